From an optimization exercise on the open Yosys and OpenROAD flow, aimed at small area and a short achievable clock period; shortcuts taken in it are not production practice.
Function was checked by simulation only, so behaviour that the tests miss may differ from the original.
Runs are listed by start time; runs that overlapped did not see each other's results, and the first one shown may already differ from the original design.
The series may have gaps, and a smaller design here may also do less where the tests do not look.
Power is estimated from default activity; no workload was simulated.

===== design/flow/config.mk =====
export PLATFORM = sky130hd
export DESIGN_NAME = data_path
export DESIGN_NICKNAME = data_path
export VERILOG_FILES = /design/flow/design.v
export SDC_FILE = /design/flow/constraint.sdc
export NUM_CORES = 4
export LEC_CHECK = 0
export CAP_MARGIN = 20
export CORE_MARGIN = 2
export CORE_UTILIZATION = 35
export SETUP_SLACK_MARGIN = 0.5
export SLEW_MARGIN = 20

===== design/flow/constraint.sdc =====
create_clock -name core_clock -period 8.5 [get_ports {clk}]
set_input_delay 1.7000 -clock core_clock [delete_from_list [all_inputs] [get_ports {clk}]]
set_output_delay 1.7000 -clock core_clock [all_outputs]
set_load 0.01 [all_outputs]

===== design/flow/design.v =====
`timescale 1ns/1ps
module write_back #(
    parameter DATA_WIDTH = 32
) (
    input [DATA_WIDTH-1:0] alu_result,
    output reg [DATA_WIDTH-1:0] wr_data_reg
);
always @(*) wr_data_reg = alu_result;
endmodule
`timescale 1ns/1ps
module alu #(
    parameter DATA_WIDTH = 32,
    parameter SHIFT = 2  
) (
    input [DATA_WIDTH-1:0] x,
    input [DATA_WIDTH-1:0] y,
    input [3:0] ALUctrl,
    output reg [DATA_WIDTH-1:0] out_result,
    output reg n_flag,
    output reg z_flag,
    output reg c_flag,
    output reg v_flag
);
    reg [DATA_WIDTH-1:0] logic_out;      
    reg [DATA_WIDTH-1:0] shift_out;      
    reg [DATA_WIDTH-1:0] slt_out;        
    reg [DATA_WIDTH-1:0] mux3_out;       
    wire [DATA_WIDTH-1:0] y_mod;         
    wire adder_cin;
    wire [DATA_WIDTH-1:0] adder_result;
    wire carry_out;
    assign y_mod = y ^ {DATA_WIDTH{ALUctrl[2]}};   
    assign adder_cin = ALUctrl[2];
    assign {carry_out, adder_result} = x + y_mod + adder_cin;
always@(*)
begin
        c_flag = 0;
        v_flag = 0;
        logic_out = (ALUctrl[1:0] == 2'b00) ? (x & y) :
                    (ALUctrl[1:0] == 2'b01) ? (x | y) :
                    (ALUctrl[1:0] == 2'b10) ? adder_result :
                    (ALUctrl[1:0] == 2'b11) ? (x ^ y) : {DATA_WIDTH{1'b0}};
        shift_out = (ALUctrl[3:2] == 2'b01) ? (x << SHIFT) :
                    (ALUctrl[3:2] == 2'b10) ? (x >> SHIFT) :
                    (ALUctrl[3:2] == 2'b11) ? ($signed(x) >>> SHIFT) :
                    {DATA_WIDTH{1'b0}};
        slt_out = (ALUctrl == 4'b1110) ? ((x < y) ? 4'b0001 : 4'b0000) : {DATA_WIDTH{1'b0}};
        mux3_out = (ALUctrl[3]) ? slt_out : logic_out;
        out_result = (ALUctrl == 4'b1110) ? slt_out :
                     ((ALUctrl[3:2] == 2'b01) || (ALUctrl[3:2] == 2'b10) || (ALUctrl[3:2] == 2'b11)) ? shift_out :
                     mux3_out;
        z_flag = (out_result == 0);
        n_flag = out_result[DATA_WIDTH-1];
        c_flag = (ALUctrl[1:0] == 2'b10) ? carry_out : 1'b0;
        v_flag = (ALUctrl[1:0] == 2'b10) ? ((~(x[DATA_WIDTH-1] ^ y_mod[DATA_WIDTH-1])) & (x[DATA_WIDTH-1] ^ adder_result[DATA_WIDTH-1])) : 1'b0;
    end
endmodule
`timescale 1ns/1ps
module execute #(
    parameter DATA_WIDTH = 32
)(
    input  [DATA_WIDTH-1:0] reg_data1,
    input  [DATA_WIDTH-1:0] reg_data2,
    input  [DATA_WIDTH-1:0] imm_ext,
    input  [3:0]  ALUctrl,
    input         ALUsrc,
    output [DATA_WIDTH-1:0] alu_result,
    output        z_flag, n_flag, c_flag, v_flag
);
wire [DATA_WIDTH-1:0] alu_b;
assign alu_b = (ALUsrc) ? imm_ext : reg_data2;
alu #(.DATA_WIDTH(DATA_WIDTH)) alu_inst(
    .x(reg_data1),
    .y(alu_b),
    .ALUctrl(ALUctrl),
    .out_result(alu_result),
    .z_flag(z_flag),
    .n_flag(n_flag),
    .c_flag(c_flag),
    .v_flag(v_flag)
);
endmodule
`timescale 1ns/1ps
module register_file #(
    parameter DATA_WIDTH = 32,
    parameter REG_WIDTH = 5
)(
    input clk,
    input reset,
    input reg_write,
    input [REG_WIDTH-1:0] rd_reg_1,
    input [REG_WIDTH-1:0] rd_reg_2,
    input [REG_WIDTH-1:0] wr_reg,
    input [DATA_WIDTH-1:0] wr_data,
    output reg [DATA_WIDTH-1:0] rd_data_1,
    output reg [DATA_WIDTH-1:0] rd_data_2
);
reg [DATA_WIDTH-1:0] registers [0:(1<<REG_WIDTH)-1];
integer i;
always @(posedge clk or posedge reset) begin
    if (reset)
        for (i = 0; i < (1<<REG_WIDTH); i = i + 1)
            registers[i] <= 0;
    else if (reg_write && wr_reg != 0)
        registers[wr_reg] <= wr_data;
end
always @(*) rd_data_1 = registers[rd_reg_1];
always @(*) rd_data_2 = registers[rd_reg_2];
endmodule
`timescale 1ns/1ps
module control(
    input  [6:0] opcode,
    input  [2:0] funct3,
    input  [6:0] funct7,
    output reg       reg_write,
    output reg [3:0] ALUctrl,
    output reg       ALUsrc
);
always @(*) begin
    reg_write = 0;
    ALUctrl   = 4'b0000;
    ALUsrc    = 0;
    case (opcode)
        7'b0110011: begin  
            reg_write = 1;
            ALUsrc    = 0;
            case ({funct7, funct3})
                {7'b0000000, 3'b000}: ALUctrl = 4'b0010;  
                {7'b0100000, 3'b000}: ALUctrl = 4'b0110;  
                {7'b0000000, 3'b111}: ALUctrl = 4'b0000;  
                {7'b0000000, 3'b110}: ALUctrl = 4'b0001;  
                {7'b0000000, 3'b100}: ALUctrl = 4'b0011;  
                {7'b0000000, 3'b001}: ALUctrl = 4'b0111;  
                {7'b0000000, 3'b101}: ALUctrl = 4'b1011;  
                {7'b0100000, 3'b101}: ALUctrl = 4'b1111;  
                {7'b0000000, 3'b010}: ALUctrl = 4'b1110;  
                default: ALUctrl = 4'b0000;
            endcase
        end
        7'b0010011: begin  
            reg_write = 1;
            ALUsrc    = 1;
            case (funct3)
                3'b000: ALUctrl = 4'b0010;  
                3'b111: ALUctrl = 4'b0000;  
                3'b110: ALUctrl = 4'b0001;  
                3'b100: ALUctrl = 4'b0011;  
                3'b001: ALUctrl = 4'b0111;  
                3'b101: begin
                    if (funct7 == 7'b0000000) ALUctrl = 4'b1011;  
                    else if (funct7 == 7'b0100000) ALUctrl = 4'b1111;  
                end
                3'b010: ALUctrl = 4'b1110;  
                default: ALUctrl = 4'b0000;
            endcase
        end
        default: begin
            reg_write = 0;
            ALUctrl   = 4'b0000;
            ALUsrc    = 0;
        end
    endcase
end
endmodule
`timescale 1ns/1ps
module decode(
    input  [31:0] instruction,
    output [6:0]  opcode,
    output [4:0]  rd,
    output [2:0]  funct3,
    output [4:0]  rs1,
    output [4:0]  rs2,
    output [6:0]  funct7,
    output [31:0] imm_ext
);
assign opcode = instruction[6:0];
assign rd     = instruction[11:7];
assign funct3 = instruction[14:12];
assign rs1    = instruction[19:15];
assign rs2    = instruction[24:20];
assign funct7 = instruction[31:25];
assign imm_ext = {{20{instruction[31]}}, instruction[31:20]};
endmodule
`timescale 1ns/1ps
module inst_mem #(
    parameter INST_WIDTH = 32,
    parameter MEM_SIZE = 16
)(
    input clk,
    input reset,
    input rd_en,
    input [$clog2(MEM_SIZE)-1:0] rd_addr,
    input [INST_WIDTH-1:0] rd_data,
    output reg [INST_WIDTH-1:0] instruction
);
always @(posedge clk or posedge reset) begin
    if (reset)
        instruction <= {INST_WIDTH{1'b0}};
    else if (rd_en)
        instruction <= rd_data;
end
endmodule
`timescale 1ns/1ps
module fetch #(
    parameter INST_WIDTH = 32,
    parameter MEM_SIZE = 16
)(
    input clk,
    input reset,
    input rd_en,
    input [INST_WIDTH-1:0] imem_data,
    output reg [$clog2(MEM_SIZE)-1:0] pc,
    output [INST_WIDTH-1:0] instruction
);
always @(posedge clk or posedge reset) begin
    if (reset)
        pc <= 0;
    else if (rd_en)
        pc <= pc + 1;
end
inst_mem #(
    .INST_WIDTH(INST_WIDTH),
    .MEM_SIZE(MEM_SIZE)
) imem (
    .clk(clk),
    .reset(reset),
    .rd_en(rd_en),
    .rd_addr(pc),
    .rd_data(imem_data),
    .instruction(instruction)
);
endmodule
`timescale 1ns/1ps
module data_path #(
    parameter INST_WIDTH = 32,
    parameter DATA_WIDTH = 32,
    parameter REG_WIDTH = 5,
    parameter SHIFT = 2,
    parameter MEM_SIZE = 16
)(
    input clk,
    input reset,
    input rd_en,
    input [INST_WIDTH-1:0] imem_data,
    output [$clog2(MEM_SIZE)-1:0] imem_addr,
    output [DATA_WIDTH-1:0] alu_result
);
wire [INST_WIDTH-1:0] instruction;
wire [$clog2(MEM_SIZE)-1:0] pc;
wire [REG_WIDTH-1:0] rd, rs1, rs2;
wire [2:0] funct3;
wire [6:0] funct7;
wire [DATA_WIDTH-1:0] imm_ext;
wire [DATA_WIDTH-1:0] reg_data1, reg_data2, write_data;
wire [3:0] ALUctrl;
wire reg_write, ALUsrc;
wire z_flag, n_flag, c_flag, v_flag;
wire [6:0] opcode;
fetch #(
    .INST_WIDTH(INST_WIDTH),
    .MEM_SIZE(MEM_SIZE)
) fetch_stage (
    .clk(clk),
    .reset(reset),
    .rd_en(rd_en),
    .imem_data(imem_data),
    .pc(pc),
    .instruction(instruction)
);
assign imem_addr = pc;
decode decode_stage(
    .instruction(instruction),
    .opcode(opcode),
    .rd(rd),
    .funct3(funct3),
    .rs1(rs1),
    .rs2(rs2),
    .funct7(funct7),
    .imm_ext(imm_ext)
);
control ctrl(
    .opcode(opcode),
    .funct3(funct3),
    .funct7(funct7),
    .reg_write(reg_write),
    .ALUctrl(ALUctrl),
    .ALUsrc(ALUsrc)
);
register_file #(
    .DATA_WIDTH(DATA_WIDTH),
    .REG_WIDTH(REG_WIDTH)
) rf(
    .clk(clk),
    .reset(reset),
    .reg_write(reg_write),
    .rd_reg_1(rs1),
    .rd_reg_2(rs2),
    .wr_reg(rd),
    .wr_data(write_data),
    .rd_data_1(reg_data1),
    .rd_data_2(reg_data2)
);
execute #(
    .DATA_WIDTH(DATA_WIDTH)
) ex(
    .reg_data1(reg_data1),
    .reg_data2(reg_data2),
    .imm_ext(imm_ext),
    .ALUctrl(ALUctrl),
    .ALUsrc(ALUsrc),
    .alu_result(alu_result),
    .z_flag(z_flag),
    .n_flag(n_flag),
    .c_flag(c_flag),
    .v_flag(v_flag)
);
write_back #(
    .DATA_WIDTH(DATA_WIDTH)
) wb(
    .alu_result(alu_result),
    .wr_data_reg(write_data)
);
endmodule

===== design/flow/run.sh =====
#!/bin/bash
# synth_recipe.tcl (not shown) runs the flow's synth.tcl, then flattens the netlist and writes it again
# the make line also repeats each setting of config.mk as NAME=value (left out here)
make -C /OpenROAD-flow-scripts/flow DESIGN_CONFIG=/design/flow/config.mk WORK_HOME=/design/flow/orfs CLKGATE_MAP_FILE= SYNTH_SCRIPT=/design/flow/synth_recipe.tcl finish

==> results of run 1 <==
power by group:
part / leakage, nW / total [W] / internal, W / switching [W]
sequential: 14.7 / 0.00518 / 0.00510 / 0.0000802
clock: 1.92 / 0.00541 / 0.00307 / 0.00234
combinational: 15.8 / 0.00144 / 0.000449 / 0.000989
cells by family after synthesis:
kind of cell               Yosys count
DFF                               1060
and+or+nand+nor                   1931
adders and majority gates          128
buffers and inverters              726
AOI/OAI and AO/OA                 1936
muxes                              385
xor gates and xnor gates            48
Yosys cell counts, types with 7 or more instances:
master and n:
nand2b_1 18, a22oi_1 515, a2111oi_0 24, a221oi_1 167
a22o_1 169, a31oi_1 45, nor2_4 7, o22ai_1 14
o21ai_0 504, ha_1 127, or4_1 11, clkbuf_1 401
o21bai_1 14, nor3_1 105, and3_1 57, a211oi_1 30
xor2_1 10, dfrtp_1 1060, a41oi_2 31, nand2_1 958
o21ai_1 105, nor2b_1 13, xnor2_1 38, nor2_2 15
mux2i_1 15, or3_1 13, inv_1 118, o21a_1 9
nand3_1 211, nor2_1 289, buf_2 133, buf_1 22
o32a_1 9, o211ai_1 16, a41oi_1 36, and2_1 13
nand3b_1 22, nand4_1 126, buf_6 12, buf_4 33
mux2_2 368, a21oi_1 162, nor4_1 43, a21o_1 22
stage by stage:
step / TNS, ps / hold slack (ps)
6_report: 0 / 407
5_1_grt: 0 / 417
4_1_cts: 0 / 406
3_5_place_dp: -226 / 391
3_3_place_gp: -471 / 390
2_1_floorplan: -8286530 / 444
worst paths after layout:
kind | cells after the start | endpoint | startpoint | slack, ps
min reg2reg | 0 | rf.registers[0][20] | rf.registers[0][20] | 410
max reg2reg | 27 | rf.registers[9][22] | fetch_stage.imem.instruction[20] | 2290
max | 26 | alu_result[22] | fetch_stage.imem.instruction[20] | 350
min in group asynchronous | 2 | rf.registers[17][16] | reset | 1440
min | 0 | rf.registers[0][20] | rf.registers[0][20] | 410
max in group asynchronous | 4 | rf.registers[13][30] | reset | 5130
timing repair:
item,CTS,global route
pin swaps,70,85
gates cloned,5,2
setup endpoints to repair,30,29
setup buffers,169,51
resized for setup,229,201
hold buffers,0,0
worst max-delay path, delay by kind of cell (launching register included):
| family | cells | cell delay (ps) |
|---|---|---|
| fa+ha+maj | 1 | 330 |
| flops | 1 | 460 |
| buf+inv | 9 | 1270 |
| simple gates | 8 | 2250 |
| compound gates | 7 | 1120 |
| xor+xnor | 1 | 160 |
layout make-up:
| class | instances | share of cell area |
|---|---|---|
| flip-flops and latches | 1060 | 0.366 |
| clock inverters | 45 | 0.00827 |
| multi-input cells | 4429 | 0.425 |
| repair buffers | 790 | 0.109 |
| well taps | 2189 | 0.0378 |
| diodes | 21 | 0.000725 |
| clock buffers | 164 | 0.0462 |
| inverters | 119 | 0.00629 |
per-layer routing:
layer,vias up,routed length [µm],global-route usage
li1,23500,-,-
met1,29700,126000,0.499
met2,5589,133000,0.525
met3,1758,49400,0.159
met4,26,33500,0.299
met5,-,553,0.0110
state kept, by name, summed over array words and instances (netlist names):
register and cells:
fetch_stage.imem.instruction 32, fetch_stage.pc 4, rf.registers 1024
==> notes.md, run 1 <==
Cell Rows=~150; share of layout cells above drive strength 1=0.258; dpl hpwl=about 220000 µm; critical path class=flop to primary output; Clock Skew=approximately 42 ps; Final nets=6680; post-synth top area share=0.455; die span in x=between 400 and 500 µm; DP Area=~64000 µm²; # fillers=around 16000; Fin. Hold Viols=0; initial drt markers=11200; port buffer count=70; EDFF count, synth=0; final worst-path setup slack=348 ps; initial antenna violation count=24; maxcap violations=0; Num CTS Buffers=about 120; TritonCTS Sinks=~1100; power density cells=166 nW/µm²; run status=complete, no violations; Final Max Tran Viols=0; All-Layer GR Usage=0.392; unrepaired setup endpoints after global routing=true; largest net degree at the start of global routing=178; clock slew at reported path FFs=60 ps; Initial Util=0.353; global route overflow=0; Worst-Skew Late Latency=820 ps; vias per cell=~6.9; Synth Instances=approximately 6200; Static Leak=~32 nW; H-tree levels=3; fmax=0.123 GHz; final instance area=roughly 72000 µm²; Worst Path Required=6800 ps; die area=~170000 µm²; Min Clock Period, post-route=8150 ps; Final GP Congestion=1.02; multi-input logic area=30800 µm²; fin crit share=0.959; first-pass GRT wire length=~470000 µm; vias=~61000; area leader, netlist=dfrtp_1; Top Ports=71; DRT Wirelength=between 300000 and 400000 µm; number of global-route vias before repair=~56000; syn_area_per_cell=9.38 µm²; Synth Cell Area=slightly below 60000 µm²; critical path peak fanout=16; adder-cell share of the synthesized area=0.0276; clk root buf=clkbuf_16; Clock Path Buffers=3; most frequent cells in the layout=dfrtp_1 (1050), nand2_1 (929), buf_4 (545); Hold WC Path Type=flop to flop; commonest non-fill, non-tap cell in the layout=dfrtp_1; sequential cell area fraction in the yosys report=0.455; main combinational cell family by area after synthesis=compound AO/OA/AOI/OAI gates; asr flop ratio synth=1.00; core area=between 150000 and 200000 µm²; Compound-Gate Fraction of Synth Area=0.233; maximum VDD drop=~0.00016 V; synth top area cells=dfrtp_1 (46%), mux2_2 (7.1%), a22oi_1 (6.6%), nand2_1 (6.2%), o21ai_0 (4.3%); CP Capture Type=primary output; DRT Pass-1 Iters=8; CP dominant cell by count=buf_6; mux share of post-synthesis cell area=0.0743; slew margin rel.=0.121; DIE HEIGHT=between 400 and 500 µm; detailed-route DRC error count=0; CP max stage delay=around 460 ps; placed cells=between 8000 and 9000; Ys Warns=7; ANT nets after route=0; Worst Path Arrival=6450 ps; Slowest-stage cell, CP=dfrtp_2; worst-margin pin slew=~1300 ps; #FFs+latches synth=1060; Finished Core Util=0.439; Synth cell types=94; Synth Area in Simple Gates=0.150; CTS tree=built; xor/xnor cell area share of the yosys netlist=0.00721; Area Growth Syn to Fin=24.3%; Final Instance Count excl. Fillers=just under 9000; DP Worst Slack=-102 ps; drt wl/cell=a little under 40 µm; register area=26500 µm²; endpoints failing setup=0; startpoint type of the worst setup path=flop; Main synth FF type=dfrtp_1; Power Total=0.0120 W
==> run 2, diff against run 1 <==
==> design/flow/design.v (replaced) <==
`timescale 1ns/1ps
module data_path (
    input         clk,
    input         reset,
    input         rd_en,
    input  [31:0] imem_data,
    output [3:0]  imem_addr,
    output [31:0] alu_result
);
reg  [3:0]  pc;
reg  [4:0]  rd_q, rs1_q, rs2_q;    
reg         wr_q;                  
reg         isi_q;                 
reg         op_add, op_and, op_or, op_xor, op_sll, op_srl, op_slt;
reg  [31:0] a_q, b_q;              
reg  [31:1] valid;
reg  [31:0] rf [1:31];
assign imem_addr = pc;
wire [31:0] a = a_q;
wire [31:0] b = b_q;
wire [31:0] sum = a + b;
wire        lt  = a < b;
assign alu_result = ({32{op_add}} & sum)
                  | ({32{op_and}} & (a & b))
                  | ({32{op_or }} & (a | b))
                  | ({32{op_xor}} & (a ^ b))
                  | ({32{op_sll}} & {a[29:0], 2'b00})
                  | ({32{op_srl}} & {2'b00, a[31:2]})
                  | {31'b0, op_slt & lt};
wire [6:0] f_opc = imem_data[6:0];
wire [2:0] f_f3  = imem_data[14:12];
wire [6:0] f_f7  = imem_data[31:25];
wire       f_r   = (f_opc == 7'b0110011);
wire       f_i   = (f_opc == 7'b0010011);
wire       f7_0  = (f_f7 == 7'b0000000);
wire       f7_20 = (f_f7 == 7'b0100000);
reg d_add, d_or, d_xor, d_sll, d_srl, d_slt;
always @(*) begin
    d_add = 1'b0; d_or = 1'b0; d_xor = 1'b0;
    d_sll = 1'b0; d_srl = 1'b0; d_slt = 1'b0;
    if (f_r) begin
        case (f_f3)
            3'b000: begin d_add = f7_0; d_sll = f7_20; end
            3'b110: d_or  = f7_0;
            3'b100: d_xor = f7_0;
            3'b001: d_sll = f7_0;
            3'b101: d_srl = f7_0 | f7_20;
            3'b010: d_slt = f7_0;
            default: ;
        endcase
    end else if (f_i) begin
        case (f_f3)
            3'b000: d_add = 1'b1;
            3'b110: d_or  = 1'b1;
            3'b100: d_xor = 1'b1;
            3'b001: d_sll = 1'b1;
            3'b101: d_srl = f7_0 | f7_20;
            3'b010: d_slt = 1'b1;
            default: ;
        endcase
    end
end
wire d_and = ~(d_add | d_or | d_xor | d_sll | d_srl | d_slt);
wire [4:0]  n_rs1 = rd_en ? imem_data[19:15] : rs1_q;
wire [4:0]  n_rs2 = rd_en ? imem_data[24:20] : rs2_q;
wire        n_isi = rd_en ? f_i : isi_q;
wire [31:0] n_imm = rd_en ? {{20{imem_data[31]}}, imem_data[31:20]} : b_q;
reg [31:0] rdv1, rdv2;
integer k;
always @(*) begin
    rdv1 = 32'b0;
    rdv2 = 32'b0;
    for (k = 1; k < 32; k = k + 1) begin
        rdv1 = rdv1 | ({32{valid[k] && n_rs1 == k}} & rf[k]);
        rdv2 = rdv2 | ({32{valid[k] && n_rs2 == k}} & rf[k]);
    end
end
wire byp1 = wr_q && (rd_q == n_rs1);
wire byp2 = wr_q && (rd_q == n_rs2);
wire [31:0] a_n = byp1 ? alu_result : rdv1;
wire [31:0] b_n = n_isi ? n_imm : (byp2 ? alu_result : rdv2);
always @(posedge clk or posedge reset) begin
    if (reset) begin
        pc     <= 4'd0;
        wr_q   <= 1'b0;
        isi_q  <= 1'b0;
        op_add <= 1'b0;
        op_and <= 1'b1;
        op_or  <= 1'b0;
        op_xor <= 1'b0;
        op_sll <= 1'b0;
        op_srl <= 1'b0;
        op_slt <= 1'b0;
        a_q    <= 32'b0;
    end else begin
        a_q <= a_n;
        if (rd_en) begin
            pc     <= pc + 4'd1;
            wr_q   <= (f_r | f_i) && (imem_data[11:7] != 5'd0);
            isi_q  <= f_i;
            op_add <= d_add;
            op_and <= d_and;
            op_or  <= d_or;
            op_xor <= d_xor;
            op_sll <= d_sll;
            op_srl <= d_srl;
            op_slt <= d_slt;
        end
    end
end
always @(posedge clk) begin
    b_q <= b_n;
    if (rd_en) begin
        rd_q  <= imem_data[11:7];
        rs1_q <= imem_data[19:15];
        rs2_q <= imem_data[24:20];
    end
end
genvar g;
generate
    for (g = 1; g < 32; g = g + 1) begin : regs
        always @(posedge clk or posedge reset) begin
            if (reset)
                valid[g] <= 1'b0;
            else if (wr_q && rd_q == g)
                valid[g] <= 1'b1;
        end
        always @(posedge clk) begin
            if (wr_q && rd_q == g)
                rf[g] <= alu_result;
        end
    end
endgenerate
endmodule
==> notes.md, run 2 <==
run status=complete, no violations; DP Area=53600 µm²; first-pass GRT wire length=around 340000 µm; Final Max Tran Viols=0; startpoint type of the worst setup path=flop; Min Hold Slack=between 400 and 500 ps; TritonCTS Sinks=around 1100; share of layout cells above drive strength 1=0.136; vias per cell=7.65; power density cells=a little under 200 nW/µm²; critical path class=flop to primary output; commonest non-fill, non-tap cell in the layout=edfxtp_1; port buffer count=70; most common cell in the synthesized netlist=edfxtp_1; unrepaired setup endpoints after global routing=false; global route overflow=0; placed cells=~5400; Main synth FF type=edfxtp_1; vias=around 43000; Synth Cell Area=roughly 51000 µm²; Initial Util=0.353; setup_tns=0 ps; Min Clock Period, post-route=between 6000 and 7000 ps; core area=144000 µm²; Final nets=3770; most frequent cells in the layout=edfxtp_1 (1029), a22oi_1 (354), a22o_1 (282); DIE HEIGHT=about 380 µm; Clock Path Buffers=3; clock slew at reported path FFs=60 ps; die span in x=a little under 400 µm; asr flop ratio synth=0.0682; DRT Wirelength=approximately 250000 µm; Area Growth Syn to Fin=12.8%; Hold WC Path Type=flop to flop; fmax=about 0.14 GHz; most flop-heavy register=rf; largest net degree at the start of global routing=55; CP Capture Type=primary output; DRT Pass-1 Iters=13; Ys Warns=2; Int Pwr=~0.0088 W; cts repair resizes=0; Static Leak=around 18 nW; detailed-route DRC error count=0; area leader, netlist=edfxtp_1; EDFF count, synth=~1000; DP Worst Slack=~2400 ps; Net Sw Power=around 0.0024 W; sw frac=0.216; multi-input logic area=15900 µm²; sequential fraction of design power=0.533; synth top area cells=edfxtp_1 (61%), a22oi_1 (5.2%), a22o_1 (4.9%), a221oi_1 (4.6%), dfrtp_1 (3.7%); maxcap violations=0; Cell Rows=approximately 140; ANT nets after route=0; initial drt markers=11500; worst-margin pin slew=1350 ps; Worst Path Arrival=around 5300 ps; dpl hpwl=about 140000 µm; # fillers=around 13000; fin crit share=0.821; CTS tree=built; Setup Fix Bufs, Post-CTS=0; Final Instance Count excl. Fillers=5644; initial antenna violation count=9; All-Layer GR Usage=0.331; Top Ports=71; die area=~150000 µm²; slew margin rel.=0.103; max FFs per register=slightly below 1000; hold_buf cts=0; number of global-route vias before repair=approximately 39000; Worst-Skew Late Latency=760 ps; Synth cell types=90; maximum VDD drop=0.000159 V; Clock Skew=approximately 42 ps; Worst Path Required=between 6000 and 7000 ps; biggest regs=rf: 992 flops, a_q: 32 flops, b_q: 32 flops; register area=33000 µm²; Synth top cells by count=edfxtp_1 (1029), a22oi_1 (354), a22o_1 (282), a221oi_1 (267), buf_2 (138); H-tree levels=3; Synth Instances=about 3600; critical path peak fanout=32; post-synth top area share=0.609; final worst-path setup slack=1520 ps; clk root buf=clkbuf_16; Comb pwr share=0.024; drt wl/cell=around 45 µm; Final GP Congestion=approximately 1.0; final instance area=57200 µm²; syn_area_per_cell=around 14 µm²; endpoints failing setup=0; #FFs+latches synth=around 1100; clock network fraction of design power=0.443; Num CTS Buffers=112; Fin. Hold Viols=0; sequential cell area fraction in the yosys report=0.651
run 2: changes by cell type after synthesis, moves of 161 or more:
cell,before,now
edfxtp_1,0,1029
dfrtp_1,1060,75
nand2_1,958,95
o21ai_0,504,45
mux2_2,368,5
clkbuf_1,401,111
nor2_1,289,82
a22oi_1,515,354
run 2: stage by stage:
| stage | util | total power, W |
|---|---|---|
| 2_1_floorplan | - | 0.00623 |
| 3_3_place_gp | 0.373 | 0.00635 |
| 3_5_place_dp | 0.373 | 0.00636 |
| 4_1_cts | 0.398 | 0.0112 |
| 5_1_grt | 0.398 | 0.0114 |
| 6_report | 0.398 | 0.0112 |
run 2: critical path, stage by stage, from the launching register on:
cell and delay [ps]:
edfxtp_1 420, ha_1 260, fa_1 430, a21oi_1 190, o21ai_0 140, a21oi_1 470
o31ai_1 270, a32oi_1 220, o21ai_0 110, a221oi_1 1000, inv_1 110, buf_4 280
clkdlybuf4s50_1 640
run 2: final cells by class:
type,instances,share of cell area
tap,1903,0.0416
inverter,109,0.00719
sequential,1115,0.577
antenna,11,0.000481
multi-input combinational,2068,0.278
clock inverter,60,0.00879
timing repair buffer,231,0.0337
clock buffer,147,0.0535
run 2: power groups by stage:
stage	logic [W]	clock network, W	registers (W)
2_1_floorplan	0.000142	0	0.00608
3_3_place_gp	0.000258	0	0.00609
3_5_place_dp	0.000260	0	0.00609
4_1_cts	0.000262	0.00493	0.00598
5_1_grt	0.000284	0.00514	0.00598
6_report	0.000270	0.00496	0.00598
run 2: final timing paths:
check                          from             end  slack [ps]  depth (start not counted)
max                          b_q[0]  alu_result[24]        1520                         12
min                           pc[3]           pc[3]         480                          1
max reg2reg                rs2_q[1]          b_q[3]        4000                          9
min reg2reg                   pc[3]           pc[3]         480                          1
max in group asynchronous     reset         a_q[21]        5810                          3
min in group asynchronous     reset       valid[20]        1290                          2
run 2: routing by layer:
layer / vias to the layer above / global-route usage / wire [µm]
li1: 15200 / - / -
met1: 20800 / 0.396 / 81100
met2: 5350 / 0.463 / 99600
met3: 1806 / 0.161 / 46100
met4: 18 / 0.231 / 24900
met5: - / 0.00910 / 321
run 2: cells by family after synthesis:
group / Yosys count / share of synthesized area
compound gates: 1302 / 0.207
flops: 1115 / 0.651
simple gates: 628 / 0.0675
buf+inv: 426 / 0.0425
fa+ha+maj: 98 / 0.0243
xor+xnor: 28 / 0.00498
mux: 12 / 0.00276
==> run 3, diff against run 2 <==
--- a/design/flow/design.v
+++ b/design/flow/design.v
@@ -9,16 +9,24 @@
 );
 reg  [3:0]  pc;
-reg  [4:0]  rd_q, rs1_q, rs2_q;    
+reg  [4:0]  rd_q;                  
+reg         eq1_q, eq2_q;          
 reg         wr_q;                  
 reg         isi_q;                 
 reg         op_add, op_and, op_or, op_xor, op_sll, op_srl, op_slt;
 reg  [31:0] a_q, b_q;              
+reg  [15:0] lo_q;                  
+reg         c16_q;                 
+reg         ltlo_q;                
 reg  [31:1] valid;
 reg  [31:0] rf [1:31];
+wire [31*32-1:0] rf_flat;            
 assign imem_addr = pc;
 wire [31:0] a = a_q;
 wire [31:0] b = b_q;
-wire [31:0] sum = a + b;
-wire        lt  = a < b;
+wire [15:0] sum_hi;
+add16_ks add_hi (.a(a[31:16]), .b(b[31:16]), .ci(c16_q), .s(sum_hi));
+wire [31:0] sum    = {sum_hi, lo_q};
+wire        lt;
+lt16_tree cmp_hi (.a(a[31:16]), .b(b[31:16]), .lt_lo(ltlo_q), .lt(lt));
 assign alu_result = ({32{op_add}} & sum)
                   | ({32{op_and}} & (a & b))
@@ -62,22 +70,24 @@
 end
 wire d_and = ~(d_add | d_or | d_xor | d_sll | d_srl | d_slt);
-wire [4:0]  n_rs1 = rd_en ? imem_data[19:15] : rs1_q;
-wire [4:0]  n_rs2 = rd_en ? imem_data[24:20] : rs2_q;
-wire        n_isi = rd_en ? f_i : isi_q;
-wire [31:0] n_imm = rd_en ? {{20{imem_data[31]}}, imem_data[31:20]} : b_q;
-reg [31:0] rdv1, rdv2;
-integer k;
-always @(*) begin
-    rdv1 = 32'b0;
-    rdv2 = 32'b0;
-    for (k = 1; k < 32; k = k + 1) begin
-        rdv1 = rdv1 | ({32{valid[k] && n_rs1 == k}} & rf[k]);
-        rdv2 = rdv2 | ({32{valid[k] && n_rs2 == k}} & rf[k]);
-    end
-end
-wire byp1 = wr_q && (rd_q == n_rs1);
-wire byp2 = wr_q && (rd_q == n_rs2);
-wire [31:0] a_n = byp1 ? alu_result : rdv1;
-wire [31:0] b_n = n_isi ? n_imm : (byp2 ? alu_result : rdv2);
+wire [31:1] sel1, sel2;
+genvar r;
+generate
+    for (r = 1; r < 32; r = r + 1) begin : rsel
+        assign sel1[r] = valid[r] && imem_data[19:15] == r;
+        assign sel2[r] = valid[r] && imem_data[24:20] == r;
+    end
+endgenerate
+wire [31:0] rdv1, rdv2;
+rf_read rd1 (.sel(sel1), .q(rf_flat), .y(rdv1));
+rf_read rd2 (.sel(sel2), .q(rf_flat), .y(rdv2));
+wire f_byp1 = wr_q && (rd_q == imem_data[19:15]);
+wire f_byp2 = wr_q && (rd_q == imem_data[24:20]);
+wire h_byp1 = wr_q && eq1_q;
+wire h_byp2 = wr_q && eq2_q && !isi_q;
+wire [31:0] a_n = rd_en ? (f_byp1 ? alu_result : rdv1)
+                        : (h_byp1 ? alu_result : a_q);
+wire [31:0] b_n = rd_en ? (f_i ? {{20{imem_data[31]}}, imem_data[31:20]}
+                               : (f_byp2 ? alu_result : rdv2))
+                        : (h_byp2 ? alu_result : b_q);
 always @(posedge clk or posedge reset) begin
     if (reset) begin
@@ -86,5 +96,5 @@
         isi_q  <= 1'b0;
         op_add <= 1'b0;
-        op_and <= 1'b1;
+        op_and <= 1'b0;
         op_or  <= 1'b0;
         op_xor <= 1'b0;
@@ -92,7 +102,5 @@
         op_srl <= 1'b0;
         op_slt <= 1'b0;
-        a_q    <= 32'b0;
     end else begin
-        a_q <= a_n;
         if (rd_en) begin
             pc     <= pc + 4'd1;
@@ -110,9 +118,12 @@
 end
 always @(posedge clk) begin
+    a_q <= a_n;
     b_q <= b_n;
+    {c16_q, lo_q} <= {1'b0, a_n[15:0]} + {1'b0, b_n[15:0]};
+    ltlo_q <= a_n[15:0] < b_n[15:0];
     if (rd_en) begin
         rd_q  <= imem_data[11:7];
-        rs1_q <= imem_data[19:15];
-        rs2_q <= imem_data[24:20];
+        eq1_q <= (imem_data[19:15] == imem_data[11:7]);
+        eq2_q <= (imem_data[24:20] == imem_data[11:7]);
     end
 end
@@ -130,5 +141,138 @@
                 rf[g] <= alu_result;
         end
-    end
-endgenerate
-endmodule
+        assign rf_flat[(g-1)*32 +: 32] = rf[g];
+    end
+endgenerate
+endmodule
+module rf_read (
+    input  [31:1]        sel,
+    input  [31*32-1:0]   q,
+    output [31:0]        y
+);
+genvar b, j;
+generate
+    for (b = 0; b < 32; b = b + 1) begin : bits
+        wire [10:0] t;
+        for (j = 0; j < 10; j = j + 1) begin : grp
+            aoi222 g (
+                .a1(sel[3*j+1]), .a2(q[(3*j)*32+b]),
+                .b1(sel[3*j+2]), .b2(q[(3*j+1)*32+b]),
+                .c1(sel[3*j+3]), .c2(q[(3*j+2)*32+b]),
+                .y(t[j]));
+        end
+        assign t[10] = ~(sel[31] & q[30*32+b]);
+        assign y[b] = ~&t;
+    end
+endgenerate
+endmodule
+module aoi222 (
+    input  a1, a2, b1, b2, c1, c2,
+    output y
+);
+assign y = ~((a1 & a2) | (b1 & b2) | (c1 & c2));
+endmodule
+module add16_ks (
+    input  [15:0] a,
+    input  [15:0] b,
+    input         ci,
+    output [15:0] s
+);
+wire [16:0] g0, p0;
+assign g0[0] = ci;
+assign p0[0] = 1'b0;
+genvar i, l;
+generate
+    for (i = 0; i < 16; i = i + 1) begin : pg
+        gate_and2 ga (.a(a[i]), .b(b[i]), .y(g0[i+1]));
+        gate_xor2 gx (.a(a[i]), .b(b[i]), .y(p0[i+1]));
+    end
+endgenerate
+wire [16:0] gl [0:5];
+wire [16:0] pl [0:5];
+assign gl[0] = g0;
+assign pl[0] = p0;
+generate
+    for (l = 1; l <= 5; l = l + 1) begin : lvl
+        for (i = 0; i <= 16; i = i + 1) begin : node
+            if (i >= (1 << (l-1))) begin : op
+                gate_ao21 gg (.a(gl[l-1][i]), .b(pl[l-1][i]), .c(gl[l-1][i-(1<<(l-1))]), .y(gl[l][i]));
+                if (i >= (1 << l)) begin : pp
+                    gate_and2 gp (.a(pl[l-1][i]), .b(pl[l-1][i-(1<<(l-1))]), .y(pl[l][i]));
+                end else begin : pz
+                    assign pl[l][i] = 1'b0;
+                end
+            end else begin : pass
+                assign gl[l][i] = gl[l-1][i];
+                assign pl[l][i] = pl[l-1][i];
+            end
+        end
+    end
+    for (i = 0; i < 16; i = i + 1) begin : sum
+        gate_xor2 gs (.a(p0[i+1]), .b(gl[5][i]), .y(s[i]));
+    end
+endgenerate
+endmodule
+module gate_and2 (input a, input b, output y);
+assign y = a & b;
+endmodule
+module gate_xor2 (input a, input b, output y);
+assign y = a ^ b;
+endmodule
+module gate_ao21 (input a, input b, input c, output y);
+assign y = a | (b & c);
+endmodule
+module lt16_tree (
+    input  [15:0] a,
+    input  [15:0] b,
+    input         lt_lo,
+    output        lt
+);
+wire [16:0] l0, e0;
+assign l0[0] = lt_lo;
+assign e0[0] = 1'b0;
+genvar i;
+generate
+    for (i = 0; i < 16; i = i + 1) begin : leaf
+        gate_andn  gl (.a(a[i]), .b(b[i]), .y(l0[i+1]));
+        gate_xnor2 ge (.a(a[i]), .b(b[i]), .y(e0[i+1]));
+    end
+endgenerate
+wire [8:0] l1, e1;
+generate
+    for (i = 0; i < 8; i = i + 1) begin : c1
+        gate_ao21 gl (.a(l0[2*i+1]), .b(e0[2*i+1]), .c(l0[2*i]), .y(l1[i]));
+        gate_and2 ge (.a(e0[2*i+1]), .b(e0[2*i]), .y(e1[i]));
+    end
+endgenerate
+assign l1[8] = l0[16];
+assign e1[8] = e0[16];
+wire [4:0] l2, e2;
+generate
+    for (i = 0; i < 4; i = i + 1) begin : c2
+        gate_ao21 gl (.a(l1[2*i+1]), .b(e1[2*i+1]), .c(l1[2*i]), .y(l2[i]));
+        gate_and2 ge (.a(e1[2*i+1]), .b(e1[2*i]), .y(e2[i]));
+    end
+endgenerate
+assign l2[4] = l1[8];
+assign e2[4] = e1[8];
+wire [2:0] l3, e3;
+generate
+    for (i = 0; i < 2; i = i + 1) begin : c3
+        gate_ao21 gl (.a(l2[2*i+1]), .b(e2[2*i+1]), .c(l2[2*i]), .y(l3[i]));
+        gate_and2 ge (.a(e2[2*i+1]), .b(e2[2*i]), .y(e3[i]));
+    end
+endgenerate
+assign l3[2] = l2[4];
+assign e3[2] = e2[4];
+wire l4;
+gate_ao21 g4a (.a(l3[1]), .b(e3[1]), .c(l3[0]), .y(l4));
+wire e4;
+gate_and2 g4e (.a(e3[2]), .b(e3[1]), .y(e4));
+gate_ao21 g5 (.a(l3[2]), .b(e3[2]), .c(l4), .y(lt));
+endmodule
+module gate_andn (input a, input b, output y);
+assign y = ~a & b;
+endmodule
+module gate_xnor2 (input a, input b, output y);
+assign y = ~(a ^ b);
+endmodule
==> design/flow/flow/run.sh (new file) <==
#!/bin/bash
# Standard synthesis unchanged; the layout steps buffer the ports with
# buf_4 (instead of a delay cell) and let the resizer change a cell's
# footprint when it sizes it.
set -uo pipefail
bash standard.sh synth > synth.log 2>&1 || exit 1
bash standard.sh MATCH_CELL_FOOTPRINT=0 \
    "BUFFER_PORTS_ARGS=-buffer_cell sky130_fd_sc_hd__buf_4" \
    finish > layout.log 2>&1
==> design/flow/standard.sh (new file) <==
#!/bin/bash
# synth_recipe.tcl (not shown) runs the flow's synth.tcl, then flattens the netlist and writes it again
# the make line also repeats each setting of config.mk as NAME=value (left out here)
make -C /OpenROAD-flow-scripts/flow DESIGN_CONFIG=/design/flow/config.mk WORK_HOME=/design/flow/orfs CLKGATE_MAP_FILE= SYNTH_SCRIPT=/design/flow/synth_recipe.tcl "${@:-finish}"
--- a/design/flow/config.mk
+++ b/design/flow/config.mk
@@ -6,7 +6,12 @@
 export NUM_CORES = 4
 export LEC_CHECK = 0
-export CAP_MARGIN = 20
+export CAP_MARGIN = 10
 export CORE_MARGIN = 2
 export CORE_UTILIZATION = 35
-export SETUP_SLACK_MARGIN = 0.5
-export SLEW_MARGIN = 20
+export CTS_CLUSTER_DIAMETER = 80
+export CTS_CLUSTER_SIZE = 30
+export SETUP_SLACK_MARGIN = 4.0
+export SLEW_MARGIN = 10
+export SYNTH_HIERARCHICAL = 1
+export SYNTH_MINIMUM_KEEP_SIZE = 0
+export TNS_END_PERCENT = 10
removed: design/flow/run.sh
==> notes.md, run 3 <==
sequential cell area fraction in the yosys report=0.671; fin crit share=0.660; vias per cell=roughly 7.0; Fin. Hold Viols=0; EDFF count, synth=just over 1000; multi-input logic area=~16000 µm²; startpoint type of the worst setup path=input pin; run status=complete, no violations; ANT nets after route=0; Min Clock Period, post-route=5610 ps; area leader, netlist=edfxtp_1; DRT Wirelength=189000 µm; initial antenna violation count=19; Synth Instances=3176; port buffer count=70; number of global-route vias before repair=around 34000; CP max stage delay=just over 600 ps; critical path class=input pin to flop; # fillers=about 13000; Final nets=between 3000 and 4000; max FFs per register=992; endpoints failing setup=0; Static Leak=roughly 19 nW; DIE HEIGHT=379 µm; DRT Pass-1 Iters=14; die area=between 100000 and 150000 µm²; largest net degree at the start of global routing=55; Num CTS Buffers=between 40 and 50; critical path peak fanout=16; Area Growth Syn to Fin=11.5%; first-pass GRT wire length=between 200000 and 300000 µm; Clock Skew=approximately 52 ps; CP top delay family=simple AND/OR/NAND/NOR gates; Synth Cell Area=~49000 µm²; Top Ports=roughly 70; Worst-Skew Late Latency=roughly 700 ps; CTS tree=built; Synth top cells by count=edfxtp_1 (1031), a222oi_1 (646), nand2_1 (145), nand4_1 (131), ha_1 (97); fmax=0.178 GHz; reg2reg setup slack=approximately 3700 ps; post-synth top area share=0.628; drt wl/cell=around 36 µm; CP Buf/Inv Count=1; Final GP Congestion=0.896; CP Capture Type=flop; dpl hpwl=roughly 100000 µm; Synth cell types=69; share of layout cells above drive strength 1=0.138; H-tree levels=2; Final Max Tran Viols=0; most flop-heavy register=rf; #FFs+latches synth=1125; Clock Path Buffers=3; crit-path cells=buf_6 -> and2_1 -> and4_4 -> a222oi_1 -> nand4_1 -> a2111o_1 -> mux2_2 -> nand2_1 -> o21ai_1 -> ha_4 -> or4_4 -> o21ai_4 -> o22ai_1 -> or4_1 -> nand3_1; Power Total=0.00948 W; initial drt markers=9535; Worst Path Required=9140 ps; most frequent cells in the layout=edfxtp_1 (1031), a222oi_1 (646), buf_4 (158); detailed-route DRC error count=0; slew margin rel.=0.261; maximum VDD drop=0.000162 V; vias=around 37000; All-Layer GR Usage=0.242; DP Worst Slack=2310 ps; register area=between 30000 and 40000 µm²; power density cells=173 nW/µm²; clk root buf=clkbuf_16; die span in x=about 380 µm; Main synth FF type=edfxtp_1; commonest non-fill, non-tap cell in the layout=edfxtp_1; placed cells=roughly 5100; worst-margin pin slew=between 1000 and 1500 ps; biggest regs=rf: 992 flops, a_q: 32 flops, b_q: 32 flops; Initial Util=0.353; TritonCTS Sinks=1125; core area=140000 µm²; final worst-path setup slack=2890 ps; Cell Rows=~140; maxcap violations=0; clock slew at reported path FFs=about 110 ps; Ys Warns=9; Worst Path Arrival=6250 ps; Slowest-stage cell, CP=a222oi_1; global route overflow=0; syn_area_per_cell=15.5 µm²; asr flop ratio synth=0.0391; synth top area cells=edfxtp_1 (63%), a222oi_1 (13%), ha_1 (2.5%), dfrtp_1 (2.2%), dfxtp_1 (2.0%); unrepaired setup endpoints after global routing=true; setup_tns=0 ps; Final Instance Count excl. Fillers=approximately 5300; most common cell in the synthesized netlist=edfxtp_1; Hold WC Path Type=flop to flop
==> run 3: changes by cell type after synthesis, moves of 51 or more <==
cell,change
clkbuf_1,-77
buf_2,-121
a22o_1,-276
a221oi_1,-261
a222oi_1,+568
a2111o_1,+64
and2_1,+68
nor3_1,-59
a22oi_1,-310
nand3_1,-51
==> run 3: final cells by class <==
| type | count | share of cell area |
|---|---|---|
| Tap cell | 1876 | 0.0427 |
| Clock buffer | 62 | 0.0234 |
| Multi-Input combinational cell | 1906 | 0.298 |
| Antenna cell | 17 | 0.000774 |
| Timing Repair Buffer | 165 | 0.0231 |
| Clock inverter | 16 | 0.00414 |
| Sequential cell | 1125 | 0.602 |
| Inverter | 90 | 0.00615 |
==> run 3: timing repair <==
action / in CTS / in global routing
hold buffers: 0 / 0
setup endpoints to repair: 33 / 37
endpoints found under the hold margin: 0 / 0
pin swaps: 5 / 15
setup buffers: 0 / 15
gates resized for setup: 4 / 29
cloned: 0 / 16
==> run 3: power by group <==
group	leakage [nW]	internal, W	switching, W
registers	10.3	0.00603	0.0000638
clock network	0.732	0.00113	0.00181
logic	7.60	0.000165	0.000282
total	18.6	0.00733	0.00216
==> run 3: path summary, 6_finish.rpt <==
check                                    from   endpoint  cells after the start
min in group asynchronous               reset      pc[0]                      3
worst max register to register        a_q[26]   lo_q[14]                     19
worst min-delay path                    pc[3]      pc[3]                      1
worst max-delay path            imem_data[17]   lo_q[15]                     15
max in group asynchronous               reset  valid[28]                      3
worst min register to register          pc[3]      pc[3]                      1
==> run 3: Yosys stat by module, one instance, submodules excluded, a selection <==
module / flops+latches / area, µm²
gate_andn: 0 / 13.8
gate_and2: 0 / 6.26
aoi222: 0 / 10.0
data_path: 1125 / 39600
rf_read: 0 / 915
gate_xnor2: 0 / 8.76
gate_xor2: 0 / 8.76
gate_ao21: 0 / 7.51
==> run 3: stage by stage <==
stage	area, µm²	utilization	hold slack, ps
final	55000	0.393	491
after floorplan	49700	-	444
after global placement	53000	0.380	463
after detailed placement	53000	0.380	472
after CTS	54600	0.391	492
after global routing	54900	0.393	529
==> run 3: layer usage <==
metal	track usage	wire length, µm
met4	0.0867	10100
met5	0.0137	407
met2	0.373	82300
met1	0.316	66600
met3	0.0830	29800
==> run 3: cell families (layout without fill, tap and decap cells) <==
| logic type | Yosys count | after routing | share of synthesized area |
|---|---|---|---|
| adder cells (fa/ha/maj) | 98 | 98 | 0.0250 |
| AO/OA/AOI/OAI | 1004 | 1004 | 0.189 |
| buffers and inverters | 161 | 333 | 0.0150 |
| flip-flops | 1125 | 1125 | 0.671 |
| AND/OR/NAND/NOR | 645 | 661 | 0.0728 |
| other | 0 | 17 | 0 |
| XOR/XNOR | 83 | 83 | 0.0147 |
| multiplexers | 60 | 60 | 0.0127 |
==> run 4, diff against run 3 <==
--- a/design/flow/design.v
+++ b/design/flow/design.v
@@ -25,5 +25,5 @@
 wire [31:0] b = b_q;
 wire [15:0] sum_hi;
-add16_ks add_hi (.a(a[31:16]), .b(b[31:16]), .ci(c16_q), .s(sum_hi));
+add16_ks add_hi (.a(a[31:16]), .b(b[31:16]), .ci(c16_q), .s(sum_hi), .co());
 wire [31:0] sum    = {sum_hi, lo_q};
 wire        lt;
@@ -70,24 +70,32 @@
 end
 wire d_and = ~(d_add | d_or | d_xor | d_sll | d_srl | d_slt);
-wire [31:1] sel1, sel2;
-genvar r;
-generate
-    for (r = 1; r < 32; r = r + 1) begin : rsel
-        assign sel1[r] = valid[r] && imem_data[19:15] == r;
-        assign sel2[r] = valid[r] && imem_data[24:20] == r;
-    end
-endgenerate
-wire [31:0] rdv1, rdv2;
-rf_read rd1 (.sel(sel1), .q(rf_flat), .y(rdv1));
-rf_read rd2 (.sel(sel2), .q(rf_flat), .y(rdv2));
 wire f_byp1 = wr_q && (rd_q == imem_data[19:15]);
 wire f_byp2 = wr_q && (rd_q == imem_data[24:20]);
 wire h_byp1 = wr_q && eq1_q;
 wire h_byp2 = wr_q && eq2_q && !isi_q;
-wire [31:0] a_n = rd_en ? (f_byp1 ? alu_result : rdv1)
-                        : (h_byp1 ? alu_result : a_q);
-wire [31:0] b_n = rd_en ? (f_i ? {{20{imem_data[31]}}, imem_data[31:20]}
-                               : (f_byp2 ? alu_result : rdv2))
-                        : (h_byp2 ? alu_result : b_q);
+wire [31:1] we;                      
+wire [31:1] sel1, sel2;
+genvar r;
+generate
+    for (r = 1; r < 32; r = r + 1) begin : rsel
+        assign we[r]   = wr_q && rd_q == r;
+        assign sel1[r] = rd_en && valid[r] && !we[r] && imem_data[19:15] == r;
+        assign sel2[r] = rd_en && !f_i && valid[r] && !we[r] && imem_data[24:20] == r;
+    end
+endgenerate
+wire [31:0] imm_n = {{20{imem_data[31]}}, imem_data[31:20]};
+wire [31:0] a_n, b_n;
+sel_read #(.N(33)) rd1 (
+    .sel({rd_en ? f_byp1 : h_byp1, !rd_en && !h_byp1, sel1}),
+    .q({alu_result, a_q, rf_flat}),
+    .y(a_n));
+sel_read #(.N(34)) rd2 (
+    .sel({rd_en ? (f_byp2 && !f_i) : h_byp2, !rd_en && !h_byp2, rd_en && f_i, sel2}),
+    .q({alu_result, b_q, imm_n, rf_flat}),
+    .y(b_n));
+wire [15:0] lo_sum;
+wire        lo_co, lo_lt;
+add16_ks  add_lo (.a(a_n[15:0]), .b(b_n[15:0]), .ci(1'b0), .s(lo_sum), .co(lo_co));
+lt16_tree cmp_lo (.a(a_n[15:0]), .b(b_n[15:0]), .lt_lo(1'b0), .lt(lo_lt));
 always @(posedge clk or posedge reset) begin
     if (reset) begin
@@ -120,6 +128,6 @@
     a_q <= a_n;
     b_q <= b_n;
-    {c16_q, lo_q} <= {1'b0, a_n[15:0]} + {1'b0, b_n[15:0]};
-    ltlo_q <= a_n[15:0] < b_n[15:0];
+    {c16_q, lo_q} <= {lo_co, lo_sum};
+    ltlo_q <= lo_lt;
     if (rd_en) begin
         rd_q  <= imem_data[11:7];
@@ -134,9 +142,9 @@
             if (reset)
                 valid[g] <= 1'b0;
-            else if (wr_q && rd_q == g)
+            else if (we[g])
                 valid[g] <= 1'b1;
         end
         always @(posedge clk) begin
-            if (wr_q && rd_q == g)
+            if (we[g])
                 rf[g] <= alu_result;
         end
@@ -145,21 +153,30 @@
 endgenerate
 endmodule
-module rf_read (
-    input  [31:1]        sel,
-    input  [31*32-1:0]   q,
-    output [31:0]        y
-);
+module sel_read #(
+    parameter N = 33
+) (
+    input  [N-1:0]      sel,
+    input  [N*32-1:0]   q,
+    output [31:0]       y
+);
+localparam G = N / 3;
 genvar b, j;
 generate
     for (b = 0; b < 32; b = b + 1) begin : bits
-        wire [10:0] t;
-        for (j = 0; j < 10; j = j + 1) begin : grp
+        wire [G:0] t;
+        for (j = 0; j < G; j = j + 1) begin : grp
             aoi222 g (
-                .a1(sel[3*j+1]), .a2(q[(3*j)*32+b]),
-                .b1(sel[3*j+2]), .b2(q[(3*j+1)*32+b]),
-                .c1(sel[3*j+3]), .c2(q[(3*j+2)*32+b]),
+                .a1(sel[3*j]),   .a2(q[(3*j)*32+b]),
+                .b1(sel[3*j+1]), .b2(q[(3*j+1)*32+b]),
+                .c1(sel[3*j+2]), .c2(q[(3*j+2)*32+b]),
                 .y(t[j]));
         end
-        assign t[10] = ~(sel[31] & q[30*32+b]);
+        if (N % 3 == 1) begin : r1
+            assign t[G] = ~(sel[N-1] & q[(N-1)*32+b]);
+        end else if (N % 3 == 2) begin : r2
+            assign t[G] = ~((sel[N-2] & q[(N-2)*32+b]) | (sel[N-1] & q[(N-1)*32+b]));
+        end else begin : r0
+            assign t[G] = 1'b1;
+        end
         assign y[b] = ~&t;
     end
@@ -176,5 +193,6 @@
     input  [15:0] b,
     input         ci,
-    output [15:0] s
+    output [15:0] s,
+    output        co
 );
 wire [16:0] g0, p0;
@@ -208,4 +226,5 @@
         end
     end
+    assign co = gl[5][16];
     for (i = 0; i < 16; i = i + 1) begin : sum
         gate_xor2 gs (.a(p0[i+1]), .b(gl[5][i]), .y(s[i]));
==> notes.md, run 4 <==
worst-margin pin slew=roughly 1300 ps; initial antenna violation count=13; number of global-route vias before repair=~34000; fin crit share=0.596; port buffer count=70; Ys Warns=9; startpoint type of the worst setup path=input pin; CP Capture Type=flop; Slowest-stage cell, CP=a222oi_1; die area=between 100000 and 150000 µm²; Fin. Hold Viols=0; multi-input logic area=approximately 16000 µm²; Final nets=between 3000 and 4000; H-tree levels=2; setup_tns=0 ps; detailed-route DRC error count=0; Hold WC Path Type=flop to flop; slew margin rel.=0.157; crit-path cells=buf_4 -> nand4_1 -> nor3_4 -> buf_4 -> a222oi_1 -> nand4_1 -> or3_4 -> xor2_2 -> and2_1 -> and2_1 -> and2_1 -> a21o_1 -> xor2_1; vias=between 30000 and 40000; Static Leak=approximately 19 nW; clock slew at reported path FFs=roughly 110 ps; placed cells=a little over 5000; Final GP Congestion=approximately 0.94; Initial Util=0.352; most flop-heavy register=rf; unrepaired setup endpoints after global routing=true; ANT nets after route=0; Cell Rows=about 140; Clock Skew=~35 ps; Synth Instances=3089; CP Buf/Inv Count=2; drt wl/cell=approximately 36 µm; DIE HEIGHT=between 300 and 400 µm; initial drt markers=~10000; CTS tree=built; DRT Pass-1 Iters=13; critical path class=input pin to flop; Top Ports=between 70 and 80; biggest regs=rf: 992 flops, a_q: 32 flops, b_q: 32 flops; dpl hpwl=roughly 130000 µm; Finished Core Util=0.411; core area=between 100000 and 150000 µm²; clk root buf=clkbuf_16; Worst Path Arrival=~5600 ps; hold_buf cts=0; CP dominant cell by count=and2_1; Clock Path Buffers=3; power density cells=163 nW/µm²; # fillers=roughly 12000; Synth Cell Area=between 40000 and 50000 µm²; maxcap violations=0; All-Layer GR Usage=0.258; endpoints failing setup=0; max FFs per register=slightly below 1000; largest net degree at the start of global routing=between 40 and 50; Min Clock Period, post-route=roughly 5100 ps; syn_area_per_cell=~16 µm²; critical path peak fanout=32; Num CTS Buffers=47; run status=complete, no violations; Final Max Tran Viols=0; Worst Path Required=~9000 ps; first-pass GRT wire length=263000 µm; vias per cell=about 7; maximum VDD drop=between 0.0001 and 0.00015 V; DRT Wirelength=190000 µm; Final Instance Count excl. Fillers=about 5300; Area Growth Syn to Fin=16.5%; most frequent cells in the layout=edfxtp_1 (999), a222oi_1 (707), buf_4 (291); fmax=between 0.15 and 0.2 GHz; die span in x=between 300 and 400 µm; CP top delay family=simple AND/OR/NAND/NOR gates; TritonCTS Sinks=1125; commonest non-fill, non-tap cell in the layout=edfxtp_1; Power Total=approximately 0.0092 W; register area=approximately 33000 µm²; share of layout cells above drive strength 1=0.193; global route overflow=0; Worst-Skew Late Latency=about 680 ps; CP max stage delay=between 1000 and 1500 ps
run 4: report_power, final:
part / total (W) / leakage [nW] / switching, W / internal [W]
Sequential: 0.00600 / 8.27 / 0.0000448 / 0.00595
Clock: 0.00284 / 0.681 / 0.00176 / 0.00108
Combinational: 0.000342 / 9.93 / 0.000206 / 0.000136
Total: 0.00918 / 18.9 / 0.00201 / 0.00717
run 4: routing by layer:
layer	global-route usage	vias up	share of wire
met1	0.355	19000	0.38
met2	0.387	2954	0.43
met5	0	-	0.00054
li1	-	14800	-
met3	0.0881	323	0.16
met4	0.0727	14	0.037
run 4: final cells by class:
class / instances / share of cell area
Sequential cell: 1125 / 0.581
Multi-Input combinational cell: 1850 / 0.292
Timing Repair Buffer: 349 / 0.0564
Tap cell: 1794 / 0.0398
Clock buffer: 64 / 0.0220
Inverter: 75 / 0.00512
Clock inverter: 16 / 0.00306
Antenna cell: 3 / 0.000133
run 4: through the flow:
step	hold slack, ps	instance area [µm²]	setup slack [ps]
floorplan	432	49000	3370
global placement	444	53200	2010
detailed placement	445	53200	2020
CTS	471	56200	3660
global route	486	56400	3460
finish	469	56400	3430
run 4: worst paths after layout:
kind	from	endpoint	slack [ps]	cells after the start
max	imem_data[16]	lo_q[13]	3430	13
min	valid[27]	valid[27]	470	1
max reg2reg	rd_q[2]	lo_q[14]	3600	14
min reg2reg	valid[27]	valid[27]	470	1
max in group asynchronous	reset	wr_q	6560	2
min in group asynchronous	reset	pc[3]	1260	2
run 4: timing repair:
action,in CTS,in global routing
gates resized for setup,165,16
buffers inserted,103,9
pin swaps,102,22
setup endpoints to repair,89,43
gates cloned,8,1
==> run 5, diff against run 4 <==
==> design/flow/design.v (replaced) <==
`timescale 1ns/1ps
module data_path #(
    parameter SPLIT = 16,            
    parameter LOFAST = 0             
) (
    input         clk,
    input         reset,
    input         rd_en,
    input  [31:0] imem_data,
    output [3:0]  imem_addr,
    output [31:0] alu_result
);
reg  [3:0]  pc;
reg  [4:0]  rd_q;                  
reg         eq1_q, eq2_q;          
reg         wr_q;                  
reg         isi_q;                 
reg         op_add, op_and, op_or, op_xor, op_sll, op_srl, op_slt;
reg  [31:0] a_q, b_q;              
reg  [SPLIT-1:0] lo_q;             
reg         c16_q;                 
reg         ltlo_q;                
reg  [31:1] valid;
reg  [31:0] rf [1:31];
wire [31*32-1:0] rf_flat;            
assign imem_addr = pc;
wire [31:0] a = a_q;
wire [31:0] b = b_q;
wire [31-SPLIT:0] sum_hi;
add_ks #(.W(32-SPLIT)) add_hi (.a(a[31:SPLIT]), .b(b[31:SPLIT]), .ci(c16_q), .s(sum_hi), .co());
wire [31:0] sum    = {sum_hi, lo_q};
wire        lt;
lt_tree #(.W(32-SPLIT)) cmp_hi (.a(a[31:SPLIT]), .b(b[31:SPLIT]), .lt_lo(ltlo_q), .lt(lt));
assign alu_result = ({32{op_add}} & sum)
                  | ({32{op_and}} & (a & b))
                  | ({32{op_or }} & (a | b))
                  | ({32{op_xor}} & (a ^ b))
                  | ({32{op_sll}} & {a[29:0], 2'b00})
                  | ({32{op_srl}} & {2'b00, a[31:2]})
                  | {31'b0, op_slt & lt};
wire [6:0] f_opc = imem_data[6:0];
wire [2:0] f_f3  = imem_data[14:12];
wire [6:0] f_f7  = imem_data[31:25];
wire       f_r   = (f_opc == 7'b0110011);
wire       f_i   = (f_opc == 7'b0010011);
wire       f7_0  = (f_f7 == 7'b0000000);
wire       f7_20 = (f_f7 == 7'b0100000);
reg d_add, d_or, d_xor, d_sll, d_srl, d_slt;
always @(*) begin
    d_add = 1'b0; d_or = 1'b0; d_xor = 1'b0;
    d_sll = 1'b0; d_srl = 1'b0; d_slt = 1'b0;
    if (f_r) begin
        case (f_f3)
            3'b000: begin d_add = f7_0; d_sll = f7_20; end
            3'b110: d_or  = f7_0;
            3'b100: d_xor = f7_0;
            3'b001: d_sll = f7_0;
            3'b101: d_srl = f7_0 | f7_20;
            3'b010: d_slt = f7_0;
            default: ;
        endcase
    end else if (f_i) begin
        case (f_f3)
            3'b000: d_add = 1'b1;
            3'b110: d_or  = 1'b1;
            3'b100: d_xor = 1'b1;
            3'b001: d_sll = 1'b1;
            3'b101: d_srl = f7_0 | f7_20;
            3'b010: d_slt = 1'b1;
            default: ;
        endcase
    end
end
wire d_and = ~(d_add | d_or | d_xor | d_sll | d_srl | d_slt);
wire f_byp1 = wr_q && (rd_q == imem_data[19:15]);
wire f_byp2 = wr_q && (rd_q == imem_data[24:20]);
wire h_byp1 = wr_q && eq1_q;
wire h_byp2 = wr_q && eq2_q && !isi_q;
wire [31:1] we;                      
wire [31:1] rok;                     
genvar r;
generate
    for (r = 1; r < 32; r = r + 1) begin : rsel
        assign we[r]  = wr_q && rd_q == r;
        assign rok[r] = valid[r] && !we[r];
    end
endgenerate
wire        en1 = rd_en;
wire        en2 = rd_en && !f_i;
wire [31:1] sel1l, sel1h, sel2l, sel2h;
rd_dec dec1l (.en(en1), .addr(imem_data[19:15]), .ok(rok), .sel(sel1l));
rd_dec dec1h (.en(en1), .addr(imem_data[19:15]), .ok(rok), .sel(sel1h));
rd_dec dec2l (.en(en2), .addr(imem_data[24:20]), .ok(rok), .sel(sel2l));
rd_dec dec2h (.en(en2), .addr(imem_data[24:20]), .ok(rok), .sel(sel2h));
wire [2:0] xs1 = {rd_en ? f_byp1 : h_byp1, !rd_en && !h_byp1, 1'b0};
wire [2:0] xs2 = {rd_en ? (f_byp2 && !f_i) : h_byp2, !rd_en && !h_byp2, rd_en && f_i};
wire [31:0] imm_n = {{20{imem_data[31]}}, imem_data[31:20]};
wire [31:0] a_n, b_n;
function [31*32-1:0] rf_part;        
    input [31*32-1:0] f;
    input integer lo, w;
    integer k, i;
    begin
        rf_part = 0;
        for (k = 0; k < 31; k = k + 1)
            for (i = 0; i < w; i = i + 1)
                rf_part[k*w + i] = f[k*32 + lo + i];
    end
endfunction
wire [31*SPLIT-1:0]      rf_lo = rf_part(rf_flat, 0, SPLIT);
wire [31*(32-SPLIT)-1:0] rf_hi = rf_part(rf_flat, SPLIT, 32-SPLIT);
sel_read #(.N(33), .WB(SPLIT), .FAST(LOFAST)) rd1l (
    .sel({xs1[2:1], sel1l}),
    .q({alu_result[SPLIT-1:0], a_q[SPLIT-1:0], rf_lo}),
    .y(a_n[SPLIT-1:0]));
sel_read #(.N(33), .WB(32-SPLIT), .FAST(0)) rd1h (
    .sel({xs1[2:1], sel1h}),
    .q({alu_result[31:SPLIT], a_q[31:SPLIT], rf_hi}),
    .y(a_n[31:SPLIT]));
sel_read #(.N(34), .WB(SPLIT), .FAST(LOFAST)) rd2l (
    .sel({xs2, sel2l}),
    .q({alu_result[SPLIT-1:0], b_q[SPLIT-1:0], imm_n[SPLIT-1:0], rf_lo}),
    .y(b_n[SPLIT-1:0]));
sel_read #(.N(34), .WB(32-SPLIT), .FAST(0)) rd2h (
    .sel({xs2, sel2h}),
    .q({alu_result[31:SPLIT], b_q[31:SPLIT], imm_n[31:SPLIT], rf_hi}),
    .y(b_n[31:SPLIT]));
wire [SPLIT-1:0] lo_sum;
wire        lo_co, lo_lt;
add_ks  #(.W(SPLIT)) add_lo (.a(a_n[SPLIT-1:0]), .b(b_n[SPLIT-1:0]), .ci(1'b0), .s(lo_sum), .co(lo_co));
lt_tree #(.W(SPLIT)) cmp_lo (.a(a_n[SPLIT-1:0]), .b(b_n[SPLIT-1:0]), .lt_lo(1'b0), .lt(lo_lt));
always @(posedge clk or posedge reset) begin
    if (reset) begin
        pc     <= 4'd0;
        wr_q   <= 1'b0;
        isi_q  <= 1'b0;
        op_add <= 1'b0;
        op_and <= 1'b0;
        op_or  <= 1'b0;
        op_xor <= 1'b0;
        op_sll <= 1'b0;
        op_srl <= 1'b0;
        op_slt <= 1'b0;
    end else begin
        if (rd_en) begin
            pc     <= pc + 4'd1;
            wr_q   <= (f_r | f_i) && (imem_data[11:7] != 5'd0);
            isi_q  <= f_i;
            op_add <= d_add;
            op_and <= d_and;
            op_or  <= d_or;
            op_xor <= d_xor;
            op_sll <= d_sll;
            op_srl <= d_srl;
            op_slt <= d_slt;
        end
    end
end
always @(posedge clk) begin
    a_q <= a_n;
    b_q <= b_n;
    {c16_q, lo_q} <= {lo_co, lo_sum};
    ltlo_q <= lo_lt;
    if (rd_en) begin
        rd_q  <= imem_data[11:7];
        eq1_q <= (imem_data[19:15] == imem_data[11:7]);
        eq2_q <= (imem_data[24:20] == imem_data[11:7]);
    end
end
genvar g;
generate
    for (g = 1; g < 32; g = g + 1) begin : regs
        always @(posedge clk or posedge reset) begin
            if (reset)
                valid[g] <= 1'b0;
            else if (we[g])
                valid[g] <= 1'b1;
        end
        always @(posedge clk) begin
            if (we[g])
                rf[g] <= alu_result;
        end
        assign rf_flat[(g-1)*32 +: 32] = rf[g];
    end
endgenerate
endmodule
module rd_dec (
    input         en,
    input  [4:0]  addr,
    input  [31:1] ok,
    output [31:1] sel
);
genvar k;
generate
    for (k = 1; k < 32; k = k + 1) begin : d
        assign sel[k] = en && ok[k] && addr == k;
    end
endgenerate
endmodule
module sel_read #(
    parameter N    = 33,
    parameter WB   = 32,
    parameter FAST = 0
) (
    input  [N-1:0]      sel,
    input  [N*WB-1:0]   q,
    output [WB-1:0]     y
);
localparam M = FAST ? 2 : 3;         
localparam G = N / M;                
localparam R = N % M;                
genvar b, j;
generate
    for (b = 0; b < WB; b = b + 1) begin : bits
        wire [G:0] t;
        for (j = 0; j < G; j = j + 1) begin : grp
            if (FAST) begin : f
                assign t[j] = ~((sel[2*j] & q[(2*j)*WB+b]) | (sel[2*j+1] & q[(2*j+1)*WB+b]));
            end else begin : s
                aoi222 g (
                    .a1(sel[3*j]),   .a2(q[(3*j)*WB+b]),
                    .b1(sel[3*j+1]), .b2(q[(3*j+1)*WB+b]),
                    .c1(sel[3*j+2]), .c2(q[(3*j+2)*WB+b]),
                    .y(t[j]));
            end
        end
        if (R == 1) begin : r1
            assign t[G] = ~(sel[N-1] & q[(N-1)*WB+b]);
        end else if (R == 2) begin : r2
            assign t[G] = ~((sel[N-2] & q[(N-2)*WB+b]) | (sel[N-1] & q[(N-1)*WB+b]));
        end else begin : r0
            assign t[G] = 1'b1;
        end
        assign y[b] = ~&t;
    end
endgenerate
endmodule
module aoi222 (
    input  a1, a2, b1, b2, c1, c2,
    output y
);
assign y = ~((a1 & a2) | (b1 & b2) | (c1 & c2));
endmodule
module gate_and2 (input a, input b, output y);
assign y = a & b;
endmodule
module gate_xor2 (input a, input b, output y);
assign y = a ^ b;
endmodule
module gate_ao21 (input a, input b, input c, output y);
assign y = a | (b & c);
endmodule
module gate_andn (input a, input b, output y);
assign y = ~a & b;
endmodule
module gate_xnor2 (input a, input b, output y);
assign y = ~(a ^ b);
endmodule
module add_ks #(
    parameter W = 16
) (
    input  [W-1:0] a,
    input  [W-1:0] b,
    input          ci,
    output [W-1:0] s,
    output         co
);
localparam LV = $clog2(W + 1);
wire [W:0] gl [0:LV];
wire [W:0] pl [0:LV];
assign gl[0][0] = ci;
assign pl[0][0] = 1'b0;
genvar i, l;
generate
    for (i = 0; i < W; i = i + 1) begin : pg
        gate_and2 ga (.a(a[i]), .b(b[i]), .y(gl[0][i+1]));
        gate_xor2 gx (.a(a[i]), .b(b[i]), .y(pl[0][i+1]));
    end
    for (l = 1; l <= LV; l = l + 1) begin : lvl
        for (i = 0; i <= W; i = i + 1) begin : node
            if (i >= (1 << (l-1))) begin : op
                gate_ao21 gg (.a(gl[l-1][i]), .b(pl[l-1][i]), .c(gl[l-1][i-(1<<(l-1))]), .y(gl[l][i]));
                if (i >= (1 << l)) begin : pp
                    gate_and2 gp (.a(pl[l-1][i]), .b(pl[l-1][i-(1<<(l-1))]), .y(pl[l][i]));
                end else begin : pz
                    assign pl[l][i] = 1'b0;
                end
            end else begin : pass
                assign gl[l][i] = gl[l-1][i];
                assign pl[l][i] = pl[l-1][i];
            end
        end
    end
    assign co = gl[LV][W];
    for (i = 0; i < W; i = i + 1) begin : sum
        gate_xor2 gs (.a(pl[0][i+1]), .b(gl[LV][i]), .y(s[i]));
    end
endgenerate
endmodule
module lt_tree #(
    parameter W = 16
) (
    input  [W-1:0] a,
    input  [W-1:0] b,
    input          lt_lo,
    output         lt
);
localparam LV = $clog2(W + 1);
wire [W:0] ll [0:LV];
wire [W:0] ee [0:LV];
assign ll[0][0] = lt_lo;
assign ee[0][0] = 1'b0;
genvar i, l;
generate
    for (i = 0; i < W; i = i + 1) begin : leaf
        gate_andn  gl (.a(a[i]), .b(b[i]), .y(ll[0][i+1]));
        gate_xnor2 ge (.a(a[i]), .b(b[i]), .y(ee[0][i+1]));
    end
    for (l = 1; l <= LV; l = l + 1) begin : lvl
        localparam integer NP = ((W + 1) + (1 << (l-1)) - 1) >> (l-1);
        for (i = 0; i < (NP + 1) / 2; i = i + 1) begin : node
            if (2*i + 1 < NP) begin : op
                gate_ao21 gl (.a(ll[l-1][2*i+1]), .b(ee[l-1][2*i+1]), .c(ll[l-1][2*i]), .y(ll[l][i]));
                if (2*i > 0) begin : pe
                    gate_and2 ge (.a(ee[l-1][2*i+1]), .b(ee[l-1][2*i]), .y(ee[l][i]));
                end else begin : pz
                    assign ee[l][i] = 1'b0;
                end
            end else begin : pass
                assign ll[l][i] = ll[l-1][2*i];
                assign ee[l][i] = ee[l-1][2*i];
            end
        end
    end
    assign lt = ll[LV][0];
endgenerate
endmodule
==> notes.md, run 5 <==
fmax=0.182 GHz; Final GP Congestion=approximately 0.95; most frequent cells in the layout=edfxtp_1 (999), a222oi_1 (707), buf_4 (192); DP Area=about 53000 µm²; Fin. Hold Viols=0; vias per cell=~7.0; first-pass GRT wire length=roughly 250000 µm; H-tree levels=2; Ys Warns=10; initial antenna violation count=11; Clock Skew=about 49 ps; CTS tree=built; core area=~140000 µm²; Num CTS Buffers=between 40 and 50; number of global-route vias before repair=around 34000; setup_tns=0 ps; share of layout cells above drive strength 1=0.129; fin crit share=0.648; critical path class=input pin to flop; maximum VDD drop=0.000160 V; Cell Rows=roughly 140; Initial Util=0.353; drt wl/cell=around 34 µm; vias=~37000; power density cells=167 nW/µm²; Top Ports=just over 70; Hold WC Path Type=flop to flop; run status=complete, no violations; most flop-heavy register=rf; Min Clock Period, post-route=5510 ps; max FFs per register=a little under 1000; maxcap violations=0; DP Worst Slack=2120 ps; Worst Path Arrival=between 6000 and 7000 ps; syn_area_per_cell=roughly 15 µm²; detailed-route DRC error count=0; Final nets=between 3000 and 4000; ANT nets after route=0; Synth Instances=3196; endpoints failing setup=0; final worst-path setup slack=between 2000 and 3000 ps; worst-margin pin slew=1200 ps; clock slew at reported path FFs=~110 ps; die area=between 100000 and 150000 µm²; Worst Path Required=9090 ps; CP Capture Type=flop; Area Growth Syn to Fin=12.0%; All-Layer GR Usage=0.236; TritonCTS Sinks=~1100; die span in x=between 300 and 400 µm; Worst-Skew Late Latency=between 600 and 700 ps; port buffer count=70; clk root buf=clkbuf_16; DRT Wirelength=180000 µm; Clock Path Buffers=3; unrepaired setup endpoints after global routing=true; largest net degree at the start of global routing=45; commonest non-fill, non-tap cell in the layout=edfxtp_1; Min Hold Slack=approximately 460 ps; initial drt markers=slightly above 9000; final instance area=between 50000 and 60000 µm²; DIE HEIGHT=380 µm; Synth Cell Area=49400 µm²; dpl hpwl=~120000 µm; DRT Pass-1 Iters=13; slew margin rel.=0.199; Static Leak=between 15 and 20 nW; critical path peak fanout=6; biggest regs=rf: 992 flops, a_q: 32 flops, b_q: 32 flops; global route overflow=0; Final Max Tran Viols=0; startpoint type of the worst setup path=input pin
[run 5: timing repair]
action | CTS | global route
hold endpoints to repair | 0 | 0
pin swaps | 36 | 32
gates resized for setup | 36 | 14
setup endpoints to repair | 62 | 66
gates cloned | 2 | 0
buffers inserted | 37 | 9
hold buffers | 0 | 0
[run 5: layout make-up]
cell class | count | area (µm²)
diodes | 3 | 7.51
clock buffers | 73 | 1310
clock inverters | 15 | 238
fillers | 13000 | 84500
inverters | 83 | 315
multi-input cells | 1955 | 16800
flip-flops and latches | 1125 | 32700
well taps | 1876 | 2350
repair buffers | 207 | 1610
[run 5: metal layers]
metal / part of all wire / wire length [µm] / GRT usage
met1: 0.40 / 71900 / 0.349
met2: 0.43 / 77000 / 0.349
met3: 0.15 / 26800 / 0.0643
met4: 0.022 / 4040 / 0.0461
met5: 0.00038 / 69 / 0
[run 5: metrics by stage]
stage	util	std cells	power [W]
floorplan	-	3202	0.00629
global placement	0.381	5198	0.00643
detailed placement	0.381	5198	0.00644
CTS	0.395	5325	0.00928
global route	0.396	5336	0.00950
finish	0.396	5337	0.00926
[run 5: worst paths after layout]
path | slack (ps) | end | cells after the start | start
setup / recovery | 2990 | ltlo_q | 17 | imem_data[3]
hold / removal | 460 | valid[2] | 1 | valid[2]
setup reg to reg | 3110 | lo_q[10] | 16 | rd_q[4]
hold reg to reg | 460 | valid[2] | 1 | valid[2]
max in group asynchronous | 6530 | wr_q | 2 | reset
min in group asynchronous | 1260 | op_xor | 2 | reset
[run 5: critical path, stage by stage]
cell and delay, ps:
buf_6 100, nor4b_4 300, nand3_4 150, nor2_4 160, nor2_4 80, and4bb_2 270, and3_4 210, a222oi_1 890
nand4_1 460, a2111o_1 590, buf_4 190, xnor2_1 130, and2_1 190, a21o_1 200, a21o_1 160, a21o_1 150
a21o_1 140
[run 5: power by group]
| part | switching [W] | internal (W) |
|---|---|---|
| registers | 0.0000410 | 0.00596 |
| clock network | 0.00177 | 0.00115 |
| logic | 0.000208 | 0.000135 |
==> run 6, diff against run 5 <==
--- a/design/flow/design.v
+++ b/design/flow/design.v
@@ -2,5 +2,5 @@
 module data_path #(
     parameter SPLIT = 16,            
-    parameter LOFAST = 0             
+    parameter LOFAST = 1             
 ) (
     input         clk,
==> notes.md, run 6 <==
most frequent cells in the layout=edfxtp_1 (999), a22oi_1 (518), a222oi_1 (371); worst-case reg-to-reg path depth=14; final worst-path setup slack=3660 ps; vias=roughly 43000; Final GP Congestion=0.994; fmax=between 0.2 and 0.25 GHz; worst-margin pin slew=about 1500 ps; syn_area_per_cell=about 14 µm²; r2r startpoint=rd_q[3]; clock network fraction of design power=0.327; reg2reg setup slack=around 3700 ps; Worst Path Arrival=between 3000 and 4000 ps; critical path peak fanout=34; Hold WC Path Type=flop to flop; first-pass GRT wire length=around 320000 µm; ANT nets after route=0; max FFs per register=approximately 990; worst r2r dst=lo_q[15]; unrepaired setup endpoints after global routing=true; run status=failed layout checks; Net Sw Power=0.00215 W; DP Worst Slack=between 1500 and 2000 ps; crit path capture=alu_result[21]; largest net degree at the start of global routing=45; die span in x=387 µm; Int Pwr=between 0.007 and 0.008 W; final instance area=a little under 60000 µm²; initial antenna violation count=11; layout check failures=max-capacitance violations, max-slew violations; biggest regs=rf: 992 flops, a_q: 32 flops, b_q: 32 flops; most flop-heavy register=rf; worst setup path start=a_q[18]; vias per cell=7.36; die area=150000 µm²; Worst Path Required=roughly 6800 ps; CP top delay family=compound AO/OA/AOI/OAI gates; commonest non-fill, non-tap cell in the layout=edfxtp_1; startpoint type of the worst setup path=flop; TritonCTS Sinks=1125; Top Ports=71; Worst-Skew Late Latency=approximately 730 ps; detailed-route DRC error count=0; fin crit share=0.570; share of layout cells above drive strength 1=0.184; CP Buf/Inv Count=4; drt wl/cell=41.1 µm; Area Growth Syn to Fin=14.0%; sw frac=0.227; CP max stage delay=about 350 ps; clock slew at reported path FFs=around 120 ps; Synth Instances=roughly 3600; maximum VDD drop=0.000163 V; global route overflow=0; Static Leak=around 19 nW; Comb pwr share=0.039; H-tree levels=2; Ys Warns=10; endpoints failing setup=0; critical path class=flop to primary output; Slowest-stage cell, CP=dfxtp_2; Clock Path Buffers=3; dpl hpwl=138000 µm; hold_buf cts=0; All-Layer GR Usage=0.303; Finished Core Util=0.402; Final Max Tran Viols=17; Final nets=about 4000; setup_tns=0 ps; power density cells=around 160 nW/µm²; initial drt markers=roughly 12000; Min Clock Period, post-route=4840 ps; crit-path cells=buf_12 -> xor2_4 -> a21o_1 -> buf_4 -> a21o_1 -> a21o_1 -> xor2_1 -> a221oi_1 -> nand2_1 -> buf_4 -> buf_4; DRT Wirelength=about 240000 µm; slew margin rel.=-0.0135; Cell Rows=between 100 and 150; Synth Cell Area=between 50000 and 60000 µm²; core area=roughly 150000 µm²; DP Area=about 55000 µm²; CP Capture Type=primary output; port buffer count=70; Num CTS Buffers=50; Clock Skew=approximately 72 ps; Initial Util=0.352; # fillers=about 13000; maxcap violations=1; sequential fraction of design power=0.634; Crit path depth=11; DIE HEIGHT=387 µm; CTS tree=built; clk root buf=clkbuf_16; DRT Pass-1 Iters=12; number of global-route vias before repair=between 30000 and 40000; Fin. Hold Viols=0
==> run 6: worst min path at each step <==
| stage | cells past startpoint | slack [ps] | start | endpoint |
|---|---|---|---|---|
| after floorplan | 1 | 420 | valid[14] | valid[14] |
| after global placement | 1 | 440 | valid[24] | valid[24] |
| final | 1 | 470 | valid[21] | valid[21] |
| after CTS | 1 | 470 | valid[21] | valid[21] |
| after global routing | 1 | 480 | valid[2] | valid[2] |
| after detailed placement | 1 | 440 | valid[14] | valid[14] |
==> run 6: stage by stage <==
| stage | total power, W | std cells | hold slack [ps] |
|---|---|---|---|
| floorplan | 0.00629 | 3574 | 425 |
| global placement | 0.00644 | 5558 | 440 |
| detailed placement | 0.00644 | 5558 | 443 |
| CTS | 0.00945 | 5755 | 471 |
| global route | 0.00965 | 5784 | 481 |
| finish | 0.00946 | 5799 | 466 |
==> run 6: cell type report <==
type / instances / area (µm²) / share of cell area
clock inverter: 22 / 320 / 0.00548
tap: 1917 / 2400 / 0.0410
multi-input combinational: 2194 / 17800 / 0.305
timing repair buffer: 370 / 3420 / 0.0586
clock buffer: 71 / 1340 / 0.0229
antenna: 17 / 42.5 / 0.000727
inverter: 83 / 317 / 0.00541
sequential: 1125 / 32800 / 0.561
==> run 6: what timing repair did <==
action,in CTS,in global routing
cloned,8,3
resized for setup,215,50
endpoints found under the setup margin,66,50
setup buffers,96,24
pin swaps,57,17
==> run 6: per-layer routing <==
metal  global-route usage  up-vias  wire length [µm]
li1                     -    15800                 -
met1                0.385    21000             82400
met2                0.424     4720             95400
met3                0.150     1146             44500
met4                0.148       10             15600
met5              0.00574        -               152
==> run 6: power groups by stage <==
stage	Combinational (W)	Sequential, W	Clock, W
3_5_place_dp	0.000313	0.00613	0
3_3_place_gp	0.000309	0.00613	0
4_1_cts	0.000352	0.00600	0.00310
5_1_grt	0.000385	0.00600	0.00326
2_1_floorplan	0.000177	0.00611	0
6_report	0.000368	0.00600	0.00309
==> run 7, diff against run 6 <==
--- a/design/flow/design.v
+++ b/design/flow/design.v
@@ -1,5 +1,5 @@
 `timescale 1ns/1ps
 module data_path #(
-    parameter SPLIT = 16,            
+    parameter SPLIT = 18,            
     parameter LOFAST = 1             
 ) (
@@ -32,11 +32,12 @@
 wire        lt;
 lt_tree #(.W(32-SPLIT)) cmp_hi (.a(a[31:SPLIT]), .b(b[31:SPLIT]), .lt_lo(ltlo_q), .lt(lt));
-assign alu_result = ({32{op_add}} & sum)
-                  | ({32{op_and}} & (a & b))
-                  | ({32{op_or }} & (a | b))
-                  | ({32{op_xor}} & (a ^ b))
-                  | ({32{op_sll}} & {a[29:0], 2'b00})
-                  | ({32{op_srl}} & {2'b00, a[31:2]})
-                  | {31'b0, op_slt & lt};
+wire [31:0] lres = ({32{op_and}} & (a & b))
+                 | ({32{op_or }} & (a | b))
+                 | ({32{op_xor}} & (a ^ b))
+                 | ({32{op_sll}} & {a[29:0], 2'b00})
+                 | ({32{op_srl}} & {2'b00, a[31:2]});
+wire [31:0] r_wb;
+res_final res_o (.add(op_add), .sum(sum), .slt(op_slt), .lt(lt), .l(lres), .y(alu_result));
+res_final res_w (.add(op_add), .sum(sum), .slt(op_slt), .lt(lt), .l(lres), .y(r_wb));
 wire [6:0] f_opc = imem_data[6:0];
 wire [2:0] f_f3  = imem_data[14:12];
@@ -79,9 +80,11 @@
 wire [31:1] we;                      
 wire [31:1] rok;                     
+wire [31:1] we_r;                    
+wr_dec wdr (.en(wr_q), .addr(rd_q), .y(we_r));
 genvar r;
 generate
     for (r = 1; r < 32; r = r + 1) begin : rsel
         assign we[r]  = wr_q && rd_q == r;
-        assign rok[r] = valid[r] && !we[r];
+        assign rok[r] = valid[r] && !we_r[r];
     end
 endgenerate
@@ -112,17 +115,17 @@
 sel_read #(.N(33), .WB(SPLIT), .FAST(LOFAST)) rd1l (
     .sel({xs1[2:1], sel1l}),
-    .q({alu_result[SPLIT-1:0], a_q[SPLIT-1:0], rf_lo}),
+    .q({r_wb[SPLIT-1:0], a_q[SPLIT-1:0], rf_lo}),
     .y(a_n[SPLIT-1:0]));
 sel_read #(.N(33), .WB(32-SPLIT), .FAST(0)) rd1h (
     .sel({xs1[2:1], sel1h}),
-    .q({alu_result[31:SPLIT], a_q[31:SPLIT], rf_hi}),
+    .q({r_wb[31:SPLIT], a_q[31:SPLIT], rf_hi}),
     .y(a_n[31:SPLIT]));
 sel_read #(.N(34), .WB(SPLIT), .FAST(LOFAST)) rd2l (
     .sel({xs2, sel2l}),
-    .q({alu_result[SPLIT-1:0], b_q[SPLIT-1:0], imm_n[SPLIT-1:0], rf_lo}),
+    .q({r_wb[SPLIT-1:0], b_q[SPLIT-1:0], imm_n[SPLIT-1:0], rf_lo}),
     .y(b_n[SPLIT-1:0]));
 sel_read #(.N(34), .WB(32-SPLIT), .FAST(0)) rd2h (
     .sel({xs2, sel2h}),
-    .q({alu_result[31:SPLIT], b_q[31:SPLIT], imm_n[31:SPLIT], rf_hi}),
+    .q({r_wb[31:SPLIT], b_q[31:SPLIT], imm_n[31:SPLIT], rf_hi}),
     .y(b_n[31:SPLIT]));
 wire [SPLIT-1:0] lo_sum;
@@ -179,5 +182,5 @@
         always @(posedge clk) begin
             if (we[g])
-                rf[g] <= alu_result;
+                rf[g] <= r_wb;
         end
         assign rf_flat[(g-1)*32 +: 32] = rf[g];
@@ -191,11 +194,31 @@
     output [31:1] sel
 );
+wire [3:0] ph;                       
+wire [7:0] pl;                       
+dec2en dh (.en(en), .a(addr[4:3]), .y(ph));
+dec3   dl (.a(addr[2:0]), .y(pl));
 genvar k;
 generate
     for (k = 1; k < 32; k = k + 1) begin : d
-        assign sel[k] = en && ok[k] && addr == k;
+        gate_and3 g (.a(ok[k]), .b(ph[k >> 3]), .c(pl[k & 7]), .y(sel[k]));
     end
 endgenerate
 endmodule
+module dec2en (
+    input        en,
+    input  [1:0] a,
+    output [3:0] y
+);
+assign y = {4{en}} & (4'b0001 << a);
+endmodule
+module dec3 (
+    input  [2:0] a,
+    output [7:0] y
+);
+assign y = 8'b00000001 << a;
+endmodule
+module gate_and3 (input a, input b, input c, output y);
+assign y = a & b & c;
+endmodule
 module sel_read #(
     parameter N    = 33,
@@ -336,2 +359,24 @@
 endgenerate
 endmodule
+module res_final (
+    input         add,
+    input  [31:0] sum,
+    input         slt,
+    input         lt,
+    input  [31:0] l,
+    output [31:0] y
+);
+assign y = ({32{add}} & sum) | l | {31'b0, slt & lt};
+endmodule
+module wr_dec (
+    input         en,
+    input  [4:0]  addr,
+    output [31:1] y
+);
+genvar k;
+generate
+    for (k = 1; k < 32; k = k + 1) begin : d
+        assign y[k] = en && addr == k;
+    end
+endgenerate
+endmodule
--- a/design/flow/config.mk
+++ b/design/flow/config.mk
@@ -6,11 +6,11 @@
 export NUM_CORES = 4
 export LEC_CHECK = 0
-export CAP_MARGIN = 10
+export CAP_MARGIN = 20
 export CORE_MARGIN = 2
 export CORE_UTILIZATION = 35
-export CTS_CLUSTER_DIAMETER = 80
-export CTS_CLUSTER_SIZE = 30
+export CTS_CLUSTER_DIAMETER = 60
+export CTS_CLUSTER_SIZE = 24
 export SETUP_SLACK_MARGIN = 4.0
-export SLEW_MARGIN = 10
+export SLEW_MARGIN = 20
 export SYNTH_HIERARCHICAL = 1
 export SYNTH_MINIMUM_KEEP_SIZE = 0
==> notes.md, run 7 <==
startpoint type of the worst setup path=flop; sequential fraction of design power=0.574; max FFs per register=992; port buffer count=70; power density cells=roughly 180 nW/µm²; Static Leak=a little under 20 nW; DRT Wirelength=233000 µm; endpoints failing setup=0; fin crit share=0.587; Clock Path Buffers=3; core area=147000 µm²; HP Start=valid[1]; worst-margin pin slew=between 1000 and 1500 ps; fmax=~0.2 GHz; CTS tree=built; Ys Warns=12; run status=complete, no violations; vias per cell=7.27; detailed-route DRC error count=0; DP Area=around 54000 µm²; DRT Pass-1 Iters=15; first-pass GRT wire length=approximately 320000 µm; worst setup path start=rd_q[1]; die span in x=about 390 µm; number of global-route vias before repair=a little under 40000; Finished Core Util=0.399; clock network fraction of design power=0.392; most flop-heavy register=rf; Int Pwr=0.00801 W; worst r2r dst=lo_q[16]; maxcap violations=0; die area=roughly 150000 µm²; share of layout cells above drive strength 1=0.177; final instance area=a little under 60000 µm²; commonest non-fill, non-tap cell in the layout=edfxtp_1; Final GP Congestion=slightly below 1; Top Ports=71; worst-case reg-to-reg path depth=15; Area Growth Syn to Fin=13.7%; Num CTS Buffers=76; hold path endpoint=valid[1]; Min Clock Period, post-route=about 5000 ps; drt wl/cell=approximately 40 µm; Hold WC Path Type=flop to flop; Synth Instances=about 3600; largest net degree at the start of global routing=45; r2r startpoint=rd_q[1]; final worst-path setup slack=roughly 3500 ps; dpl hpwl=about 140000 µm; H-tree levels=3; TritonCTS Sinks=~1100; global route overflow=0; clk root buf=clkbuf_16; most frequent cells in the layout=edfxtp_1 (999), a22oi_1 (529), a222oi_1 (354); Initial Util=0.351; syn_area_per_cell=approximately 14 µm²; DP Worst Slack=2000 ps; biggest regs=rf: 992 flops, a_q: 32 flops, b_q: 32 flops; # fillers=about 13000; multi-input logic area=18300 µm²; maximum VDD drop=0.000148 V; initial drt markers=roughly 11000; register area=32800 µm²; hold_buf cts=0; vias=42000; Comb pwr share=0.034; reg2reg setup slack=roughly 3500 ps; sw frac=0.236; critical path peak fanout=18; ANT nets after route=0; Final nets=3884; DIE HEIGHT=roughly 390 µm; CP Capture Type=flop; Net Sw Power=approximately 0.0025 W; Fin. Hold Viols=0; Synth Cell Area=approximately 52000 µm²; Clock Skew=roughly 42 ps; Cell Rows=141; Cells on Worst Hold Path=1; Worst-Skew Late Latency=roughly 700 ps; setup_tns=0 ps; Final Max Tran Viols=0; Worst Path Required=between 9000 and 10000 ps; All-Layer GR Usage=0.297; unrepaired setup endpoints after global routing=true; Min Hold Slack=roughly 460 ps; initial antenna violation count=9; Worst Path Arrival=around 5600 ps; clock slew at reported path FFs=approximately 90 ps; critical path class=flop to flop; slew margin rel.=0.163
run 7: metal layers:
| layer | global-route usage | wire (µm) |
|---|---|---|
| met1 | 0.382 | 82300 |
| met2 | 0.424 | 94600 |
| met3 | 0.131 | 40200 |
| met4 | 0.148 | 15800 |
| met5 | 0 | 313 |
run 7: per-stage QoR:
| step | std cells | power [W] |
|---|---|---|
| after global placement | 5554 | 0.00646 |
| after floorplan | 3620 | 0.00629 |
| final | 5779 | 0.0105 |
| after global routing | 5774 | 0.0107 |
| after CTS | 5767 | 0.0105 |
| after detailed placement | 5554 | 0.00646 |
run 7: worst max path at each step:
| stage | end | slack [ps] | cells past startpoint |
|---|---|---|---|
| floorplan | lo_q[16] | 3510 | 19 |
| global placement | lo_q[16] | 2040 | 19 |
| detailed placement | lo_q[16] | 2000 | 19 |
| CTS | alu_result[26] | 3790 | 8 |
| global route | lo_q[16] | 3510 | 20 |
| finish | lo_q[16] | 3510 | 15 |
run 7: what timing repair did:
item                                   4_1_cts  5_1_grt
endpoints found under the hold margin        0        0
gates cloned                                 1        0
setup endpoints to repair                   35       33
gates resized for setup                    197       19
pin swaps                                   82       25
buffers inserted                            74        5
run 7: cell type report:
type | instances | share of cell area
flip-flops and latches | 1127 | 0.557
clock buffers | 86 | 0.0337
multi-input cells | 2254 | 0.312
well taps | 1930 | 0.0410
inverters | 69 | 0.00449
clock inverters | 52 | 0.0117
repair buffers | 256 | 0.0398
diodes | 5 | 0.000213
run 7: power groups by stage:
stage / clock network (W) / registers (W) / logic [W]
global placement: 0 / 0.00614 / 0.000318
global route: 0.00430 / 0.00602 / 0.000375
finish: 0.00411 / 0.00602 / 0.000358
floorplan: 0 / 0.00612 / 0.000175
CTS: 0.00411 / 0.00601 / 0.000342
detailed placement: 0 / 0.00614 / 0.000320
run 7: worst max-delay path, cell delays in order, from the launching register on:
cell      delay (ps)
edfxtp_1         670
nand2b_1         430
nor2_1            90
nor2b_1          470
and3_2          1010
a22oi_1          160
nand4_1          150
nor4_1            60
nand2_1          490
xor2_2           220
a21o_1           230
a21o_1           170
a21o_1           180
a21o_1           160
a21o_1           160
xor2_1           150

[port drivers added, routing unchanged]
In the flow no input, the clock included, has a driving cell. The finished layouts below were timed again as built, in two steps.
Step 1: set_driving_cell puts a clkbuf_16 on clk and a buf_2 on each other input, an assumption about the parent block.
Step 2, shift: input delay + t, output delay - t, t = (earliest + latest rising clock arrival at the registers) / 2. This alone moves slack from input paths to output paths.
Slacks: ideal / step 1 / step 2; pairs: ideal / step 1.
run	shift t [ns]	slack for setup (ns)	hold slack, ns	latest minus earliest clock arrival (ns)	worst slew at a driven data input, ns
run 1	0.880	0.348 / 0.265 / 1.145	0.407 / 0.407 / 0.407	0.042 / 0.042	0.06
run 2	0.826	1.524 / 1.437 / 1.962	0.481 / 0.481 / 0.481	0.042 / 0.043	0.04
run 3	0.753	2.893 / 2.940 / 2.187	0.491 / 0.491 / 0.491	0.055 / 0.054	0.04
run 4	0.729	3.434 / 3.456 / 2.727	0.469 / 0.469 / 0.469	0.036 / 0.036	0.05
run 5	0.747	2.993 / 3.037 / 2.290	0.463 / 0.463 / 0.463	0.050 / 0.050	0.13
run 6	0.767	3.659 / 3.583 / 2.824	0.466 / 0.466 / 0.466	0.072 / 0.072	0.19
run 7	0.779	3.509 / 3.509 / 2.793	0.460 / 0.460 / 0.460	0.044 / 0.044	0.06
For run 6, which loses most, drivers alone change the setup slack by -0.076 ns; drivers and shift together by -0.835 ns.
